From an optimization exercise on the open Yosys and OpenROAD flow, aimed at small area; shortcuts taken in it are not production practice.
At most, simulation tests tie the RTL to the original design; equivalence was not proved.
Runs are listed by start time; runs that overlapped did not see each other's results, and the first one shown may already differ from the original design.
Not every run is shown, and edits may drop behaviour that the tests do not exercise.
Function not checked in runs 2, 9 and 10: the RTL went through the layout flow alone.
The clock cells of runs 7 to 16 come from the design's own scripts or RTL, not from TritonCTS.
No driver is modelled on the clock port, so clock power and skew are understated where the tree is cut down; a real chip needs a root buffer or a tree.

==> design.v <==
module t1b_ultrasonic(
    input clk_50M, reset, echo_rx,
    output reg trig,
    output op,
    output wire [15:0] distance_out
);
localparam CYCLE_LENGTH        = 600554; 
localparam TRIGGER_PULSE_WIDTH = 500;    
localparam INIT_DELAY_LENGTH   = 51;     
parameter S_INIT_DELAY = 2'd0; 
parameter S_RUN        = 2'd1; 
parameter S_IDLE       = 2'd0; 
parameter S_WAIT_ECHO  = 2'd1; 
parameter S_MEASURE    = 2'd2; 
reg [1:0] state;     
reg [1:0] sub_state;      
reg [19:0] cycle_counter;      
reg [6:0] delay_counter;      
reg [19:0] echo_counter;        
reg [15:0] distance;            
reg detection;                 
wire [31:0] distance_product = echo_counter * 34;
wire [15:0] calculated_distance = distance_product / 10000; 
always @(posedge clk_50M or negedge reset) begin
    if (!reset) begin                            
        state <= S_INIT_DELAY;
        sub_state <= S_IDLE;
        trig <= 1'b0;
        cycle_counter <= 0;
        delay_counter <= 0;
        echo_counter <= 0;
        distance <= 0;
        detection <= 0;
    end else begin
        case (state)                                                 
            S_INIT_DELAY: begin
                if (delay_counter == INIT_DELAY_LENGTH - 1) begin
                    state <= S_RUN;
                    cycle_counter <= 0;
                end else begin
                    delay_counter <= delay_counter + 1;
                end
            end
            S_RUN: begin
                if (cycle_counter == CYCLE_LENGTH - 1) begin
                    cycle_counter <= 0;
                end else begin
                    cycle_counter <= cycle_counter + 1;
                end
                trig <= (cycle_counter < TRIGGER_PULSE_WIDTH);       
                case (sub_state)                                     
                    S_IDLE: begin
                        if (cycle_counter == TRIGGER_PULSE_WIDTH) begin
                            sub_state <= S_WAIT_ECHO;                
                            if (!echo_rx) begin
                                distance <= 0;
                                detection <= 0;
                            end
                        end
                    end
                    S_WAIT_ECHO: begin                                
                        if (echo_rx) begin
                            sub_state <= S_MEASURE;
                            echo_counter <= 0;
                        end else if (cycle_counter == (TRIGGER_PULSE_WIDTH + 1)) begin
                            distance <= 0;
                            detection <= 0;
                        end else if (cycle_counter == CYCLE_LENGTH - 1) begin
                            distance <= 0;
                            detection <= 1'b0;
                            sub_state <= S_IDLE;
                        end
                    end
                    S_MEASURE: begin
                        if (cycle_counter == CYCLE_LENGTH - 1) begin
                            distance <= 0;
                            detection <= 1'b0;
                            echo_counter <= 0;
                            sub_state <= S_IDLE;
                        end else if (echo_rx) begin
                            echo_counter <= echo_counter + 1;            
                        end else begin
                            distance <= calculated_distance;             
                            detection <= (calculated_distance < 70);
                            sub_state <= S_IDLE;
                        end
                    end
                endcase
            end
        endcase
    end
end
assign op = detection;
assign distance_out = distance;
endmodule
==> run.sh <==
#!/bin/bash
# synth_recipe.tcl (not shown) runs the flow's synth.tcl, then flattens the netlist and writes it again
# the make line also repeats each setting of config.mk as NAME=value (left out here)
make -C /OpenROAD-flow-scripts/flow DESIGN_CONFIG=/design/flow/config.mk WORK_HOME=/design/flow/orfs CLKGATE_MAP_FILE= SYNTH_SCRIPT=/design/flow/synth_recipe.tcl finish
==> config.mk <==
export PLATFORM = sky130hd
export DESIGN_NAME = t1b_ultrasonic
export DESIGN_NICKNAME = t1b_ultrasonic
export VERILOG_FILES = /design/flow/design.v
export SDC_FILE = /design/flow/constraint.sdc
export NUM_CORES = 4
export LEC_CHECK = 0
export CAP_MARGIN = 20
export CORE_MARGIN = 2
export CORE_UTILIZATION = 40
export SLEW_MARGIN = 20
==> constraint.sdc <==
create_clock -name core_clock -period 20.0 [get_ports {clk_50M}]
set_input_delay 4.0000 -clock core_clock [delete_from_list [all_inputs] [get_ports {clk_50M}]]
set_output_delay 4.0000 -clock core_clock [all_outputs]
set_load 0.01 [all_outputs]
==> impl_metrics.py, run 1 <==
metrics = {
    "synth": {
        "netlist_area_um2": 12900,
        "yosys.area_share.simple": 0.311,
        "synth_warnings": 1,
        "synthAdderAreaFrac": 0.0432,
        "synth_mux_area_frac": 0.0304,
        "synth_compound_area_frac": 0.355,
        "synth_top_family_by_area": "compound AO/OA/AOI/OAI gates",
        "yosysTopAreaCellShare": 0.126,
        "synth.largest_area_cell": "dfrtp_1",
        "synth_seq_cells": 65,
        "ys_seq_area_frac": 0.126,
        "synthXorXnorAreaFrac": 0.0996,
        "synthArstFlopShare": 1.00,
        "synth_cell_types": 134,
        "synth-edff-count": 0,
        "synth_flop_cell": "dfrtp_1",
        "synth.top_cells.by_area": "dfrtp_1 13%, xnor2_1 6.9%, nand2_1 5.8%, o21ai_0 5.2%, nor2_1 4.4%",
        "syn_inst": 1781,
        "syn_area_per_cell_um2": 7.25,
    },
    "critical_path": {
        "critPathLaunchType": "flip-flop",
        "critical_path_class": "reg -> reg",
        "endpoint_kind": "flip-flop",
        "critical_path.max_stage_delay_ns": 0.78,
        "arrival_ns": 19.03,
        "crit_slowest_cell": "dfrtp_1",
        "worstPathRequired_ns": 20.24,
        "crit_fanout": 21,
    },
    "timing": {
        "max_freq_mhz": 53.2,
        "final_max_slew_viol_count": 0,
        "setup_viol": 0,
        "tightest_slew_ns": 1.04,
        "final.period_utilization": 0.939,
        "hold_viol": 0,
        "timing.slew.headroom": 0.307,
        "fin_crit_ns": 18.79,
        "fin_ws_ns": 1.21,
        "skew_ns": 0.0132,
        "rsz0062_at_grt": "false",
        "fin_tns_setup_ns": 0,
    },
    "placement": {
        "place_area_um2": 13300,
        "dp.cells": 2142,
        "gp_congestion": 0.972,
        "io_buffers": 17,
        "hpwlAfterDp_um": 34900,
        "dp_slack_ns": 1.01,
    },
    "floorplan": {
        "chipHeight_um": 184,
        "io_pins": 21,
        "fp.coreArea_um2": 31600,
        "fp-row-count": 65,
        "start_util": 0.408,
        "die_w_um": 184,
        "dieArea_um2": 33700,
    },
    "cells_and_area": {
        "most-common-layout-cells": "200 x nand2_1, 153 x nor2_1, 135 x o21ai_0, 100 x xnor2_1, 93 x a21oi_1",
        "fin_cells": 2158,
        "drive_gt1_frac": 0.0831,
        "area_growth_pct": 6.01,
        "design_area_um2": 13700,
        "final_nets": 1798,
        "diodes": 0,
        "final_common_cell": "nand2_1",
    },
    "routing": {
        "routed_via_density": 6.69,
        "wl_met3_um": 3020,
        "drt_iter0_drc": 1435,
        "ant_nets": 0,
        "drt-wirelength-per-cell_um": 20.5,
        "drt-met1-wl_um": 20500,
        "drc": 0,
        "dr.max_layer_used": "met5",
        "met2_length_um": 19700,
        "vias": 14400,
        "routed_wl_um": 44300,
        "firstDrtPassIters": 5,
    },
    "cts": {
        "cts_buffers": 9,
        "htree_levels": 3,
        "path_clk_slew_ns": 0.07,
        "cts_root_buf": "clkbuf_16",
        "cts_tree": "yes",
        "cts.sinks": 65,
        "cts_setup_buffers": 0,
        "clk_path_buf_depth": 2,
        "clkLatencyLatePin_ns": 0.36,
    },
    "job": {
        "max_cap_viol_count": 0,
    },
    "status": {
        "outcome": "no timing/DRC/antenna violations",
    },
    "global_routing": {
        "grt_pass1_vias": 13100,
        "grt-ovfl-total": 0,
        "track_usage": 0.258,
        "antenna_found_initial": 1,
        "grt_max_degree": 66,
        "grt_pass1_wl_um": 71000,
    },
    "hold_path": {
        "hp-class": "reg -> reg",
    },
}
[sequential cells by signal, summed over array words and instances (netlist names)]
name,flops
cycle_counter,20
echo_counter,20
distance,13
delay_counter,7
sub_state,2
detection,1
state,1
trig,1
[critical path: cells and delay by family (launching register included)]
| kind | cells | cell delay, ns |
|---|---|---|
| AO/OA/AOI/OAI | 32 | 11.32 |
| AND/OR/NAND/NOR | 13 | 4.53 |
| adder cells (fa/ha/maj) | 2 | 0.91 |
| flip-flops | 1 | 0.78 |
| XOR/XNOR | 2 | 0.54 |
| multiplexers | 1 | 0.54 |
[metrics by stage]
stage               hold slack (ns)   util
finish                        0.477  0.433
global route                  0.493  0.433
CTS                           0.480  0.431
detailed placement            0.460  0.422
global placement              0.453  0.422
floorplan                     0.437      -
[final cells by class]
| class | count | area [um^2] |
|---|---|---|
| fill | 3215 | 17900 |
| sequential | 65 | 1630 |
| tap | 402 | 503 |
| clock inverter | 7 | 85.1 |
| multi-input combinational | 1618 | 10900 |
| clock buffer | 9 | 225 |
| inverter | 29 | 109 |
| timing repair buffer | 28 | 248 |
[what timing repair did]
item                                    CTS  global route
hold buffers                              0             0
gates resized for setup                   0             6
hold endpoints to repair                  0             0
endpoints found under the setup margin    0             2
[logic make-up after synthesis]
logic type	count (synthesis)
simple gates	767
compound gates	624
xor+xnor	143
buf+inv	100
flops	65
fa+ha+maj	44
mux	37
other cells	1
[path summary, 6_finish.rpt]
check	startpoint	endpoint	slack, ns	depth (start not counted)
worst max-delay path	echo_counter[2]$_DFFE_PN0P_	distance[0]$_DFFE_PN0P_	1.21	50
min in group asynchronous	reset	distance[2]$_DFFE_PN0P_	3.84	2
worst max register to register	echo_counter[2]$_DFFE_PN0P_	distance[0]$_DFFE_PN0P_	1.21	50
worst min-delay path	delay_counter[6]$_DFFE_PN0P_	delay_counter[6]$_DFFE_PN0P_	0.48	1
max in group asynchronous	reset	echo_counter[17]$_DFFE_PN0P_	15.54	2
worst min register to register	delay_counter[6]$_DFFE_PN0P_	delay_counter[6]$_DFFE_PN0P_	0.48	1
[synthesized netlist by cell type (9+ instances only)]
library cell and count:
inv_1 28, xor2_1 38, mux2_2 11, a221oi_1 10
or2_2 15, nor4_1 21, a21o_1 31, clkbuf_1 39
a31o_2 9, o31ai_1 24, and3_1 49, dfrtp_1 65
nand2b_1 21, buf_2 18, nand2_1 200, or3_1 26
o21a_1 18, o2111ai_1 10, nor3_1 56, o211a_1 14
and4_1 11, or4_1 9, nand3_1 82, nor2_1 153
o211ai_1 33, a211oi_1 38, nand4_1 31, a21oi_1 95
o21ai_0 135, a31oi_1 24, o22ai_1 10, mux2i_1 24
and2_1 30, ha_1 43, xnor2_1 102, o21ai_1 17
[metal layers]
layer / track usage / vias up
met5: 0 / -
met3: 0.0258 / 96
met4: 0.0762 / 2
met2: 0.409 / 658
met1: 0.370 / 6878
li1: - / 6804
Power of run 1 is not shown: the default activity estimate is doubtful for this run.
==> inputs of run 2 (changes only) <==
==> design.v (replaced) <==
module t1b_ultrasonic(
    input clk_50M, reset, echo_rx,
    output reg trig,
    output op,
    output wire [15:0] distance_out
);
localparam [19:0] LF_A = 20'h92d73;
localparam [19:0] LF_B = 20'h9eaa7;
localparam [19:0] LF_C = 20'hc96b9;
localparam [19:0] LF_R = 20'hc7a1b;
localparam [8:0] U_P = 9'h100;
localparam [8:0] U_S = 9'h000;
localparam [8:0] U_E = 9'h017;
localparam [1:0] S_IDLE = 2'd0, S_WF = 2'd1, S_WAIT = 2'd2, S_MEAS = 2'd3;
reg [19:0] lf;
reg [1:0]  sub;
reg [10:0] dreg;
reg        det;
reg [8:0]  u;
reg [4:0]  p;
reg [10:0] q;
wire at_b = (lf == LF_B);
wire at_c = (lf == LF_C);
wire at_a = (lf == LF_A);
wire meas = (sub == S_MEAS);
wire ovf  = (u == U_E);
wire lnext = (p == 5'd7) | (p == 5'd16);
always @(posedge clk_50M or negedge reset) begin
    if (!reset) begin
        lf   <= LF_R;
        sub  <= S_IDLE;
        trig <= 1'b0;
        dreg <= 11'd0;
        det  <= 1'b0;
    end else begin
        lf <= {lf[18:0], ~(lf[19] ^ lf[16]) ^ at_c};
        if (at_a) trig <= 1'b1;
        else if (at_b) trig <= 1'b0;
        case (sub)
            S_IDLE: if (at_b) begin
                sub <= S_WF;
                if (!echo_rx) begin dreg <= 11'd0; det <= 1'b0; end
            end
            S_WF: if (echo_rx) sub <= S_MEAS;
                  else begin sub <= S_WAIT; dreg <= 11'd0; det <= 1'b0; end
            S_WAIT: if (echo_rx) sub <= S_MEAS;
                    else if (at_c) begin sub <= S_IDLE; dreg <= 11'd0; det <= 1'b0; end
            S_MEAS: if (at_c) begin sub <= S_IDLE; dreg <= 11'd0; det <= 1'b0; end
                    else if (!echo_rx) begin
                        sub <= S_IDLE; dreg <= q; det <= (q < 11'd70);
                    end
        endcase
    end
end
always @(posedge clk_50M) begin
    if (!meas) begin
        u <= U_P;
        p <= 5'd0;
        q <= 11'd0;
    end else if (ovf) begin
        u <= lnext ? U_P : U_S;
        p <= (p == 5'd16) ? 5'd0 : p + 5'd1;
        q <= q + 11'd1;
    end else begin
        u <= {u[7:0], ~(u[8] ^ u[4])};
    end
end
assign op = det;
assign distance_out = {5'd0, dreg};
endmodule
==> impl_metrics.py, run 2 <==
metrics = {
    "placement": {
        "io_buffers": 15,
        "gp_congestion": 0.736,
        "hpwlAfterDp_um": 3570,
        "place_area_um2": 2780,
    },
    "cells_and_area": {
        "final_common_cell": "dfxtp_1",
        "seq_area_um2": 1390,
        "most-common-layout-cells": "25 x dfxtp_1, 24 x dfrtp_1, 16 x o31ai_1, 15 x clkdlybuf4s50_1",
        "fillers": 609,
        "reg.largest.list": "lf (20), dreg (11), q (11)",
        "final_nets": 262,
        "area_growth_pct": 16.3,
        "largest-register": "lf",
        "largest_reg_flops": 20,
        "design_area_um2": 3010,
        "diodes": 0,
        "drive_gt1_frac": 0.134,
        "multi_input_area_um2": 1110,
    },
    "cts": {
        "clkLatencyLatePin_ns": 0.33,
        "cts.sinks": 60,
        "cts_tree": "yes",
        "path_clk_slew_ns": 0.06,
        "postCtsResizedCells": 0,
        "clk_path_buf_depth": 2,
        "htree_levels": 3,
        "cts_root_buf": "clkbuf_8",
        "cts_buffers": 9,
        "ctsHoldBuffers": 0,
        "cts_setup_buffers": 0,
    },
    "floorplan": {
        "chipHeight_um": 84.5,
        "die_w_um": 84.5,
        "fp-row-count": 29,
        "start_util": 0.410,
        "fp.coreArea_um2": 6310,
        "io_pins": 21,
        "dieArea_um2": 7140,
    },
    "routing": {
        "drt_iter0_drc": 98,
        "ant_nets": 0,
        "met2_length_um": 2570,
        "firstDrtPassIters": 4,
        "routed_wl_um": 5500,
        "dr.max_layer_used": "met4",
        "wl_met3_um": 192,
        "drt-met1-wl_um": 2660,
        "drc": 0,
        "vias": 1877,
        "routed_via_density": 5.55,
        "drt-wirelength-per-cell_um": 16.3,
    },
    "synth": {
        "syn_inst": 240,
        "yosysTopAreaCellShare": 0.232,
        "synth_cell_types": 45,
        "synth.top_cells.by_area": "dfrtp_1 23%, dfxtp_1 19%, dfstp_2 11%, mux2i_1 5.0%, o31ai_1 4.9%",
        "synth_seq_cells": 60,
        "synth_warnings": 1,
        "yosysMostFrequentCell": "dfxtp_1",
        "synth-edff-count": 0,
        "netlist_top_cells_count": "25 x dfxtp_1, 24 x dfrtp_1, 17 x o31ai_1",
        "synthArstFlopShare": 0.583,
        "syn_area_per_cell_um2": 10.8,
        "synth.largest_area_cell": "dfrtp_1",
        "ys_seq_area_frac": 0.536,
        "netlist_area_um2": 2590,
        "synth_flop_cell": "dfxtp_1",
    },
    "timing": {
        "final.period_utilization": 0.276,
        "setup_viol": 0,
        "skew_ns": 0.00738,
        "fin_crit_ns": 5.52,
        "tightest_slew_ns": 0.828,
        "max_freq_mhz": 181,
        "hold_viol": 0,
        "fin_tns_setup_ns": 0,
        "final_max_slew_viol_count": 0,
        "rsz0062_at_grt": "false",
        "timing.slew.headroom": 0.441,
    },
    "hold_path": {
        "hp-class": "reg -> reg",
    },
    "job": {
        "max_cap_viol_count": 0,
    },
    "critical_path": {
        "crit_fanout": 12,
        "critPathLaunchType": "input pin",
        "worstPathRequired_ns": 20.25,
        "endpoint_kind": "flip-flop",
        "arrival_ns": 5.77,
        "critical_path_class": "in -> reg",
    },
    "global_routing": {
        "track_usage": 0.164,
        "grt_pass1_wl_um": 9250,
        "grt_pass1_vias": 1823,
        "grt_max_degree": 36,
        "grt-ovfl-total": 0,
        "antenna_found_initial": 0,
    },
    "status": {
        "outcome": "no timing/DRC/antenna violations",
    },
}
## run 2: logic make-up after synthesis
family	Yosys count	synth area share
and+or+nand+nor	82	0.190
DFF	60	0.536
AOI/OAI and AO/OA	52	0.139
buffers and inverters	21	0.0410
muxes	13	0.0502
xor gates and xnor gates	8	0.0270
adders and majority gates	3	0.0145
other	1	0.00145
## run 2: layer usage
metal / vias to the layer above / GRT usage
met5: - / 0
met4: 0 / 0.0620
met3: 8 / 0.0472
met2: 36 / 0.235
met1: 914 / 0.236
li1: 919 / -
## run 2: critical path, stage by stage
cell and delay [ns]:
clkdlybuf4s50_1 0.52, or4_1 0.57, o31ai_2 0.19, buf_4 0.28, mux2i_1 0.21
## run 2: final timing paths
check | startpoint | to | slack [ns] | cells past startpoint
max in group asynchronous | reset | lf[11]$_DFF_PN1_ | 15.58 | 2
setup / recovery | echo_rx | dreg[2]$_DFFE_PN0P_ | 14.48 | 5
hold / removal | lf[0]$_DFF_PN1_ | lf[1]$_DFF_PN1_ | 0.37 | 0
setup reg to reg | u[4]$_SDFF_PP0_ | u[8]$_SDFF_PN1_ | 17.41 | 4
hold reg to reg | lf[0]$_DFF_PN1_ | lf[1]$_DFF_PN1_ | 0.37 | 0
min in group asynchronous | reset | sub[1]$_DFFE_PN0P_ | 4.08 | 2
## run 2: final cells by class
class / count / area share
Clock inverter: 3 / 0.0141
Timing Repair Buffer: 18 / 0.0585
Clock buffer: 13 / 0.0594
Sequential cell: 60 / 0.461
Inverter: 4 / 0.00498
Multi-Input combinational cell: 163 / 0.370
Tap cell: 77 / 0.0320
## run 2: stage by stage
stage | utilization | setup WS (ns) | hold slack, ns | cells
6_report | 0.477 | 14.48 | 0.366 | 338
5_1_grt | 0.477 | 14.40 | 0.370 | 338
4_1_cts | 0.476 | 14.50 | 0.366 | 337
3_5_place_dp | 0.441 | 14.15 | 0.357 | 321
3_3_place_gp | 0.441 | 14.19 | 0.353 | 321
2_1_floorplan | - | 14.51 | 0.348 | 244
Power of run 2 is not shown: the default activity estimate is doubtful for this run.
==> inputs of run 3 (changes only) <==
--- a/design.v
+++ b/design.v
@@ -17,14 +17,20 @@
 reg [10:0] dreg;
 reg        det;
 reg [8:0]  u;
-reg [4:0]  p;
 reg [10:0] q;
 wire at_b = (lf == LF_B);
 wire at_c = (lf == LF_C);
 wire at_a = (lf == LF_A);
 wire meas = (sub == S_MEAS);
+wire cnt  = meas & echo_rx & ~at_c;    
 wire ovf  = (u == U_E);
+reg [4:0] p;
 wire lnext = (p == 5'd7) | (p == 5'd16);
+wire ld  = meas & ~echo_rx & ~at_c;
+wire clr = ((sub == S_IDLE) & at_b & ~echo_rx) |
+           ((sub == S_WF) & ~echo_rx) |
+           ((sub == S_WAIT) & at_c & ~echo_rx) |
+           (meas & at_c);
 always @(posedge clk_50M or negedge reset) begin
     if (!reset) begin
         lf   <= LF_R;
@@ -37,23 +43,19 @@
         if (at_a) trig <= 1'b1;
         else if (at_b) trig <= 1'b0;
         case (sub)
-            S_IDLE: if (at_b) begin
-                sub <= S_WF;
-                if (!echo_rx) begin dreg <= 11'd0; det <= 1'b0; end
-            end
-            S_WF: if (echo_rx) sub <= S_MEAS;
-                  else begin sub <= S_WAIT; dreg <= 11'd0; det <= 1'b0; end
-            S_WAIT: if (echo_rx) sub <= S_MEAS;
-                    else if (at_c) begin sub <= S_IDLE; dreg <= 11'd0; det <= 1'b0; end
-            S_MEAS: if (at_c) begin sub <= S_IDLE; dreg <= 11'd0; det <= 1'b0; end
-                    else if (!echo_rx) begin
-                        sub <= S_IDLE; dreg <= q; det <= (q < 11'd70);
-                    end
+            S_IDLE: if (at_b) sub <= S_WF;
+            S_WF:   sub <= echo_rx ? S_MEAS : S_WAIT;
+            S_WAIT: if (echo_rx) sub <= S_MEAS; else if (at_c) sub <= S_IDLE;
+            S_MEAS: if (~cnt) sub <= S_IDLE;
         endcase
+        if (ld | clr) begin
+            dreg <= ld ? q : 11'd0;
+            det  <= ld & (q < 11'd70);
+        end
     end
 end
 always @(posedge clk_50M) begin
-    if (!meas) begin
+    if (!cnt) begin
         u <= U_P;
         p <= 5'd0;
         q <= 11'd0;
==> flow/run.sh (new file) <==
#!/bin/bash
set -euo pipefail
W=$(pwd)
export MY_ABC_SCRIPT=$W/flow/area.abc
export FLOW_SYNTH_TCL=$W/synth_recipe.tcl
bash standard.sh SYNTH_SCRIPT=$W/flow/my_synth.tcl ADDER_MAP_FILE= \
  "BUFFER_PORTS_ARGS=-buffer_cell sky130_fd_sc_hd__buf_1" \
  ${EXTRA_MAKE_ARGS:-} finish > flow_make.log 2>&1
==> flow/area.abc (new file) <==
strash; dc2; &get -n; &dch -f; &nf -R 1000; &put; topo
==> flow/my_synth.tcl (new file) <==
# The standard synthesis, with an area-oriented ABC script in place of
# ORFS's delay-oriented one.  Registers are mapped exactly as in the standard
# synthesis; only the combinational mapping differs.
proc abc {args} {
  set out {}
  set skip 0
  foreach a $args {
    if {$skip} { set skip 0; continue }
    if {$a eq "-script" || $a eq "-D" || $a eq "-constr"} { set skip 1; continue }
    lappend out $a
  }
  yosys abc -script $::env(MY_ABC_SCRIPT) {*}$out
}
source $::env(FLOW_SYNTH_TCL)
==> standard.sh (new file) <==
#!/bin/bash
# synth_recipe.tcl (not shown) runs the flow's synth.tcl, then flattens the netlist and writes it again
# the make line also repeats each setting of config.mk as NAME=value (left out here)
make -C /OpenROAD-flow-scripts/flow DESIGN_CONFIG=/design/flow/config.mk WORK_HOME=/design/flow/orfs CLKGATE_MAP_FILE= SYNTH_SCRIPT=/design/flow/synth_recipe.tcl "${@:-finish}"
removed: run.sh
==> impl_metrics.py, run 3 <==
metrics = {
    "cts": {
        "cts_buffers": 9,
        "clk_path_buf_depth": 2,
        "postCtsResizedCells": 0,
        "htree_levels": 3,
        "clkLatencyLatePin_ns": 0.33,
        "cts_setup_buffers": 0,
        "cts_tree": "yes",
        "ctsHoldBuffers": 0,
        "cts.sinks": 60,
        "path_clk_slew_ns": 0.06,
        "cts_root_buf": "clkbuf_8",
    },
    "cells_and_area": {
        "drive_gt1_frac": 0.136,
        "largest-register": "lf",
        "reg.largest.list": "lf (20), dreg (11), q (11)",
        "largest_reg_flops": 20,
        "diodes": 0,
        "final_nets": 211,
        "area_growth_pct": 17.5,
        "most-common-layout-cells": "25 x dfxtp_1, 24 x dfrtp_1, 16 x nand2_1, 15 x nor2_1, 14 x buf_1",
        "fillers": 506,
        "design_area_um2": 2510,
        "final_common_cell": "dfxtp_1",
    },
    "synth": {
        "syn_inst": 181,
        "synth_warnings": 1,
        "syn_area_per_cell_um2": 11.8,
        "synth_seq_cells": 60,
        "synth.top_cells.by_area": "dfrtp_1 28%, dfxtp_1 23%, dfstp_2 14%, a22o_1 4.5%, nor3_1 3.0%",
        "yosysTopAreaCellShare": 0.281,
        "netlist_top_cells_count": "25 x dfxtp_1, 24 x dfrtp_1, 16 x nand2_1",
        "synthArstFlopShare": 0.583,
        "ys_seq_area_frac": 0.650,
        "synth.largest_area_cell": "dfrtp_1",
        "synth_flop_cell": "dfxtp_1",
        "synth-edff-count": 0,
        "synth_cell_types": 36,
        "netlist_area_um2": 2140,
        "yosysMostFrequentCell": "dfxtp_1",
    },
    "global_routing": {
        "antenna_found_initial": 0,
        "grt_pass1_vias": 1388,
        "track_usage": 0.141,
        "grt_pass1_wl_um": 6380,
        "grt_max_degree": 36,
        "grt-ovfl-total": 0,
    },
    "timing": {
        "max_freq_mhz": 180,
        "fin_tns_setup_ns": 0,
        "fin_crit_ns": 5.55,
        "final_max_slew_viol_count": 0,
        "tightest_slew_ns": 0.812,
        "final.period_utilization": 0.278,
        "rsz0062_at_grt": "false",
        "hold_viol": 0,
        "setup_viol": 0,
        "holdWs_ns": 0.374,
        "timing.slew.headroom": 0.459,
        "skew_ns": 0.00801,
    },
    "floorplan": {
        "dieArea_um2": 5950,
        "fp-row-count": 26,
        "die_w_um": 77.1,
        "io_pins": 21,
        "fp.coreArea_um2": 5140,
        "start_util": 0.416,
        "chipHeight_um": 77.1,
    },
    "placement": {
        "hpwlAfterDp_um": 2330,
        "io_buffers": 15,
        "place_area_um2": 2280,
        "gp_congestion": 0.714,
    },
    "routing": {
        "routed_via_density": 4.93,
        "vias": 1394,
        "firstDrtPassIters": 4,
        "ant_nets": 0,
        "routed_wl_um": 3550,
        "drc": 0,
        "drt-wirelength-per-cell_um": 12.6,
        "drt_iter0_drc": 89,
    },
    "status": {
        "outcome": "no timing/DRC/antenna violations",
    },
    "critical_path": {
        "crit_fanout": 19,
        "reg2reg_depth": 13,
        "critical_path_class": "in -> reg",
        "critPathLaunchType": "input pin",
        "endpoint_kind": "flip-flop",
        "r2r_start": "u[4]$_SDFF_PP0_",
        "arrival_ns": 5.77,
        "worstPathRequired_ns": 20.22,
        "reg2reg_slack_ns": 17.10,
        "r2r_end": "q[10]$_SDFFE_PP0N_",
    },
    "hold_path": {
        "hold_end": "lf[4]$_DFF_PN1_",
        "whs_path_depth": 0,
        "worstHoldStart": "lf[3]$_DFF_PN1_",
        "hp-class": "reg -> reg",
    },
    "job": {
        "max_cap_viol_count": 0,
    },
}
-- run 3: cell count changes after synthesis, sizes merged, moves of 6 or more --
cell,change
nand2,+7
nand3,-9
mux2i,-13
or3,-6
clkbuf,-9
a22o,+11
nor3,+11
and3,-8
o211ai,-10
o31ai,-17
and2,+7
-- run 3: worst max-delay path by stage --
stage / startpoint / end / depth (start not counted)
6_report: echo_rx / dreg[0]$_DFFE_PN0P_ / 4
5_1_grt: echo_rx / dreg[3]$_DFFE_PN0P_ / 4
4_1_cts: echo_rx / dreg[0]$_DFFE_PN0P_ / 4
3_5_place_dp: echo_rx / dreg[0]$_DFFE_PN0P_ / 4
3_3_place_gp: echo_rx / dreg[6]$_DFFE_PN0P_ / 4
2_1_floorplan: echo_rx / dreg[0]$_DFFE_PN0P_ / 3
-- run 3: per-stage QoR --
step | std cells | setup slack [ns] | util
after floorplan | 185 | 14.73 | -
after global placement | 267 | 14.13 | 0.443
after detailed placement | 267 | 14.07 | 0.443
after CTS | 283 | 14.45 | 0.489
after global routing | 283 | 14.21 | 0.489
final | 283 | 14.45 | 0.489
-- run 3: per-layer routing --
metal,vias up,track usage,wire length (um)
met2,23,0.206,1590
met4,0,0.0661,35
met3,4,0.0682,149
li1,708,-,-
met5,-,0,0
met1,659,0.176,1780
-- run 3: cell type report --
| type | count | area, um^2 | share of cell area |
|---|---|---|---|
| flip-flops and latches | 60 | 1390 | 0.553 |
| well taps | 70 | 87.6 | 0.0349 |
| repair buffers | 17 | 72.6 | 0.0289 |
| clock buffers | 13 | 169 | 0.0672 |
| clock inverters | 3 | 67.6 | 0.0269 |
| inverters | 1 | 3.75 | 0.00149 |
| multi-input cells | 119 | 722 | 0.287 |
-- run 3: cell families after synthesis --
logic type,synth area share
AO/OA/AOI/OAI,0.105
other,0.00175
flip-flops,0.650
XOR/XNOR,0.0205
buffers and inverters,0.0193
AND/OR/NAND/NOR,0.203
-- run 3: critical path: stages --
cell,delay [ns]
buf_1,0.14
nand4_1,0.60
nand4_1,0.62
a22o_1,0.42
Power of run 3 is not shown: the default activity estimate is doubtful for this run.
==> inputs of run 4 (changes only) <==
==> flow/run.sh (replaced) <==
#!/bin/bash
set -euo pipefail
W=$(pwd)
export MY_ABC_SCRIPT=$W/flow/area.abc
export FLOW_SYNTH_TCL=$W/synth_recipe.tcl
bash standard.sh SYNTH_SCRIPT=$W/flow/my_synth.tcl ADDER_MAP_FILE= \
  "BUFFER_PORTS_ARGS=-buffer_cell sky130_fd_sc_hd__buf_1" \
  "CTS_ARGS=-sink_clustering_enable -sink_clustering_size 80 -sink_clustering_max_diameter 500 -buf_list sky130_fd_sc_hd__clkbuf_16 -root_buf sky130_fd_sc_hd__clkbuf_16 -dont_use_dummy_load -repair_clock_nets" finish > flow_make.log 2>&1
==> impl_metrics.py, run 4 <==
metrics = {
    "global_routing": {
        "antenna_found_initial": 0,
        "grt-ovfl-total": 0,
        "grt_max_degree": 36,
        "track_usage": 0.139,
        "grt_pass1_wl_um": 6240,
        "grt_pass1_vias": 1354,
    },
    "routing": {
        "routed_via_density": 4.99,
        "vias": 1377,
        "routed_wl_um": 3530,
        "firstDrtPassIters": 4,
        "drc": 0,
        "drt-wirelength-per-cell_um": 12.8,
        "drt_iter0_drc": 73,
        "ant_nets": 0,
    },
    "critical_path": {
        "crit_fanout": 19,
        "arrival_ns": 5.77,
        "reg2reg_depth": 13,
        "worstPathRequired_ns": 20.20,
        "reg2reg_slack_ns": 17.11,
        "critPathLaunchType": "input pin",
        "critical_path_class": "in -> reg",
        "r2r_end": "q[10]$_SDFFE_PP0N_",
        "endpoint_kind": "flip-flop",
        "r2r_start": "u[4]$_SDFF_PP0_",
    },
    "timing": {
        "fin_ws_ns": 14.43,
        "fin_tns_setup_ns": 0,
        "tightest_slew_ns": 0.803,
        "skew_ns": 0.0137,
        "fin_crit_ns": 5.57,
        "final.period_utilization": 0.278,
        "hold_viol": 0,
        "timing.slew.headroom": 0.465,
        "setup_viol": 0,
        "max_freq_mhz": 180,
        "final_max_slew_viol_count": 0,
        "rsz0062_at_grt": "false",
    },
    "synth": {
        "synth_seq_cells": 60,
        "ys_seq_area_frac": 0.650,
        "synth_flop_cell": "dfxtp_1",
        "synthArstFlopShare": 0.583,
        "netlist_area_um2": 2140,
        "yosysMostFrequentCell": "dfxtp_1",
        "synth_warnings": 1,
        "syn_area_per_cell_um2": 11.8,
        "yosysTopAreaCellShare": 0.281,
        "syn_inst": 181,
        "synth.largest_area_cell": "dfrtp_1",
        "synth_cell_types": 36,
        "netlist_top_cells_count": "25 x dfxtp_1, 24 x dfrtp_1, 16 x nand2_1",
        "synth-edff-count": 0,
        "synth.top_cells.by_area": "dfrtp_1 28%, dfxtp_1 23%, dfstp_2 14%, a22o_1 4.5%, nor3_1 3.0%",
    },
    "hold_path": {
        "whs_path_depth": 0,
        "hp-class": "reg -> reg",
        "worstHoldStart": "lf[3]$_DFF_PN1_",
        "hold_end": "lf[4]$_DFF_PN1_",
    },
    "cells_and_area": {
        "largest-register": "lf",
        "drive_gt1_frac": 0.112,
        "diodes": 0,
        "most-common-layout-cells": "25 x dfxtp_1, 24 x dfrtp_1, 16 x nand2_1, 15 x nor2_1, 14 x buf_1",
        "fillers": 499,
        "reg.largest.list": "lf (20), dreg (11), q (11)",
        "final_nets": 211,
        "largest_reg_flops": 20,
        "final_common_cell": "dfxtp_1",
        "multi_input_area_um2": 722,
        "post-route-util": 0.487,
        "area_growth_pct": 17.0,
        "seq_area_um2": 1390,
        "design_area_um2": 2500,
    },
    "placement": {
        "hpwlAfterDp_um": 2330,
        "dp_slack_ns": 14.07,
        "io_buffers": 15,
        "gp_congestion": 0.714,
        "place_area_um2": 2280,
    },
    "cts": {
        "path_clk_slew_ns": 0.05,
        "htree_levels": 3,
        "clkLatencyLatePin_ns": 0.32,
        "cts.sinks": 60,
        "cts_setup_buffers": 0,
        "cts_buffers": 9,
        "postCtsResizedCells": 0,
        "cts_tree": "yes",
        "cts_root_buf": "clkbuf_16",
        "clk_path_buf_depth": 2,
        "ctsHoldBuffers": 0,
    },
    "floorplan": {
        "io_pins": 21,
        "fp-row-count": 26,
        "die_w_um": 77.1,
        "chipHeight_um": 77.1,
        "start_util": 0.416,
        "fp.coreArea_um2": 5140,
        "dieArea_um2": 5950,
    },
    "job": {
        "max_cap_viol_count": 0,
    },
    "status": {
        "outcome": "no timing/DRC/antenna violations",
    },
}
## run 4: cell counts after synthesis
No cell type changed its count.
## run 4: critical path: stages
cell     delay [ns]
buf_1          0.13
nand4_1        0.60
nand4_1        0.62
a22o_1         0.41
## run 4: worst max-delay path by stage
stage / depth (start not counted) / endpoint / from / slack, ns
global route: 4 / dreg[6]$_DFFE_PN0P_ / echo_rx / 14.18
floorplan: 3 / dreg[0]$_DFFE_PN0P_ / echo_rx / 14.73
finish: 4 / dreg[0]$_DFFE_PN0P_ / echo_rx / 14.43
detailed placement: 4 / dreg[0]$_DFFE_PN0P_ / echo_rx / 14.07
global placement: 4 / dreg[6]$_DFFE_PN0P_ / echo_rx / 14.13
CTS: 4 / dreg[0]$_DFFE_PN0P_ / echo_rx / 14.42
## run 4: cells by family (layout without fill, tap and decap cells)
group	after synthesis	count (layout)	synth area share
flops	60	60	0.650
buf+inv	6	27	0.0193
simple gates	79	79	0.203
other cells	1	5	0.00175
compound gates	30	30	0.105
xor+xnor	5	5	0.0205
## run 4: layout make-up
cell class                      instances  area share
Tap cell                               70      0.0350
Clock buffer                            9      0.0900
Inverter                                1     0.00150
Timing Repair Buffer                   17      0.0290
Multi-Input combinational cell        119       0.289
Sequential cell                        60       0.556
## run 4: stage by stage
stage          hold slack, ns  std cells
6_report                0.366        276
5_1_grt                 0.372        276
3_5_place_dp            0.368        267
4_1_cts                 0.365        276
2_1_floorplan           0.358        185
3_3_place_gp            0.370        267
## run 4: routing by layer
layer  up-vias  share of wire  wire [um]  GRT usage
li1        702              -          -          -
met1       648           0.50       1760      0.171
met2        23           0.45       1580      0.202
met3         4          0.043        153     0.0647
met4         0         0.0096         34     0.0786
met5         -              0          0          0
Power of run 4 is not shown: the default activity estimate is doubtful for this run.
==> inputs of run 5 (changes only) <==
==> flow/run.sh (replaced) <==
#!/bin/bash
set -euo pipefail
W=$(pwd)
export MY_ABC_SCRIPT=$W/flow/area.abc
export FLOW_SYNTH_TCL=$W/synth_recipe.tcl
bash standard.sh SYNTH_SCRIPT=$W/flow/my_synth.tcl ADDER_MAP_FILE= \
  "BUFFER_PORTS_ARGS=-buffer_cell sky130_fd_sc_hd__buf_1" \
  "CTS_ARGS=-sink_clustering_enable -sink_clustering_size 30 -sink_clustering_max_diameter 200 -buf_list sky130_fd_sc_hd__clkbuf_4 -root_buf sky130_fd_sc_hd__clkbuf_4 -dont_use_dummy_load -repair_clock_nets" finish > flow_make.log 2>&1
==> impl_metrics.py, run 5 <==
metrics = {
    "status": {
        "outcome": "no timing/DRC/antenna violations",
    },
    "synth": {
        "ys_seq_area_frac": 0.650,
        "synth.largest_area_cell": "dfrtp_1",
        "synth_flop_cell": "dfxtp_1",
        "synth.top_cells.by_area": "dfrtp_1 28%, dfxtp_1 23%, dfstp_2 14%, a22o_1 4.5%, nor3_1 3.0%",
        "synth_seq_cells": 60,
        "synth_warnings": 1,
        "syn_inst": 181,
        "synth_cell_types": 36,
        "netlist_area_um2": 2140,
        "yosysTopAreaCellShare": 0.281,
        "synth-edff-count": 0,
        "syn_area_per_cell_um2": 11.8,
        "synthArstFlopShare": 0.583,
        "netlist_top_cells_count": "25 x dfxtp_1, 24 x dfrtp_1, 16 x nand2_1",
        "yosysMostFrequentCell": "dfxtp_1",
    },
    "cts": {
        "cts_buffers": 9,
        "cts_root_buf": "clkbuf_4",
        "postCtsResizedCells": 0,
        "ctsHoldBuffers": 0,
        "clkLatencyLatePin_ns": 0.39,
        "cts_setup_buffers": 0,
        "htree_levels": 3,
        "cts_tree": "yes",
        "clk_path_buf_depth": 2,
        "cts.sinks": 60,
        "path_clk_slew_ns": 0.09,
    },
    "timing": {
        "max_freq_mhz": 182,
        "tightest_slew_ns": 0.805,
        "hold_viol": 0,
        "fin_crit_ns": 5.48,
        "rsz0062_at_grt": "false",
        "timing.slew.headroom": 0.463,
        "setup_viol": 0,
        "fin_tns_setup_ns": 0,
        "final_max_slew_viol_count": 0,
        "skew_ns": 0.0312,
        "final.period_utilization": 0.274,
    },
    "critical_path": {
        "reg2reg_depth": 13,
        "worstPathRequired_ns": 20.28,
        "cpMostUsedCell": "nand4_1",
        "worstPathCellList": "buf_1 -> nand4_1 -> nand4_1 -> a22o_1",
        "critical_path.top_delay_family": "simple AND/OR/NAND/NOR gates",
        "r2r_end": "q[10]$_SDFFE_PP0N_",
        "critPathLaunchType": "input pin",
        "critPathLaunch": "echo_rx",
        "crit_slowest_cell": "nand4_1",
        "arrival_ns": 5.76,
        "critPathBufInv": 1,
        "endpoint_kind": "flip-flop",
        "reg2reg_slack_ns": 17.14,
        "crit_fanout": 19,
        "setup.worst_path.end": "dreg[0]$_DFFE_PN0P_",
        "r2r_start": "u[4]$_SDFF_PP0_",
        "cp.depth": 4,
        "critical_path_class": "in -> reg",
        "critical_path.max_stage_delay_ns": 0.61,
    },
    "cells_and_area": {
        "largest-register": "lf",
        "final_common_cell": "dfxtp_1",
        "most-common-layout-cells": "25 x dfxtp_1, 24 x dfrtp_1, 16 x nand2_1, 15 x nor2_1, 14 x buf_1",
        "fillers": 527,
        "area_growth_pct": 9.60,
        "largest_reg_flops": 20,
        "reg.largest.list": "lf (20), dreg (11), q (11)",
        "drive_gt1_frac": 0.112,
        "final_nets": 211,
        "diodes": 0,
    },
    "global_routing": {
        "antenna_found_initial": 0,
        "grt_pass1_vias": 1356,
        "track_usage": 0.139,
        "grt-ovfl-total": 0,
        "grt_pass1_wl_um": 6280,
        "grt_max_degree": 36,
    },
    "routing": {
        "vias": 1385,
        "drt_iter0_drc": 86,
        "firstDrtPassIters": 4,
        "routed_via_density": 5.02,
        "ant_nets": 0,
        "routed_wl_um": 3490,
        "drt-wirelength-per-cell_um": 12.6,
        "drc": 0,
    },
    "floorplan": {
        "fp.coreArea_um2": 5140,
        "fp-row-count": 26,
        "die_w_um": 77.1,
        "start_util": 0.416,
        "dieArea_um2": 5950,
        "chipHeight_um": 77.1,
        "io_pins": 21,
    },
    "placement": {
        "io_buffers": 15,
        "hpwlAfterDp_um": 2330,
        "gp_congestion": 0.714,
    },
    "hold_path": {
        "hp-class": "reg -> reg",
    },
    "job": {
        "max_cap_viol_count": 0,
    },
}
run 5: kinds of logic (layout without fill, tap and decap cells):
kind of cell,after synthesis,after routing,synth area share
and+or+nand+nor,79,79,0.203
other,1,5,0.00175
AOI/OAI and AO/OA,30,30,0.105
xor gates and xnor gates,5,5,0.0205
buffers and inverters,6,27,0.0193
DFF,60,60,0.650
run 5: worst min-delay path by stage:
| stage | start | end | slack, ns | depth (start not counted) |
|---|---|---|---|---|
| 6_report | lf[3]$_DFF_PN1_ | lf[4]$_DFF_PN1_ | 0.35 | 0 |
| 5_1_grt | lf[3]$_DFF_PN1_ | lf[4]$_DFF_PN1_ | 0.36 | 0 |
| 4_1_cts | lf[3]$_DFF_PN1_ | lf[4]$_DFF_PN1_ | 0.36 | 0 |
| 3_5_place_dp | lf[12]$_DFF_PN1_ | lf[13]$_DFF_PN1_ | 0.37 | 0 |
| 3_3_place_gp | lf[0]$_DFF_PN1_ | lf[1]$_DFF_PN1_ | 0.37 | 0 |
| 2_1_floorplan | lf[12]$_DFF_PN1_ | lf[13]$_DFF_PN1_ | 0.36 | 0 |
run 5: area by class of cell:
type | instances | area (um^2) | area share
clock buffer | 9 | 67.6 | 0.0288
timing repair buffer | 17 | 72.6 | 0.0310
multi-input combinational | 119 | 722 | 0.308
sequential | 60 | 1390 | 0.593
inverter | 1 | 3.75 | 0.00160
tap | 70 | 87.6 | 0.0374
run 5: worst reg2reg max path, cell delays in order, from the launching register on:
cell and delay, ns:
dfxtp_1 0.36, nand4_1 0.11, or4_1 0.40, nor3_1 0.15
buf_4 0.19, nand2_1 0.10, nor2_1 0.18, and2_0 0.26
and3_1 0.24, and2_0 0.25, and3_1 0.23, nand2_1 0.08
xor2_1 0.14, nor2_1 0.05
run 5: through the flow:
stage          utilization  instance area [um^2]  hold WS (ns)  setup WS, ns  cells
6_report             0.456                  2340         0.354         14.52    276
5_1_grt              0.456                  2340         0.360         14.29    276
4_1_cts              0.456                  2340         0.355         14.52    276
3_5_place_dp         0.443                  2280         0.368         14.07    267
3_3_place_gp         0.443                  2280         0.370         14.13    267
2_1_floorplan            -                  2150         0.358         14.73    185
run 5: per-layer routing:
layer	wire, um	up-vias	GRT usage	share of wire
met5	0	-	0	0
met4	37	0	0.0518	0.011
met3	181	5	0.0788	0.052
met2	1550	20	0.202	0.45
met1	1720	654	0.172	0.49
li1	-	706	-	-
Power of run 5 is not shown: the default activity estimate is doubtful for this run.
==> inputs of run 6 (changes only) <==
--- a/design.v
+++ b/design.v
@@ -4,10 +4,13 @@
     output op,
     output wire [15:0] distance_out
 );
-localparam [19:0] LF_A = 20'h92d73;
-localparam [19:0] LF_B = 20'h9eaa7;
-localparam [19:0] LF_C = 20'hc96b9;
-localparam [19:0] LF_R = 20'hc7a1b;
+localparam [19:0] LF_A = 20'h9d693;
+localparam [19:0] LF_B = 20'h6cd59;
+localparam [19:0] LF_C = 20'hceb49;
+localparam [19:0] LF_R = 20'h01d39;
+localparam [19:0] M_A = 20'hfefde;
+localparam [19:0] M_B = 20'hedbff;
+localparam [19:0] M_C = 20'h7f7ef;
 localparam [8:0] U_P = 9'h100;
 localparam [8:0] U_S = 9'h000;
 localparam [8:0] U_E = 9'h017;
@@ -17,14 +20,14 @@
 reg [10:0] dreg;
 reg        det;
 reg [8:0]  u;
+reg [4:0]  p;
 reg [10:0] q;
-wire at_b = (lf == LF_B);
-wire at_c = (lf == LF_C);
-wire at_a = (lf == LF_A);
+wire at_a = ((lf & M_A) == (LF_A & M_A));
+wire at_b = ((lf & M_B) == (LF_B & M_B));
+wire at_c = ((lf & M_C) == (LF_C & M_C));
 wire meas = (sub == S_MEAS);
 wire cnt  = meas & echo_rx & ~at_c;    
 wire ovf  = (u == U_E);
-reg [4:0] p;
 wire lnext = (p == 5'd7) | (p == 5'd16);
 wire ld  = meas & ~echo_rx & ~at_c;
 wire clr = ((sub == S_IDLE) & at_b & ~echo_rx) |
@@ -39,14 +42,14 @@
         dreg <= 11'd0;
         det  <= 1'b0;
     end else begin
-        lf <= {lf[18:0], ~(lf[19] ^ lf[16]) ^ at_c};
+        lf <= {lf[18:0], ~(lf[19] ^ lf[2]) ^ at_c};
         if (at_a) trig <= 1'b1;
         else if (at_b) trig <= 1'b0;
         case (sub)
             S_IDLE: if (at_b) sub <= S_WF;
             S_WF:   sub <= echo_rx ? S_MEAS : S_WAIT;
             S_WAIT: if (echo_rx) sub <= S_MEAS; else if (at_c) sub <= S_IDLE;
-            S_MEAS: if (~cnt) sub <= S_IDLE;
+            default: if (~cnt) sub <= S_IDLE;
         endcase
         if (ld | clr) begin
             dreg <= ld ? q : 11'd0;
==> flow/run.sh (replaced) <==
#!/bin/bash
# The standard layout (standard.sh), with:
#  - an area-oriented ABC mapping in synthesis (flow/my_synth.tcl, flow/area.abc);
#    registers are mapped exactly as in the standard synthesis
#  - the smallest buffer on every port
#  - small clock buffers and no dummy clock loads in CTS
#  - no timing-driven buffering in global placement, and one tie cell for
#    the constant outputs
set -euo pipefail
W=$(pwd)
export MY_ABC_SCRIPT=$W/flow/area.abc
export FLOW_SYNTH_TCL=$W/synth_recipe.tcl
bash standard.sh SYNTH_SCRIPT=$W/flow/my_synth.tcl ADDER_MAP_FILE= SYNTH_INSBUF=0 \
  "BUFFER_PORTS_ARGS=-buffer_cell sky130_fd_sc_hd__buf_1" \
  GPL_TIMING_DRIVEN=0 SKIP_REPAIR_TIE_FANOUT=1 \
  "CTS_ARGS=-sink_clustering_enable -sink_clustering_size 30 -sink_clustering_max_diameter 200 -buf_list sky130_fd_sc_hd__clkbuf_4 -root_buf sky130_fd_sc_hd__clkbuf_4 -dont_use_dummy_load -repair_clock_nets" \
  finish > flow_make.log 2>&1
==> flow/area.abc (replaced) <==
strash; &get -n; &deepsyn -T 10; &dch -f; &nf -R 1000; &put; topo
==> impl_metrics.py, run 6 <==
metrics = {
    "status": {
        "outcome": "no timing/DRC/antenna violations",
    },
    "cts": {
        "cts.sinks": 60,
        "cts_root_buf": "clkbuf_4",
        "cts_tree": "yes",
        "cts_buffers": 9,
        "ctsHoldBuffers": 0,
        "path_clk_slew_ns": 0.08,
        "htree_levels": 3,
        "clkLatencyLatePin_ns": 0.38,
        "postCtsResizedCells": 0,
        "cts_setup_buffers": 0,
        "clk_path_buf_depth": 2,
    },
    "hold_path": {
        "hold_end": "lf[4]$_DFF_PN1_",
        "whs_path_depth": 0,
        "hp-class": "reg -> reg",
        "worstHoldStart": "lf[3]$_DFF_PN1_",
    },
    "timing": {
        "max_freq_mhz": 186,
        "fin_tns_setup_ns": 0,
        "tightest_slew_ns": 0.830,
        "holdWs_ns": 0.371,
        "rsz0062_at_grt": "false",
        "fin_crit_ns": 5.38,
        "setup_viol": 0,
        "final.period_utilization": 0.269,
        "final_max_slew_viol_count": 0,
        "skew_ns": 0.0173,
        "timing.slew.headroom": 0.444,
        "hold_viol": 0,
    },
    "synth": {
        "synthAdderAreaFrac": 0,
        "yosys.area_share.simple": 0.197,
        "synth_flop_cell": "dfrtp_1",
        "yosysTopAreaCellShare": 0.325,
        "synthXorXnorAreaFrac": 0.0126,
        "ys_seq_area_frac": 0.667,
        "synth_compound_area_frac": 0.117,
        "netlist_area_um2": 2080,
        "synth_top_family_by_area": "simple AND/OR/NAND/NOR gates",
        "synth_warnings": 1,
        "yosysMostFrequentCell": "dfrtp_1",
        "synthArstFlopShare": 0.583,
        "netlist_top_cells_count": "27 x dfrtp_1, 25 x dfxtp_1, 22 x nor2_1",
        "synth-edff-count": 0,
        "synth_cell_types": 31,
        "synth.largest_area_cell": "dfrtp_1",
        "syn_inst": 176,
        "synth.top_cells.by_area": "dfrtp_1 32%, dfxtp_1 24%, dfstp_2 10%, a22o_1 5.1%, nor2_1 4.0%",
        "syn_area_per_cell_um2": 11.8,
        "synth_mux_area_frac": 0,
        "synth_seq_cells": 60,
    },
    "floorplan": {
        "fp-row-count": 26,
        "io_pins": 21,
        "fp.coreArea_um2": 5070,
        "start_util": 0.410,
        "chipHeight_um": 76.1,
        "die_w_um": 76.1,
        "dieArea_um2": 5790,
    },
    "global_routing": {
        "track_usage": 0.155,
        "grt_pass1_wl_um": 6860,
        "grt-ovfl-total": 0,
        "grt_pass1_vias": 1473,
        "antenna_found_initial": 0,
        "grt_max_degree": 36,
    },
    "cells_and_area": {
        "most-common-layout-cells": "27 x dfrtp_1, 25 x dfxtp_1, 22 x nor2_1, 14 x nor3_1, 14 x buf_1",
        "design_area_um2": 2300,
        "largest_reg_flops": 20,
        "final_nets": 205,
        "fin_cells": 270,
        "fillers": 497,
        "largest-register": "lf",
        "reg.largest.list": "lf (20), dreg (11), q (11)",
        "diodes": 0,
        "final_common_cell": "dfrtp_1",
        "seq_area_um2": 1390,
        "area_growth_pct": 10.5,
        "drive_gt1_frac": 0.0950,
        "multi_input_area_um2": 687,
    },
    "critical_path": {
        "critical_path.max_stage_delay_ns": 0.69,
        "worstPathCellList": "buf_1 -> nand4b_1 -> a41o_1 -> a211o_1",
        "worstPathRequired_ns": 20.27,
        "arrival_ns": 5.65,
        "critPathLaunchType": "input pin",
        "endpoint_kind": "flip-flop",
        "critical_path.top_delay_family": "compound AO/OA/AOI/OAI gates",
        "cp.depth": 4,
        "reg2reg_slack_ns": 17.07,
        "r2r_end": "u[5]$_SDFF_PP0_",
        "r2r_start": "lf[3]$_DFF_PN1_",
        "crit_fanout": 20,
        "crit_slowest_cell": "nand4b_1",
        "critPathBufInv": 1,
        "reg2reg_depth": 6,
        "critical_path_class": "in -> reg",
    },
    "placement": {
        "gp_congestion": 0.793,
        "hpwlAfterDp_um": 2690,
        "place_area_um2": 2230,
        "dp.cells": 261,
        "io_buffers": 15,
    },
    "routing": {
        "ant_nets": 0,
        "routed_wl_um": 3910,
        "routed_via_density": 5.30,
        "drt_iter0_drc": 77,
        "firstDrtPassIters": 5,
        "drc": 0,
        "drt-wirelength-per-cell_um": 14.5,
        "vias": 1431,
    },
    "job": {
        "max_cap_viol_count": 0,
    },
}
-- run 6: cell count changes in the layout (fill, tap and decap cells not counted), moves of 3 or more --
cell and change:
nor3b_1 -3, and2_0 -4, nand4_1 -5, dfstp_2 -3, conb_1 -4, nand3_1 +3
nor2_1 +7, dfrtp_1 +3, nand2_1 -5, and4_1 +3
-- run 6: cell families after synthesis --
logic type	count (synthesis)
and+or+nand+nor	76
AOI/OAI and AO/OA	33
xor gates and xnor gates	3
buffers and inverters	3
other	1
DFF	60
-- run 6: worst max-delay path by stage --
| stage | startpoint | to |
|---|---|---|
| 6_report | echo_rx | u[8]$_SDFF_PP1_ |
| 3_3_place_gp | echo_rx | u[8]$_SDFF_PP1_ |
| 2_1_floorplan | echo_rx | u[8]$_SDFF_PP1_ |
| 3_5_place_dp | echo_rx | u[8]$_SDFF_PP1_ |
| 4_1_cts | echo_rx | u[8]$_SDFF_PP1_ |
| 5_1_grt | echo_rx | u[8]$_SDFF_PP1_ |
-- run 6: final cells by class --
cell class	count	share of cell area
Sequential cell	60	0.603
Tap cell	70	0.0381
Timing Repair Buffer	15	0.0251
Clock buffer	9	0.0294
Inverter	3	0.00490
Multi-Input combinational cell	113	0.299
-- run 6: metrics by stage --
step | utilization | setup slack, ns
CTS | 0.453 | 14.63
floorplan | - | 14.78
detailed placement | 0.439 | 14.21
finish | 0.453 | 14.62
global placement | 0.438 | 14.34
global route | 0.453 | 14.53
-- run 6: worst reg2reg max path, stage by stage, from the launching register on --
cell      delay (ns)
dfstp_2         0.54
nor4bb_1        0.26
nor4bb_1        0.36
nor4bb_1        0.54
nand4b_1        0.67
nor2_1          0.22
and2_0          0.22
-- run 6: routing by layer --
layer / routed length, um / GRT usage / part of all wire / up-vias
met1: 1810 / 0.192 / 0.46 / 703
met5: 0 / 0 / 0 / -
met4: 79 / 0.0764 / 0.020 / 0
li1: - / - / - / 694
met3: 170 / 0.0604 / 0.043 / 7
met2: 1850 / 0.238 / 0.47 / 27
Power of run 6 is not shown: the default activity estimate is doubtful for this run.
==> inputs of run 7 (changes only) <==
--- a/flow/run.sh
+++ b/flow/run.sh
@@ -3,7 +3,8 @@
 #  - an area-oriented ABC mapping in synthesis (flow/my_synth.tcl, flow/area.abc);
 #    registers are mapped exactly as in the standard synthesis
 #  - the smallest buffer on every port
-#  - small clock buffers and no dummy clock loads in CTS
+#  - a flat clock tree: after CTS, flow/post_cts.tcl replaces CTS's tree with
+#    two clock buffers, each driving half of the flip-flops
 #  - no timing-driven buffering in global placement, and one tie cell for
 #    the constant outputs
 set -euo pipefail
@@ -13,5 +14,6 @@
 bash standard.sh SYNTH_SCRIPT=$W/flow/my_synth.tcl ADDER_MAP_FILE= SYNTH_INSBUF=0 \
   "BUFFER_PORTS_ARGS=-buffer_cell sky130_fd_sc_hd__buf_1" \
   GPL_TIMING_DRIVEN=0 SKIP_REPAIR_TIE_FANOUT=1 \
+  POST_CTS_TCL=$W/flow/post_cts.tcl \
   "CTS_ARGS=-sink_clustering_enable -sink_clustering_size 30 -sink_clustering_max_diameter 200 -buf_list sky130_fd_sc_hd__clkbuf_4 -root_buf sky130_fd_sc_hd__clkbuf_4 -dont_use_dummy_load -repair_clock_nets" \
   finish > flow_make.log 2>&1
==> flow/post_cts.tcl (new file) <==
# split a list of {iterm x y} into k groups of (nearly) equal size by recursive
# bisection, alternating the axis
proc my_split {g k axis} {
  if {$k <= 1} { return [list $g] }
  set k1 [expr {$k / 2}]
  set s [lsort -integer -index $axis $g]
  set h [expr {([llength $s] * $k1 + $k / 2) / $k}]
  set na [expr {3 - $axis}]
  return [concat [my_split [lrange $s 0 [expr {$h-1}]] $k1 $na] [my_split [lrange $s $h end] [expr {$k - $k1}] $na]]
}

# Replace the clock tree that CTS built with a flat one: the clock port drives
# NLEAF clock buffers, each driving an equal share of the flip-flops, split by
# recursive bisection of their placed locations.
proc my_clock_tree {nleaf leafcell} {
  set block [ord::get_db_block]
  set db [ord::get_db]
  set clknet [$block findNet clk_50M]
  # remove the buffers and nets CTS made
  foreach inst [$block getInsts] {
    set n [$inst getName]
    if {[string match "clkbuf_*" $n] || [string match "clkload*" $n]} {
      puts "removing $n [[$inst getMaster] getName]"
      foreach it [$inst getITerms] { $it disconnect }
      odb::dbInst_destroy $inst
    }
  }
  foreach net [$block getNets] {
    if {[string match "clknet_*" [$net getName]]} {
      foreach it [$net getITerms] { $it disconnect }
      odb::dbNet_destroy $net
    }
  }
  set sinks {}
  foreach inst [$block getInsts] {
    if {[string match "*__df*" [[$inst getMaster] getName]]} {
      set it [$inst findITerm CLK]
      $it disconnect
      set b [$inst getBBox]
      lappend sinks [list $it [expr {([$b xMin]+[$b xMax])/2}] [expr {([$b yMin]+[$b yMax])/2}]]
    }
  }
  set groups [my_split $sinks $nleaf 1]
  set master [$db findMaster $leafcell]
  set k 0
  foreach g $groups {
    set sx 0; set sy 0
    foreach s $g { set sx [expr {$sx + [lindex $s 1]}]; set sy [expr {$sy + [lindex $s 2]}] }
    set cx [expr {$sx / [llength $g]}]; set cy [expr {$sy / [llength $g]}]
    set inst [odb::dbInst_create $block $master "clkbuf_leaf_$k"]
    set net [odb::dbNet_create $block "clknet_leaf_$k"]
    $net setSigType CLOCK
    $inst setLocation $cx $cy
    $inst setPlacementStatus PLACED
    [$inst findITerm A] connect $clknet
    [$inst findITerm X] connect $net
    foreach s $g { [lindex $s 0] connect $net }
    puts "clock leaf $k: [llength $g] flip-flops at ($cx, $cy)"
    incr k
  }
}

my_clock_tree 2 sky130_fd_sc_hd__clkbuf_16
detailed_placement
check_placement -verbose
estimate_parasitics -placement
report_clock_skew
==> impl_metrics.py, run 7 <==
metrics = {
    "synth": {
        "synthXorXnorAreaFrac": 0.0126,
        "yosysMostFrequentCell": "dfrtp_1",
        "synth-edff-count": 0,
        "synthAdderAreaFrac": 0,
        "synth_warnings": 1,
        "synth_flop_cell": "dfrtp_1",
        "synthArstFlopShare": 0.583,
        "yosys.area_share.simple": 0.197,
        "syn_inst": 176,
        "synth_top_family_by_area": "simple AND/OR/NAND/NOR gates",
        "synth.top_cells.by_area": "dfrtp_1 32%, dfxtp_1 24%, dfstp_2 10%, a22o_1 5.1%, nor2_1 4.0%",
        "netlist_area_um2": 2080,
        "synth_cell_types": 31,
        "synth.largest_area_cell": "dfrtp_1",
        "synth_seq_cells": 60,
        "synth_mux_area_frac": 0,
        "ys_seq_area_frac": 0.667,
        "yosysTopAreaCellShare": 0.325,
        "synth_compound_area_frac": 0.117,
        "netlist_top_cells_count": "27 x dfrtp_1, 25 x dfxtp_1, 22 x nor2_1",
        "syn_area_per_cell_um2": 11.8,
    },
    "routing": {
        "routed_via_density": 5.35,
        "ant_nets": 0,
        "drt-wirelength-per-cell_um": 14.5,
        "drt_iter0_drc": 80,
        "firstDrtPassIters": 5,
        "vias": 1407,
        "routed_wl_um": 3810,
        "drc": 0,
    },
    "floorplan": {
        "start_util": 0.410,
        "fp.coreArea_um2": 5070,
        "io_pins": 21,
        "dieArea_um2": 5790,
        "chipHeight_um": 76.1,
        "die_w_um": 76.1,
        "fp-row-count": 26,
    },
    "cells_and_area": {
        "diodes": 0,
        "most-common-layout-cells": "27 x dfrtp_1, 25 x dfxtp_1, 22 x nor2_1, 14 x nor3_1, 14 x buf_1",
        "largest_reg_flops": 20,
        "final_nets": 198,
        "largest-register": "lf",
        "drive_gt1_frac": 0.0622,
        "post-route-util": 0.449,
        "reg.largest.list": "lf (20), dreg (11), q (11)",
        "final_common_cell": "dfrtp_1",
        "area_growth_pct": 9.63,
    },
    "critical_path": {
        "r2r_end": "u[5]$_SDFF_PP0_",
        "reg2reg_slack_ns": 17.06,
        "endpoint_kind": "flip-flop",
        "setup.worst_path.end": "u[8]$_SDFF_PP1_",
        "crit_fanout": 20,
        "reg2reg_depth": 6,
        "worstPathRequired_ns": 20.07,
        "r2r_start": "lf[3]$_DFF_PN1_",
        "critPathLaunch": "echo_rx",
        "arrival_ns": 5.64,
        "critical_path_class": "in -> reg",
        "critPathLaunchType": "input pin",
    },
    "global_routing": {
        "grt_pass1_vias": 1403,
        "grt_max_degree": 36,
        "antenna_found_initial": 0,
        "grt_pass1_wl_um": 6670,
        "grt-ovfl-total": 0,
        "track_usage": 0.141,
    },
    "timing": {
        "tightest_slew_ns": 0.832,
        "final.period_utilization": 0.279,
        "timing.slew.headroom": 0.442,
        "fin_tns_setup_ns": 0,
        "setup_viol": 0,
        "skew_ns": 0.00683,
        "fin_ws_ns": 14.42,
        "final_max_slew_viol_count": 0,
        "rsz0062_at_grt": "false",
        "hold_viol": 0,
        "fin_crit_ns": 5.58,
        "max_freq_mhz": 179,
    },
    "cts": {
        "cts.sinks": 60,
        "clkLatencyLatePin_ns": 0.17,
        "path_clk_slew_ns": 0.11,
    },
    "placement": {
        "dp_slack_ns": 14.21,
        "gp_congestion": 0.793,
        "io_buffers": 15,
        "hpwlAfterDp_um": 2690,
    },
    "hold_path": {
        "hp-class": "reg -> reg",
    },
    "status": {
        "outcome": "no timing/DRC/antenna violations",
    },
    "job": {
        "max_cap_viol_count": 0,
    },
}
[run 7: cell counts after synthesis]
Identical to the previous run, type by type.
[run 7: worst min-delay path by stage]
stage	start	endpoint	slack, ns	cells after the start
finish	lf[3]$_DFF_PN1_	lf[4]$_DFF_PN1_	0.38	0
global route	lf[3]$_DFF_PN1_	lf[4]$_DFF_PN1_	0.39	0
detailed placement	lf[3]$_DFF_PN1_	lf[4]$_DFF_PN1_	0.37	0
global placement	lf[3]$_DFF_PN1_	lf[4]$_DFF_PN1_	0.36	0
floorplan	lf[3]$_DFF_PN1_	lf[4]$_DFF_PN1_	0.36	0
[run 7: through the flow]
stage          area, um^2  std cells  hold WS (ns)
3_5_place_dp         2230        261         0.366
5_1_grt              2280        263         0.389
2_1_floorplan        2080        176         0.356
6_report             2280        263         0.380
3_3_place_gp         2220        261         0.363
[run 7: metal layers]
layer,vias to the layer above,GRT usage,part of all wire
li1,677,-,-
met2,22,0.229,0.47
met5,-,0,0
met1,702,0.197,0.48
met4,0,0.0345,0.014
met3,6,0.0284,0.036
[run 7: cells by family after synthesis]
| logic type | count (synthesis) |
|---|---|
| and+or+nand+nor | 76 |
| DFF | 60 |
| AOI/OAI and AO/OA | 33 |
| xor gates and xnor gates | 3 |
| buffers and inverters | 3 |
| other | 1 |
[run 7: cell type report]
class,count,area [um^2]
buffer,2,50.0
multi-input combinational,113,687
inverter,3,11.3
fill,493,2800
tap,70,87.6
timing repair buffer,15,57.6
sequential,60,1390
[run 7: critical path, stage by stage]
cell,delay [ns]
buf_1,0.16
nand4b_1,0.69
a41o_1,0.52
a211o_1,0.27
Power of run 7 is not shown: the default activity estimate is doubtful for this run.
==> inputs of run 8 (changes only) <==
--- a/flow/run.sh
+++ b/flow/run.sh
@@ -4,7 +4,7 @@
 #    registers are mapped exactly as in the standard synthesis
 #  - the smallest buffer on every port
 #  - a flat clock tree: after CTS, flow/post_cts.tcl replaces CTS's tree with
-#    two clock buffers, each driving half of the flip-flops
+#    three clock buffers, each driving a third of the flip-flops
 #  - no timing-driven buffering in global placement, and one tie cell for
 #    the constant outputs
 set -euo pipefail
--- a/flow/post_cts.tcl
+++ b/flow/post_cts.tcl
@@ -60,7 +60,7 @@
   }
 }
 
-my_clock_tree 2 sky130_fd_sc_hd__clkbuf_16
+my_clock_tree 3 sky130_fd_sc_hd__clkbuf_8
 detailed_placement
 check_placement -verbose
 estimate_parasitics -placement
==> impl_metrics.py, run 8 <==
metrics = {
    "cells_and_area": {
        "diodes": 0,
        "final_common_cell": "dfrtp_1",
        "area_growth_pct": 9.21,
        "seq_area_um2": 1390,
        "post-route-util": 0.447,
        "largest_reg_flops": 20,
        "most-common-layout-cells": "27 x dfrtp_1, 25 x dfxtp_1, 22 x nor2_1, 14 x nor3_1, 14 x buf_1",
        "largest-register": "lf",
        "final_nets": 199,
        "fillers": 497,
        "reg.largest.list": "lf (20), dreg (11), q (11)",
        "multi_input_area_um2": 687,
        "fin_cells": 264,
        "drive_gt1_frac": 0.0670,
    },
    "synth": {
        "ys_seq_area_frac": 0.667,
        "synth.top_cells.by_area": "dfrtp_1 32%, dfxtp_1 24%, dfstp_2 10%, a22o_1 5.1%, nor2_1 4.0%",
        "synth-edff-count": 0,
        "syn_area_per_cell_um2": 11.8,
        "syn_inst": 176,
        "synth_flop_cell": "dfrtp_1",
        "synth_warnings": 1,
        "netlist_top_cells_count": "27 x dfrtp_1, 25 x dfxtp_1, 22 x nor2_1",
        "synth_cell_types": 31,
        "synth.largest_area_cell": "dfrtp_1",
        "synthArstFlopShare": 0.583,
        "yosysMostFrequentCell": "dfrtp_1",
        "netlist_area_um2": 2080,
        "yosysTopAreaCellShare": 0.325,
        "synth_seq_cells": 60,
    },
    "critical_path": {
        "r2r_end": "u[5]$_SDFF_PP0_",
        "arrival_ns": 5.64,
        "critPathBufInv": 1,
        "worstPathCellList": "buf_1 -> nand4b_1 -> a41o_1 -> a211o_1",
        "r2r_start": "lf[3]$_DFF_PN1_",
        "crit_slowest_cell": "nand4b_1",
        "endpoint_kind": "flip-flop",
        "reg2reg_slack_ns": 17.06,
        "critical_path.top_delay_family": "compound AO/OA/AOI/OAI gates",
        "crit_fanout": 20,
        "critical_path.max_stage_delay_ns": 0.68,
        "reg2reg_depth": 6,
        "worstPathRequired_ns": 20.07,
        "critPathLaunchType": "input pin",
        "critical_path_class": "in -> reg",
    },
    "placement": {
        "gp_congestion": 0.793,
        "dp.cells": 261,
        "hpwlAfterDp_um": 2690,
        "io_buffers": 15,
    },
    "timing": {
        "hold_viol": 0,
        "final.period_utilization": 0.279,
        "max_freq_mhz": 179,
        "final_max_slew_viol_count": 0,
        "timing.slew.headroom": 0.446,
        "tightest_slew_ns": 0.827,
        "setup_viol": 0,
        "fin_tns_setup_ns": 0,
        "rsz0062_at_grt": "false",
        "fin_crit_ns": 5.57,
        "skew_ns": 0.00576,
    },
    "floorplan": {
        "fp-row-count": 26,
        "start_util": 0.410,
        "fp.coreArea_um2": 5070,
        "dieArea_um2": 5790,
        "chipHeight_um": 76.1,
        "die_w_um": 76.1,
        "io_pins": 21,
    },
    "global_routing": {
        "grt_max_degree": 36,
        "grt_pass1_wl_um": 6730,
        "grt_pass1_vias": 1402,
        "track_usage": 0.145,
        "antenna_found_initial": 0,
        "grt-ovfl-total": 0,
    },
    "hold_path": {
        "whs_path_depth": 0,
        "hold_end": "lf[4]$_DFF_PN1_",
        "worstHoldStart": "lf[3]$_DFF_PN1_",
        "hp-class": "reg -> reg",
    },
    "routing": {
        "firstDrtPassIters": 4,
        "vias": 1405,
        "drt_iter0_drc": 78,
        "drt-wirelength-per-cell_um": 14.4,
        "drc": 0,
        "routed_wl_um": 3800,
        "ant_nets": 0,
        "routed_via_density": 5.32,
    },
    "status": {
        "outcome": "no timing/DRC/antenna violations",
    },
    "cts": {
        "path_clk_slew_ns": 0.11,
        "clkLatencyLatePin_ns": 0.17,
        "cts.sinks": 60,
    },
    "job": {
        "max_cap_viol_count": 0,
    },
}
==> run 8: cell counts after synthesis <==
No cell type changed its count.
==> run 8: how the worst max path moves through the flow <==
| stage | from | cells past startpoint | slack, ns | end |
|---|---|---|---|---|
| after global routing | echo_rx | 4 | 14.30 | u[8]$_SDFF_PP1_ |
| final | echo_rx | 4 | 14.43 | u[8]$_SDFF_PP1_ |
| after global placement | echo_rx | 4 | 14.34 | u[8]$_SDFF_PP1_ |
| after floorplan | echo_rx | 3 | 14.78 | u[8]$_SDFF_PP1_ |
| after detailed placement | echo_rx | 4 | 14.21 | u[8]$_SDFF_PP1_ |
==> run 8: cell type report <==
type | instances | area share
flip-flops and latches | 60 | 0.610
multi-input cells | 113 | 0.302
well taps | 70 | 0.0386
repair buffers | 15 | 0.0253
plain buffers | 3 | 0.0182
inverters | 3 | 0.00496
==> run 8: worst reg2reg max path: stages (launching register included) <==
cell and delay (ns):
dfstp_2 0.55, nor4bb_1 0.26, nor4bb_1 0.37, nor4bb_1 0.56, nand4b_1 0.67, nor2_1 0.22
and2_0 0.22
==> run 8: logic make-up (layout without fill, tap and decap cells) <==
| group | Yosys count | count (layout) | share of synthesized area |
|---|---|---|---|
| XOR/XNOR | 3 | 3 | 0.0126 |
| buffers and inverters | 3 | 21 | 0.00541 |
| AO/OA/AOI/OAI | 33 | 33 | 0.117 |
| AND/OR/NAND/NOR | 76 | 76 | 0.197 |
| other | 1 | 1 | 0.00180 |
| flip-flops | 60 | 60 | 0.667 |
==> run 8: per-stage QoR <==
stage	area (um^2)	worst slack, ns	hold slack, ns
after global placement	2220	14.34	0.363
after detailed placement	2230	14.21	0.366
after floorplan	2080	14.78	0.356
final	2270	14.43	0.381
after global routing	2270	14.30	0.391
==> run 8: routing by layer <==
metal,vias up,share of wire,track usage,wire (um)
li1,677,-,-,-
met1,700,0.47,0.198,1780
met2,24,0.48,0.229,1840
met3,4,0.034,0.0249,129
met4,0,0.015,0.0618,56
met5,-,0,0,0
Power of run 8 is not shown: the default activity estimate is doubtful for this run.
==> inputs of run 9 (changes only) <==
--- a/design.v
+++ b/design.v
@@ -58,7 +58,7 @@
     end
 end
 always @(posedge clk_50M) begin
-    if (!cnt) begin
+    if (!meas) begin
         u <= U_P;
         p <= 5'd0;
         q <= 11'd0;
==> flow/area.abc (replaced) <==
strash; &get -n; &deepsyn -T 10; &dch -f; &nf -R 1000; &put; &get -n; &dch -f; &nf -R 1000; &put; topo
==> impl_metrics.py, run 9 <==
metrics = {
    "critical_path": {
        "critical_path_class": "in -> reg",
        "arrival_ns": 5.20,
        "crit_fanout": 12,
        "critPathLaunchType": "input pin",
        "worstPathRequired_ns": 20.11,
        "endpoint_kind": "flip-flop",
    },
    "synth": {
        "yosysMostFrequentCell": "dfrtp_1",
        "netlist_top_cells_count": "27 x dfrtp_1, 25 x dfxtp_1, 14 x a21oi_1, 14 x nor2_1, 13 x nor3_1",
        "synth_warnings": 1,
        "yosysTopAreaCellShare": 0.331,
        "synthArstFlopShare": 0.583,
        "synth.top_cells.by_area": "dfrtp_1 33%, dfxtp_1 24%, dfstp_2 10%, a22o_1 4.7%, a21oi_1 3.4%",
        "synth-edff-count": 0,
        "synth.largest_area_cell": "dfrtp_1",
        "synth_flop_cell": "dfrtp_1",
        "netlist_area_um2": 2040,
        "syn_area_per_cell_um2": 12.0,
        "ys_seq_area_frac": 0.679,
        "syn_inst": 170,
        "synth_cell_types": 26,
        "synth_seq_cells": 60,
    },
    "timing": {
        "final_max_slew_viol_count": 0,
        "fin_crit_ns": 5.09,
        "fin_ws_ns": 14.91,
        "skew_ns": 0.00666,
        "fin_tns_setup_ns": 0,
        "setup_viol": 0,
        "timing.slew.headroom": 0.464,
        "hold_viol": 0,
        "tightest_slew_ns": 0.801,
        "final.period_utilization": 0.255,
        "max_freq_mhz": 196,
        "rsz0062_at_grt": "false",
    },
    "cells_and_area": {
        "most-common-layout-cells": "27 x dfrtp_1, 25 x dfxtp_1, 14 x nor2_1, 14 x a21oi_1, 14 x buf_1",
        "reg.largest.list": "lf (20), dreg (11), q (11)",
        "largest_reg_flops": 20,
        "fillers": 485,
        "final_nets": 193,
        "drive_gt1_frac": 0.0745,
        "final_common_cell": "dfrtp_1",
        "area_growth_pct": 9.68,
        "largest-register": "lf",
        "fin_cells": 258,
        "diodes": 0,
    },
    "floorplan": {
        "io_pins": 21,
        "start_util": 0.408,
        "fp-row-count": 26,
        "die_w_um": 75.5,
        "dieArea_um2": 5700,
        "fp.coreArea_um2": 5010,
        "chipHeight_um": 75.5,
    },
    "routing": {
        "ant_nets": 0,
        "drt_iter0_drc": 65,
        "wl_met3_um": 126,
        "vias": 1366,
        "met2_length_um": 1830,
        "drc": 0,
        "drt-met1-wl_um": 1660,
        "routed_wl_um": 3640,
        "dr.max_layer_used": "met4",
        "firstDrtPassIters": 4,
        "drt-wirelength-per-cell_um": 14.1,
        "routed_via_density": 5.29,
    },
    "global_routing": {
        "grt_max_degree": 36,
        "grt-ovfl-total": 0,
        "grt_pass1_wl_um": 6020,
        "grt_pass1_vias": 1336,
        "track_usage": 0.140,
        "antenna_found_initial": 0,
    },
    "placement": {
        "hpwlAfterDp_um": 2530,
        "gp_congestion": 0.781,
        "dp_slack_ns": 14.69,
        "io_buffers": 15,
        "dp.cells": 255,
    },
    "job": {
        "max_cap_viol_count": 0,
    },
    "cts": {
        "clkLatencyLatePin_ns": 0.17,
        "cts.sinks": 60,
        "path_clk_slew_ns": 0.11,
    },
    "status": {
        "outcome": "no timing/DRC/antenna violations",
    },
    "hold_path": {
        "hp-class": "reg -> reg",
    },
}
run 9: final timing paths:
path,startpoint,endpoint,slack [ns],cells past startpoint
setup / recovery,echo_rx,dreg[10]$_DFFE_PN0P_,14.91,4
hold / removal,lf[3]$_DFF_PN1_,lf[4]$_DFF_PN1_,0.38,0
setup reg to reg,u[4]$_SDFF_PP0_,q[10]$_SDFFE_PP0N_,17.19,10
hold reg to reg,lf[3]$_DFF_PN1_,lf[4]$_DFF_PN1_,0.38,0
max in group asynchronous,reset,lf[7]$_DFF_PN0_,15.64,1
min in group asynchronous,reset,trig$_DFFE_PN0P_,3.89,1
run 9: area by class of cell:
class / instances / area (um^2) / area share
plain buffers: 3 / 41.3 / 0.0184
multi-input cells: 109 / 664 / 0.296
flip-flops and latches: 60 / 1390 / 0.619
well taps: 70 / 87.6 / 0.0391
inverters: 1 / 3.75 / 0.00168
repair buffers: 15 / 57.6 / 0.0257
run 9: per-layer routing:
metal | track usage | vias to the layer above
met2 | 0.235 | 20
met5 | 0 | -
li1 | - | 653
met3 | 0.0437 | 3
met4 | 0.0370 | 0
met1 | 0.177 | 690
run 9: critical path, stage by stage:
cell     delay [ns]
buf_1          0.19
a21oi_1        0.12
nor2_1         0.62
a22o_1         0.26
run 9: stage by stage:
stage / utilization / hold slack (ns) / instance area, um^2
6_report: 0.447 / 0.383 / 2240
2_1_floorplan: - / 0.358 / 2040
3_3_place_gp: 0.437 / 0.365 / 2190
3_5_place_dp: 0.438 / 0.367 / 2190
5_1_grt: 0.447 / 0.389 / 2240
run 9: cells by family (layout without fill, tap and decap cells):
family	after synthesis	count (layout)	share of synthesized area
DFF	60	60	0.679
xor gates and xnor gates	3	3	0.0129
AOI/OAI and AO/OA	36	36	0.123
and+or+nand+nor	69	69	0.182
buffers and inverters	1	19	0.00184
other	1	1	0.00184
Power of run 9 is not shown: the default activity estimate is doubtful for this run.
==> inputs of run 10 (changes only) <==
--- a/design.v
+++ b/design.v
@@ -22,9 +22,10 @@
 reg [8:0]  u;
 reg [4:0]  p;
 reg [10:0] q;
-wire at_a = ((lf & M_A) == (LF_A & M_A));
 wire at_b = ((lf & M_B) == (LF_B & M_B));
 wire at_c = ((lf & M_C) == (LF_C & M_C));
+reg at_c_d;
+always @(posedge clk_50M) at_c_d <= at_c;
 wire meas = (sub == S_MEAS);
 wire cnt  = meas & echo_rx & ~at_c;    
 wire ovf  = (u == U_E);
@@ -43,8 +44,7 @@
         det  <= 1'b0;
     end else begin
         lf <= {lf[18:0], ~(lf[19] ^ lf[2]) ^ at_c};
-        if (at_a) trig <= 1'b1;
-        else if (at_b) trig <= 1'b0;
+        trig <= (at_c_d & (lf[1] == 1'b1)) | (trig & ~at_b);
         case (sub)
             S_IDLE: if (at_b) sub <= S_WF;
             S_WF:   sub <= echo_rx ? S_MEAS : S_WAIT;
==> impl_metrics.py, run 10 <==
metrics = {
    "synth": {
        "synth.largest_area_cell": "dfrtp_1",
        "synth_cell_types": 30,
        "synth_flop_cell": "dfrtp_1",
        "synth_seq_cells": 61,
        "syn_area_per_cell_um2": 12.4,
        "synth-edff-count": 0,
        "netlist_area_um2": 2030,
        "synth.top_cells.by_area": "dfrtp_1 33%, dfxtp_1 26%, dfstp_2 10%, a22o_1 4.7%, nor2_1 2.8%",
        "syn_inst": 164,
        "synthArstFlopShare": 0.574,
        "ys_seq_area_frac": 0.693,
        "yosysTopAreaCellShare": 0.333,
        "yosysMostFrequentCell": "dfrtp_1",
        "synth_warnings": 1,
        "netlist_top_cells_count": "27 x dfrtp_1, 26 x dfxtp_1, 15 x nor2_1",
    },
    "critical_path": {
        "critPathLaunchType": "input pin",
        "reg2reg_slack_ns": 17.37,
        "arrival_ns": 5.07,
        "endpoint_kind": "flip-flop",
        "critical_path_class": "in -> reg",
        "crit_fanout": 12,
        "worstPathRequired_ns": 20.12,
    },
    "cells_and_area": {
        "largest_reg_flops": 20,
        "largest-register": "lf",
        "reg.largest.list": "lf (20), dreg (11), q (11)",
        "multi_input_area_um2": 614,
        "fillers": 464,
        "most-common-layout-cells": "27 x dfrtp_1, 26 x dfxtp_1, 15 x nor2_1, 14 x buf_1, 11 x a22o_1",
        "final_common_cell": "dfrtp_1",
        "design_area_um2": 2220,
        "diodes": 0,
        "area_growth_pct": 9.24,
        "drive_gt1_frac": 0.0714,
        "seq_area_um2": 1410,
        "final_nets": 187,
    },
    "timing": {
        "skew_ns": 0.0110,
        "timing.slew.headroom": 0.380,
        "max_freq_mhz": 202,
        "rsz0062_at_grt": "false",
        "fin_tns_setup_ns": 0,
        "fin_crit_ns": 4.95,
        "holdWs_ns": 0.371,
        "final_max_slew_viol_count": 0,
        "tightest_slew_ns": 0.923,
        "setup_viol": 0,
        "hold_viol": 0,
        "final.period_utilization": 0.248,
    },
    "cts": {
        "clkLatencyLatePin_ns": 0.17,
        "cts.sinks": 61,
        "path_clk_slew_ns": 0.12,
    },
    "placement": {
        "io_buffers": 15,
        "place_area_um2": 2180,
        "hpwlAfterDp_um": 2430,
        "gp_congestion": 0.758,
    },
    "global_routing": {
        "grt_pass1_wl_um": 5820,
        "grt_pass1_vias": 1258,
        "antenna_found_initial": 0,
        "grt-ovfl-total": 0,
        "grt_max_degree": 36,
        "track_usage": 0.135,
    },
    "routing": {
        "vias": 1282,
        "ant_nets": 0,
        "drt-wirelength-per-cell_um": 13.9,
        "routed_via_density": 5.15,
        "routed_wl_um": 3460,
        "drt_iter0_drc": 48,
        "drc": 0,
        "firstDrtPassIters": 4,
    },
    "floorplan": {
        "start_util": 0.422,
        "fp-row-count": 25,
        "dieArea_um2": 5660,
        "io_pins": 21,
        "chipHeight_um": 75.3,
        "die_w_um": 75.3,
        "fp.coreArea_um2": 4820,
    },
    "hold_path": {
        "hp-class": "reg -> reg",
    },
    "status": {
        "outcome": "no timing/DRC/antenna violations",
    },
    "job": {
        "max_cap_viol_count": 0,
    },
}
[run 10: cell count changes in the layout (fill, tap and decap cells not counted), sizes merged, moves of 2 or more]
| cell | change |
|---|---|
| a21o | -3 |
| nand2b | +2 |
| nand2 | -4 |
| nand4 | -2 |
| a211oi | +2 |
| a21oi | -4 |
| o21ai | +2 |
| nor4bb | -2 |
| nor3 | -2 |
| clkinv | +3 |
| nor2b | -3 |
[run 10: area by class of cell]
| class | count | share of cell area |
|---|---|---|
| inverters | 4 | 0.00677 |
| multi-input cells | 99 | 0.277 |
| well taps | 67 | 0.0378 |
| plain buffers | 3 | 0.0186 |
| repair buffers | 15 | 0.0259 |
| flip-flops and latches | 61 | 0.634 |
[run 10: stage by stage]
stage               setup slack (ns)  utilization  cells
floorplan                      14.97            -    164
finish                         15.05        0.461    249
global placement               14.49        0.451    246
detailed placement             14.84        0.452    246
global route                   14.96        0.461    249
[run 10: final timing paths]
path | from | cells past startpoint | endpoint
max | echo_rx | 3 | det$_DFFE_PN0P_
min | lf[4]$_DFF_PN1_ | 0 | lf[5]$_DFF_PN1_
max reg2reg | u[5]$_SDFF_PP0_ | 6 | u[8]$_SDFF_PP1_
min reg2reg | lf[4]$_DFF_PN1_ | 0 | lf[5]$_DFF_PN1_
max in group asynchronous | reset | 1 | sub[0]$_DFFE_PN0P_
min in group asynchronous | reset | 1 | lf[15]$_DFF_PN0_
[run 10: cell families after synthesis]
| family | synth area share |
|---|---|
| AOI/OAI and AO/OA | 0.122 |
| xor gates and xnor gates | 0.0173 |
| buffers and inverters | 0.00739 |
| DFF | 0.693 |
| muxes | 0.00554 |
| other | 0.00185 |
| and+or+nand+nor | 0.153 |
[run 10: worst max-delay path, cell delays in order]
cell and delay (ns):
buf_1 0.13, nor3_2 0.68, a32o_1 0.26
[run 10: per-layer routing]
| layer | GRT usage | up-vias | routed length (um) |
|---|---|---|---|
| li1 | - | 630 | - |
| met4 | 0.0370 | 0 | 43 |
| met2 | 0.231 | 12 | 1700 |
| met3 | 0.0281 | 4 | 102 |
| met1 | 0.174 | 636 | 1620 |
| met5 | 0 | - | 0 |
Power of run 10 is not shown: the default activity estimate is doubtful for this run.
==> inputs of run 11 (changes only) <==
--- a/design.v
+++ b/design.v
@@ -14,6 +14,7 @@
 localparam [8:0] U_P = 9'h100;
 localparam [8:0] U_S = 9'h000;
 localparam [8:0] U_E = 9'h017;
+localparam [8:0] M_U = 9'h0bd;    
 localparam [1:0] S_IDLE = 2'd0, S_WF = 2'd1, S_WAIT = 2'd2, S_MEAS = 2'd3;
 reg [19:0] lf;
 reg [1:0]  sub;
@@ -28,8 +29,8 @@
 always @(posedge clk_50M) at_c_d <= at_c;
 wire meas = (sub == S_MEAS);
 wire cnt  = meas & echo_rx & ~at_c;    
-wire ovf  = (u == U_E);
-wire lnext = (p == 5'd7) | (p == 5'd16);
+wire ovf  = ((u & M_U) == (U_E & M_U));
+wire lnext = p[4] | (p[3:0] == 4'd7);
 wire ld  = meas & ~echo_rx & ~at_c;
 wire clr = ((sub == S_IDLE) & at_b & ~echo_rx) |
            ((sub == S_WF) & ~echo_rx) |
@@ -64,7 +65,7 @@
         q <= 11'd0;
     end else if (ovf) begin
         u <= lnext ? U_P : U_S;
-        p <= (p == 5'd16) ? 5'd0 : p + 5'd1;
+        p <= p[4] ? 5'd0 : p + 5'd1;
         q <= q + 11'd1;
     end else begin
         u <= {u[7:0], ~(u[8] ^ u[4])};
==> impl_metrics.py, run 11 <==
metrics = {
    "critical_path": {
        "r2r_end": "q[10]$_SDFFE_PP0N_",
        "critical_path_class": "in -> reg",
        "setup.worst_path.end": "dreg[9]$_DFFE_PN0P_",
        "reg2reg_slack_ns": 17.02,
        "reg2reg_depth": 10,
        "critPathLaunch": "echo_rx",
        "crit_fanout": 12,
        "worstPathRequired_ns": 20.11,
        "endpoint_kind": "flip-flop",
        "arrival_ns": 5.15,
        "r2r_start": "u[4]$_SDFF_PP0_",
        "critPathLaunchType": "input pin",
    },
    "synth": {
        "netlist_top_cells_count": "27 x dfrtp_1, 26 x dfxtp_1, 13 x a21oi_1, 13 x nor2_1, 12 x a22o_1",
        "synth_seq_cells": 61,
        "ys_seq_area_frac": 0.703,
        "synth_flop_cell": "dfrtp_1",
        "synth_cell_types": 26,
        "yosysTopAreaCellShare": 0.338,
        "syn_inst": 161,
        "yosysMostFrequentCell": "dfrtp_1",
        "synth.largest_area_cell": "dfrtp_1",
        "synth.top_cells.by_area": "dfrtp_1 34%, dfxtp_1 26%, dfstp_2 11%, a22o_1 5.2%, a21oi_1 3.3%",
        "syn_area_per_cell_um2": 12.4,
        "synth_warnings": 1,
        "synth-edff-count": 0,
        "synthArstFlopShare": 0.574,
        "netlist_area_um2": 2000,
    },
    "timing": {
        "rsz0062_at_grt": "false",
        "tightest_slew_ns": 1.01,
        "setup_viol": 0,
        "fin_crit_ns": 5.04,
        "final.period_utilization": 0.252,
        "fin_tns_setup_ns": 0,
        "timing.slew.headroom": 0.324,
        "hold_viol": 0,
        "skew_ns": 0.00923,
        "final_max_slew_viol_count": 0,
        "max_freq_mhz": 198,
    },
    "cells_and_area": {
        "diodes": 0,
        "reg.largest.list": "lf (20), dreg (11), q (11)",
        "largest-register": "lf",
        "area_growth_pct": 9.38,
        "final_common_cell": "dfrtp_1",
        "final_nets": 184,
        "largest_reg_flops": 20,
        "drive_gt1_frac": 0.0726,
        "most-common-layout-cells": "27 x dfrtp_1, 26 x dfxtp_1, 14 x buf_1, 13 x nor2_1, 13 x a21oi_1",
    },
    "hold_path": {
        "hp-class": "reg -> reg",
    },
    "floorplan": {
        "dieArea_um2": 5590,
        "start_util": 0.418,
        "die_w_um": 74.7,
        "chipHeight_um": 74.7,
        "io_pins": 21,
        "fp.coreArea_um2": 4790,
        "fp-row-count": 25,
    },
    "cts": {
        "clkLatencyLatePin_ns": 0.17,
        "path_clk_slew_ns": 0.11,
        "cts.sinks": 61,
    },
    "job": {
        "max_cap_viol_count": 0,
    },
    "routing": {
        "routed_wl_um": 3310,
        "firstDrtPassIters": 4,
        "vias": 1250,
        "ant_nets": 0,
        "drt-wirelength-per-cell_um": 13.4,
        "routed_via_density": 5.08,
        "drt_iter0_drc": 102,
        "drc": 0,
    },
    "global_routing": {
        "grt_max_degree": 36,
        "grt-ovfl-total": 0,
        "grt_pass1_wl_um": 5560,
        "track_usage": 0.133,
        "antenna_found_initial": 0,
        "grt_pass1_vias": 1208,
    },
    "placement": {
        "io_buffers": 15,
        "hpwlAfterDp_um": 2310,
        "gp_congestion": 0.715,
    },
    "status": {
        "outcome": "no timing/DRC/antenna violations",
    },
}
run 11: worst min-delay path by stage:
stage	cells after the start	end	slack, ns	startpoint
after global placement	0	lf[8]$_DFF_PN1_	0.36	lf[7]$_DFF_PN0_
after floorplan	0	lf[8]$_DFF_PN1_	0.35	lf[7]$_DFF_PN0_
after global routing	0	lf[11]$_DFF_PN1_	0.38	lf[10]$_DFF_PN1_
final	0	lf[11]$_DFF_PN1_	0.37	lf[10]$_DFF_PN1_
after detailed placement	0	lf[11]$_DFF_PN1_	0.36	lf[10]$_DFF_PN1_
run 11: critical path, stage by stage:
cell and delay [ns]:
buf_1 0.16, clkinv_1 0.14, o211ai_1 0.23, o21a_1 0.42, a22o_1 0.20
run 11: cells by family after synthesis:
kind of cell              share of synthesized area
AOI/OAI and AO/OA                             0.128
xor gates and xnor gates                     0.0219
buffers and inverters                       0.00750
DFF                                           0.703
muxes                                       0.00500
other                                       0.00187
and+or+nand+nor                               0.133
run 11: final cells by class:
class	instances	area, um^2
tap	67	83.8
sequential	61	1410
multi-input combinational	96	586
fill	463	2600
timing repair buffer	15	57.6
buffer	3	41.3
inverter	4	15.0
run 11: layer usage:
| metal | wire length [um] | global-route usage | vias up |
|---|---|---|---|
| met5 | 0 | 0 | - |
| met4 | 65 | 0.0536 | 0 |
| met3 | 103 | 0.0281 | 6 |
| met2 | 1550 | 0.218 | 19 |
| met1 | 1590 | 0.174 | 613 |
| li1 | - | - | 612 |
run 11: stage by stage:
step            util  cells  setup WS (ns)  cell area (um^2)  hold slack [ns]
2_1_floorplan      -    161          14.97              2000            0.346
3_3_place_gp   0.448    243          14.43              2140            0.357
3_5_place_dp   0.449    243          14.74              2150            0.359
5_1_grt        0.458    246          14.84              2190            0.377
6_report       0.458    246          14.96              2190            0.373
Power of run 11 is not shown: the default activity estimate is doubtful for this run.
==> inputs of run 12 (changes only) <==
--- a/flow/run.sh
+++ b/flow/run.sh
@@ -4,7 +4,8 @@
 #    registers are mapped exactly as in the standard synthesis
 #  - the smallest buffer on every port
 #  - a flat clock tree: after CTS, flow/post_cts.tcl replaces CTS's tree with
-#    three clock buffers, each driving a third of the flip-flops
+#    three clkbuf_8 (or, if their slew would be too close to the limit, two
+#    clkbuf_16), each driving an equal share of the flip-flops
 #  - no timing-driven buffering in global placement, and one tie cell for
 #    the constant outputs
 set -euo pipefail
--- a/flow/post_cts.tcl
+++ b/flow/post_cts.tcl
@@ -60,8 +60,33 @@
   }
 }
 
-my_clock_tree 3 sky130_fd_sc_hd__clkbuf_8
-detailed_placement
+# largest estimated slew at a flip-flop clock pin
+proc my_max_clk_slew {} {
+  estimate_parasitics -placement
+  set mx 0.0
+  foreach inst [[ord::get_db_block] getInsts] {
+    if {[string match "*__df*" [[$inst getMaster] getName]]} {
+      set s [get_property [get_pins [$inst getName]/CLK] slew_max]
+      if {$s > $mx} { set mx $s }
+    }
+  }
+  return $mx
+}
+
+proc my_clock_tree_fit {} {
+  my_clock_tree 3 sky130_fd_sc_hd__clkbuf_8
+  detailed_placement
+  set s [my_max_clk_slew]
+  puts "clock tree: 3 x clkbuf_8, estimated max clock-pin slew $s"
+  if {$s > 0.115} {
+    my_clock_tree 2 sky130_fd_sc_hd__clkbuf_16
+    detailed_placement
+    set s [my_max_clk_slew]
+    puts "clock tree: 2 x clkbuf_16, estimated max clock-pin slew $s"
+  }
+}
+
+my_clock_tree_fit
 check_placement -verbose
 estimate_parasitics -placement
 report_clock_skew
==> impl_metrics.py, run 12 <==
metrics = {
    "status": {
        "outcome": "no timing/DRC/antenna violations",
    },
    "job": {
        "max_cap_viol_count": 0,
    },
    "critical_path": {
        "critical_path.max_stage_delay_ns": 0.42,
        "crit_fanout": 12,
        "r2r_end": "q[10]$_SDFFE_PP0N_",
        "reg2reg_depth": 10,
        "worstPathCellList": "buf_1 -> clkinv_1 -> o211ai_1 -> o21a_1 -> a22o_1",
        "crit_slowest_cell": "o21a_1",
        "critPathLaunchType": "input pin",
        "critical_path_class": "in -> reg",
        "reg2reg_slack_ns": 17.02,
        "r2r_start": "u[4]$_SDFF_PP0_",
        "arrival_ns": 5.15,
        "endpoint_kind": "flip-flop",
        "worstPathRequired_ns": 20.11,
    },
    "cells_and_area": {
        "final_common_cell": "dfrtp_1",
        "area_growth_pct": 9.81,
        "largest-register": "lf",
        "fillers": 461,
        "final_nets": 183,
        "diodes": 0,
        "multi_input_area_um2": 586,
        "most-common-layout-cells": "27 x dfrtp_1, 26 x dfxtp_1, 14 x buf_1, 13 x nor2_1, 13 x a21oi_1",
        "reg.largest.list": "lf (20), dreg (11), q (11)",
        "post-route-util": 0.459,
        "largest_reg_flops": 20,
        "drive_gt1_frac": 0.0674,
        "seq_area_um2": 1410,
    },
    "routing": {
        "drt-wirelength-per-cell_um": 13.1,
        "firstDrtPassIters": 4,
        "drc": 0,
        "drt_iter0_drc": 86,
        "vias": 1228,
        "routed_via_density": 5.01,
        "ant_nets": 0,
        "routed_wl_um": 3200,
    },
    "global_routing": {
        "antenna_found_initial": 0,
        "grt_pass1_wl_um": 5550,
        "track_usage": 0.130,
        "grt-ovfl-total": 0,
        "grt_pass1_vias": 1191,
        "grt_max_degree": 36,
    },
    "timing": {
        "rsz0062_at_grt": "false",
        "fin_crit_ns": 5.04,
        "tightest_slew_ns": 1.01,
        "timing.slew.headroom": 0.319,
        "fin_tns_setup_ns": 0,
        "final.period_utilization": 0.252,
        "max_freq_mhz": 198,
        "skew_ns": 0.00341,
        "hold_viol": 0,
        "final_max_slew_viol_count": 0,
        "setup_viol": 0,
    },
    "synth": {
        "syn_inst": 161,
        "yosysMostFrequentCell": "dfrtp_1",
        "synthArstFlopShare": 0.574,
        "synth_flop_cell": "dfrtp_1",
        "yosysTopAreaCellShare": 0.338,
        "netlist_top_cells_count": "27 x dfrtp_1, 26 x dfxtp_1, 13 x a21oi_1, 13 x nor2_1, 12 x a22o_1",
        "synth_seq_cells": 61,
        "synth_warnings": 1,
        "syn_area_per_cell_um2": 12.4,
        "ys_seq_area_frac": 0.703,
        "synth_cell_types": 26,
        "netlist_area_um2": 2000,
        "synth.largest_area_cell": "dfrtp_1",
        "synth.top_cells.by_area": "dfrtp_1 34%, dfxtp_1 26%, dfstp_2 11%, a22o_1 5.2%, a21oi_1 3.3%",
        "synth-edff-count": 0,
    },
    "hold_path": {
        "whs_path_depth": 0,
        "hp-class": "reg -> reg",
        "hold_end": "lf[11]$_DFF_PN1_",
        "worstHoldStart": "lf[10]$_DFF_PN1_",
    },
    "cts": {
        "clkLatencyLatePin_ns": 0.16,
        "cts.sinks": 61,
        "path_clk_slew_ns": 0.10,
    },
    "floorplan": {
        "io_pins": 21,
        "dieArea_um2": 5590,
        "fp.coreArea_um2": 4790,
        "start_util": 0.418,
        "die_w_um": 74.7,
        "chipHeight_um": 74.7,
        "fp-row-count": 25,
    },
    "placement": {
        "gp_congestion": 0.715,
        "hpwlAfterDp_um": 2310,
        "io_buffers": 15,
    },
}
## run 12: area by class of cell
cell class              count  share of cell area
repair buffers             15              0.0262
plain buffers               2              0.0228
multi-input cells          96               0.266
well taps                  67              0.0381
flip-flops and latches     61               0.640
inverters                   4             0.00683
## run 12: worst max-delay path: cells and delay by family
family / cells / cell delay, ns
compound gates: 3 / 0.85
buf+inv: 2 / 0.30
## run 12: cell families (layout without fill, tap and decap cells)
| kind of cell | count (synthesis) | count (layout) | synth area share |
|---|---|---|---|
| buf+inv | 4 | 21 | 0.00750 |
| other cells | 1 | 1 | 0.00187 |
| simple gates | 50 | 50 | 0.133 |
| xor+xnor | 5 | 5 | 0.0219 |
| mux | 1 | 1 | 0.00500 |
| compound gates | 39 | 39 | 0.128 |
| flops | 61 | 61 | 0.703 |
## run 12: layer usage
metal  share of wire  track usage  routed length [um]  up-vias
li1                -            -                   -      610
met1            0.48        0.177                1530      595
met2            0.48        0.216                1540       20
met3           0.035       0.0321                 112        3
met4          0.0081       0.0238                  26        0
met5               0            0                   0        -
## run 12: worst max path at each step
| stage | startpoint | to | slack [ns] |
|---|---|---|---|
| final | echo_rx | dreg[0]$_DFFE_PN0P_ | 14.96 |
| after global routing | echo_rx | dreg[6]$_DFFE_PN0P_ | 14.83 |
| after detailed placement | echo_rx | dreg[9]$_DFFE_PN0P_ | 14.74 |
| after global placement | reset | lf[14]$_DFF_PN0_ | 14.43 |
| after floorplan | echo_rx | det$_DFFE_PN0P_ | 14.97 |
## run 12: stage by stage
stage,instance area [um^2],instances,setup slack [ns],hold slack (ns)
after global placement,2140,243,14.43,0.357
final,2200,245,14.96,0.372
after floorplan,2000,161,14.97,0.346
after detailed placement,2150,243,14.74,0.359
after global routing,2200,245,14.83,0.376
Power of run 12 is not shown: the default activity estimate is doubtful for this run.
==> inputs of run 13 (changes only) <==
--- a/flow/run.sh
+++ b/flow/run.sh
@@ -6,6 +6,7 @@
 #  - a flat clock tree: after CTS, flow/post_cts.tcl replaces CTS's tree with
 #    three clkbuf_8 (or, if their slew would be too close to the limit, two
 #    clkbuf_16), each driving an equal share of the flip-flops
+#  - a denser placement (shorter clock wires)
 #  - no timing-driven buffering in global placement, and one tie cell for
 #    the constant outputs
 set -euo pipefail
@@ -14,7 +15,7 @@
 export FLOW_SYNTH_TCL=$W/synth_recipe.tcl
 bash standard.sh SYNTH_SCRIPT=$W/flow/my_synth.tcl ADDER_MAP_FILE= SYNTH_INSBUF=0 \
   "BUFFER_PORTS_ARGS=-buffer_cell sky130_fd_sc_hd__buf_1" \
-  GPL_TIMING_DRIVEN=0 SKIP_REPAIR_TIE_FANOUT=1 \
+  GPL_TIMING_DRIVEN=0 SKIP_REPAIR_TIE_FANOUT=1 CORE_UTILIZATION=65 PLACE_DENSITY=0.8 \
   POST_CTS_TCL=$W/flow/post_cts.tcl \
   "CTS_ARGS=-sink_clustering_enable -sink_clustering_size 30 -sink_clustering_max_diameter 200 -buf_list sky130_fd_sc_hd__clkbuf_4 -root_buf sky130_fd_sc_hd__clkbuf_4 -dont_use_dummy_load -repair_clock_nets" \
   finish > flow_make.log 2>&1
==> impl_metrics.py, run 13 <==
metrics = {
    "synth": {
        "ys_seq_area_frac": 0.703,
        "synthXorXnorAreaFrac": 0.0219,
        "synth_mux_area_frac": 0.00500,
        "synth.largest_area_cell": "dfrtp_1",
        "yosysMostFrequentCell": "dfrtp_1",
        "synth_seq_cells": 61,
        "synth-edff-count": 0,
        "yosysTopAreaCellShare": 0.338,
        "yosys.area_share.simple": 0.133,
        "netlist_area_um2": 2000,
        "synthAdderAreaFrac": 0,
        "synthArstFlopShare": 0.574,
        "synth_cell_types": 26,
        "synth_warnings": 1,
        "netlist_top_cells_count": "27 x dfrtp_1, 26 x dfxtp_1, 13 x a21oi_1, 13 x nor2_1, 12 x a22o_1",
        "synth_flop_cell": "dfrtp_1",
        "synth.top_cells.by_area": "dfrtp_1 34%, dfxtp_1 26%, dfstp_2 11%, a22o_1 5.2%, a21oi_1 3.3%",
        "synth_top_family_by_area": "simple AND/OR/NAND/NOR gates",
        "syn_inst": 161,
        "synth_compound_area_frac": 0.128,
        "syn_area_per_cell_um2": 12.4,
    },
    "cells_and_area": {
        "drive_gt1_frac": 0.0730,
        "diodes": 0,
        "largest-register": "lf",
        "multi_input_area_um2": 591,
        "reg.largest.list": "lf (20), dreg (11), q (11)",
        "seq_area_um2": 1410,
        "fillers": 214,
        "final_nets": 183,
        "area_growth_pct": 7.94,
        "final_common_cell": "dfrtp_1",
        "fin_cells": 211,
        "most-common-layout-cells": "27 x dfrtp_1, 26 x dfxtp_1, 14 x buf_1, 13 x nor2_1, 13 x a21oi_1",
        "largest_reg_flops": 20,
    },
    "routing": {
        "vias": 1269,
        "routed_via_density": 6.01,
        "routed_wl_um": 3420,
        "firstDrtPassIters": 4,
        "ant_nets": 0,
        "drc": 0,
        "drt-wirelength-per-cell_um": 16.2,
        "drt_iter0_drc": 63,
    },
    "global_routing": {
        "grt_max_degree": 36,
        "antenna_found_initial": 0,
        "grt_pass1_wl_um": 5600,
        "track_usage": 0.211,
        "grt-ovfl-total": 0,
        "grt_pass1_vias": 1206,
    },
    "placement": {
        "dp.cells": 209,
        "io_buffers": 15,
        "hpwlAfterDp_um": 2310,
        "dp_slack_ns": 14.75,
        "gp_congestion": 0.767,
    },
    "floorplan": {
        "fp.coreArea_um2": 2980,
        "dieArea_um2": 3540,
        "chipHeight_um": 59.5,
        "io_pins": 21,
        "start_util": 0.672,
        "fp-row-count": 20,
        "die_w_um": 59.5,
    },
    "critical_path": {
        "worstPathRequired_ns": 20.11,
        "arrival_ns": 5.21,
        "critical_path_class": "in -> reg",
        "crit_slowest_cell": "o21a_1",
        "endpoint_kind": "flip-flop",
        "worstPathCellList": "buf_1 -> clkinv_1 -> o211ai_1 -> o21a_1 -> a22o_1",
        "reg2reg_slack_ns": 17.22,
        "crit_fanout": 12,
        "critPathLaunchType": "input pin",
        "critical_path.max_stage_delay_ns": 0.45,
    },
    "job": {
        "max_cap_viol_count": 0,
    },
    "timing": {
        "fin_ws_ns": 14.90,
        "rsz0062_at_grt": "false",
        "max_freq_mhz": 196,
        "skew_ns": 0.00775,
        "setup_viol": 0,
        "fin_crit_ns": 5.10,
        "tightest_slew_ns": 0.755,
        "hold_viol": 0,
        "final_max_slew_viol_count": 0,
        "final.period_utilization": 0.255,
        "fin_tns_setup_ns": 0,
        "timing.slew.headroom": 0.494,
    },
    "status": {
        "outcome": "no timing/DRC/antenna violations",
    },
    "cts": {
        "path_clk_slew_ns": 0.10,
        "clkLatencyLatePin_ns": 0.17,
        "cts.sinks": 61,
    },
    "hold_path": {
        "hp-class": "reg -> reg",
    },
}
## run 13: cell counts after synthesis
Identical to the previous run, type by type.
## run 13: worst paths after layout
check                                  from                   to  depth (start not counted)
max                                 echo_rx  dreg[9]$_DFFE_PN0P_                          5
min                        lf[11]$_DFF_PN1_     lf[12]$_DFF_PN1_                          0
max reg2reg                 u[5]$_SDFF_PP0_   q[10]$_SDFFE_PP0N_                         10
min reg2reg                lf[11]$_DFF_PN1_     lf[12]$_DFF_PN1_                          0
max in group asynchronous             reset     lf[18]$_DFF_PN0_                          1
min in group asynchronous             reset  dreg[3]$_DFFE_PN0P_                          1
## run 13: metal layers
| layer | GRT usage | share of wire |
|---|---|---|
| met5 | 0 | 0 |
| met2 | 0.339 | 0.50 |
| met4 | 0.0444 | 0 |
| met1 | 0.305 | 0.47 |
| met3 | 0.0415 | 0.034 |
## run 13: kinds of logic after synthesis
kind of cell | after synthesis
xor gates and xnor gates | 5
and+or+nand+nor | 50
buffers and inverters | 4
muxes | 1
AOI/OAI and AO/OA | 39
other | 1
DFF | 61
## run 13: worst max-delay path: cells and delay by family
family | cells | cell delay [ns]
AO/OA/AOI/OAI | 3 | 0.88
buffers and inverters | 2 | 0.32
## run 13: stage by stage
stage,hold slack [ns],utilization,instance area [um^2]
finish,0.373,0.726,2160
global placement,0.356,0.705,2100
global route,0.380,0.726,2160
detailed placement,0.358,0.707,2110
floorplan,0.346,-,2000
## run 13: layout make-up
class / count / share of cell area
sequential: 61 / 0.651
multi-input combinational: 96 / 0.273
timing repair buffer: 15 / 0.0266
buffer: 2 / 0.0232
tap: 33 / 0.0191
inverter: 4 / 0.00695
Power of run 13 is not shown: the default activity estimate is doubtful for this run.
==> inputs of run 14 (changes only) <==
--- a/flow/post_cts.tcl
+++ b/flow/post_cts.tcl
@@ -78,7 +78,7 @@
   detailed_placement
   set s [my_max_clk_slew]
   puts "clock tree: 3 x clkbuf_8, estimated max clock-pin slew $s"
-  if {$s > 0.115} {
+  if {$s > 0.118} {
     my_clock_tree 2 sky130_fd_sc_hd__clkbuf_16
     detailed_placement
     set s [my_max_clk_slew]
==> impl_metrics.py, run 14 <==
metrics = {
    "status": {
        "outcome": "no timing/DRC/antenna violations",
    },
    "cells_and_area": {
        "area_growth_pct": 7.50,
        "diodes": 0,
        "drive_gt1_frac": 0.0782,
        "reg.largest.list": "lf (20), dreg (11), q (11)",
        "largest-register": "lf",
        "final_common_cell": "dfrtp_1",
        "largest_reg_flops": 20,
        "most-common-layout-cells": "27 x dfrtp_1, 26 x dfxtp_1, 14 x buf_1, 13 x nor2_1, 13 x a21oi_1",
        "final_nets": 184,
        "fillers": 215,
    },
    "synth": {
        "synth.top_cells.by_area": "dfrtp_1 34%, dfxtp_1 26%, dfstp_2 11%, a22o_1 5.2%, a21oi_1 3.3%",
        "syn_area_per_cell_um2": 12.4,
        "synthArstFlopShare": 0.574,
        "syn_inst": 161,
        "synth_seq_cells": 61,
        "yosysMostFrequentCell": "dfrtp_1",
        "synth.largest_area_cell": "dfrtp_1",
        "synth_cell_types": 26,
        "synth_flop_cell": "dfrtp_1",
        "netlist_top_cells_count": "27 x dfrtp_1, 26 x dfxtp_1, 13 x a21oi_1, 13 x nor2_1, 12 x a22o_1",
        "ys_seq_area_frac": 0.703,
        "netlist_area_um2": 2000,
        "yosysTopAreaCellShare": 0.338,
        "synth-edff-count": 0,
        "synth_warnings": 1,
    },
    "global_routing": {
        "track_usage": 0.217,
        "grt_pass1_wl_um": 5640,
        "antenna_found_initial": 0,
        "grt-ovfl-total": 0,
        "grt_pass1_vias": 1204,
        "grt_max_degree": 36,
    },
    "timing": {
        "setup_viol": 0,
        "timing.slew.headroom": 0.491,
        "fin_tns_setup_ns": 0,
        "final_max_slew_viol_count": 0,
        "rsz0062_at_grt": "false",
        "hold_viol": 0,
        "max_freq_mhz": 196,
        "final.period_utilization": 0.255,
        "fin_crit_ns": 5.10,
        "skew_ns": 0.00949,
        "tightest_slew_ns": 0.759,
    },
    "floorplan": {
        "io_pins": 21,
        "dieArea_um2": 3540,
        "fp-row-count": 20,
        "die_w_um": 59.5,
        "chipHeight_um": 59.5,
        "fp.coreArea_um2": 2980,
        "start_util": 0.672,
    },
    "routing": {
        "drt-wirelength-per-cell_um": 16.1,
        "ant_nets": 0,
        "drt_iter0_drc": 51,
        "firstDrtPassIters": 4,
        "drc": 0,
        "vias": 1269,
        "routed_via_density": 5.99,
        "routed_wl_um": 3410,
    },
    "critical_path": {
        "critical_path_class": "in -> reg",
        "critical_path.max_stage_delay_ns": 0.45,
        "crit_slowest_cell": "o21a_1",
        "reg2reg_depth": 10,
        "reg2reg_slack_ns": 17.27,
        "critPathBufInv": 2,
        "crit_fanout": 12,
        "critPathLaunchType": "input pin",
        "arrival_ns": 5.21,
        "endpoint_kind": "flip-flop",
        "critical_path.top_delay_family": "compound AO/OA/AOI/OAI gates",
        "worstPathRequired_ns": 20.11,
        "worstPathCellList": "buf_1 -> clkinv_1 -> o211ai_1 -> o21a_1 -> a22o_1",
        "cp.depth": 5,
    },
    "cts": {
        "clkLatencyLatePin_ns": 0.17,
        "cts.sinks": 61,
        "path_clk_slew_ns": 0.11,
    },
    "placement": {
        "hpwlAfterDp_um": 2310,
        "io_buffers": 15,
        "gp_congestion": 0.767,
    },
    "job": {
        "max_cap_viol_count": 0,
    },
    "hold_path": {
        "whs_path_depth": 0,
        "hp-class": "reg -> reg",
    },
}
run 14: cell counts after synthesis:
No cell type changed its count.
run 14: through the flow:
stage          worst slack, ns  hold WS (ns)   util  instances  instance area [um^2]
2_1_floorplan            14.97         0.346      -        161                  2000
3_3_place_gp             14.48         0.356  0.705        209                  2100
3_5_place_dp             14.75         0.358  0.707        209                  2110
5_1_grt                  14.81         0.372  0.723        212                  2150
6_report                 14.90         0.366  0.723        212                  2150
run 14: cell type report:
class	instances	area [um^2]	area share
inverter	4	15.0	0.00698
multi-input combinational	96	591	0.274
sequential	61	1410	0.653
timing repair buffer	15	57.6	0.0267
buffer	3	41.3	0.0192
tap	33	41.3	0.0192
run 14: metal layers:
metal / track usage / vias up / part of all wire / routed length, um
met1: 0.318 / 639 / 0.48 / 1640
met2: 0.325 / 17 / 0.48 / 1620
met4: 0.0889 / 0 / 0.014 / 46
met3: 0.0349 / 5 / 0.028 / 96
li1: - / 608 / - / -
met5: 0 / - / 0 / 0
run 14: kinds of logic (layout without fill, tap and decap cells):
family,after synthesis,count (layout),share of synthesized area
DFF,61,61,0.703
other,1,1,0.00187
AOI/OAI and AO/OA,39,39,0.128
xor gates and xnor gates,5,5,0.0219
and+or+nand+nor,50,50,0.133
muxes,1,1,0.00500
buffers and inverters,4,22,0.00750
run 14: worst paths after layout:
| check | start | end |
|---|---|---|
| setup / recovery | echo_rx | dreg[5]$_DFFE_PN0P_ |
| hold / removal | lf[11]$_DFF_PN1_ | lf[12]$_DFF_PN1_ |
| max in group asynchronous | reset | dreg[10]$_DFFE_PN0P_ |
| min in group asynchronous | reset | dreg[3]$_DFFE_PN0P_ |
| setup reg to reg | u[4]$_SDFF_PP0_ | q[10]$_SDFFE_PP0N_ |
| hold reg to reg | lf[11]$_DFF_PN1_ | lf[12]$_DFF_PN1_ |
Power of run 14 is not shown: the default activity estimate is doubtful for this run.
==> inputs of run 15 (changes only) <==
--- a/flow/run.sh
+++ b/flow/run.sh
@@ -1,6 +1,7 @@
 #!/bin/bash
 # The standard layout (standard.sh), with:
-#  - an area-oriented ABC mapping in synthesis (flow/my_synth.tcl, flow/area.abc);
+#  - an area-oriented ABC mapping in synthesis (flow/my_synth.tcl, flow/area.abc),
+#    best of six &deepsyn seeds;
 #    registers are mapped exactly as in the standard synthesis
 #  - the smallest buffer on every port
 #  - a flat clock tree: after CTS, flow/post_cts.tcl replaces CTS's tree with
==> flow/area.abc (replaced) <==
strash; &get -n; &deepsyn -T 10 -S SEED; &dch -f; &nf -R 1000; &put; &get -n; &dch -f; &nf -R 1000; &put; topo
==> flow/my_synth.tcl (replaced) <==
# The standard synthesis, with an area-oriented ABC mapping in place of
# ORFS's delay-oriented one.  Registers are mapped exactly as in the standard
# synthesis; only the combinational mapping differs.  ABC's &deepsyn is run
# with several random seeds and the smallest mapping is kept.
proc abc {args} {
  set out {}
  set lib {}
  set skip 0
  set prev {}
  foreach a $args {
    if {$skip} { set skip 0; set prev $a; continue }
    if {$a eq "-script" || $a eq "-D" || $a eq "-constr"} { set skip 1; continue }
    if {$prev eq "-liberty"} { set lib $a }
    lappend out $a
    set prev $a
  }
  set tmpl [read [open $::env(MY_ABC_SCRIPT)]]
  set dir [file dirname $::env(MY_ABC_SCRIPT)]
  yosys design -save my_pre_abc
  set best 1e30
  foreach seed {0 1 2 3 4 5} {
    yosys design -load my_pre_abc
    set f $::env(RESULTS_DIR)/my_abc_seed$seed.abc
    set fh [open $f w]
    puts $fh [string map [list SEED $seed] $tmpl]
    close $fh
    yosys abc -script $f {*}$out
    yosys tee -q -o $::env(RESULTS_DIR)/my_abc_seed$seed.stat stat -liberty $lib
    set txt [read [open $::env(RESULTS_DIR)/my_abc_seed$seed.stat]]
    regexp {Chip area for module [^:]*:\s*([0-9.]+)} $txt -> area
    puts "ABC seed $seed: area $area"
    if {$area < $best} { set best $area; yosys design -save my_best_abc }
  }
  yosys design -load my_best_abc
  puts "ABC: kept area $best"
}
source $::env(FLOW_SYNTH_TCL)
==> impl_metrics.py, run 15 <==
metrics = {
    "status": {
        "outcome": "no timing/DRC/antenna violations",
    },
    "timing": {
        "final.period_utilization": 0.248,
        "skew_ns": 0.00665,
        "holdWs_ns": 0.375,
        "rsz0062_at_grt": "false",
        "tightest_slew_ns": 0.862,
        "fin_tns_setup_ns": 0,
        "hold_viol": 0,
        "timing.slew.headroom": 0.420,
        "final_max_slew_viol_count": 0,
        "max_freq_mhz": 201,
        "fin_ws_ns": 15.04,
        "setup_viol": 0,
        "fin_crit_ns": 4.96,
    },
    "cells_and_area": {
        "fin_cells": 211,
        "diodes": 0,
        "reg.largest.list": "lf (20), dreg (11), q (11)",
        "largest_reg_flops": 20,
        "drive_gt1_frac": 0.0730,
        "largest-register": "lf",
        "final_nets": 183,
        "final_common_cell": "dfrtp_1",
        "area_growth_pct": 7.28,
        "most-common-layout-cells": "27 x dfrtp_1, 26 x dfxtp_1, 14 x nor2_1, 14 x buf_1",
    },
    "critical_path": {
        "critPathBufInv": 1,
        "worstPathCellList": "buf_1 -> a21boi_0 -> nor2_1 -> nand2_1 -> a22o_1",
        "worstPathRequired_ns": 20.06,
        "critical_path.max_stage_delay_ns": 0.33,
        "crit_slowest_cell": "a22o_1",
        "critPathLaunchType": "input pin",
        "crit_fanout": 12,
        "critical_path_class": "in -> reg",
        "arrival_ns": 5.02,
        "critical_path.top_delay_family": "compound AO/OA/AOI/OAI gates",
        "endpoint_kind": "flip-flop",
    },
    "floorplan": {
        "start_util": 0.669,
        "die_w_um": 59.4,
        "fp-row-count": 20,
        "io_pins": 21,
        "fp.coreArea_um2": 2980,
        "dieArea_um2": 3530,
        "chipHeight_um": 59.4,
    },
    "routing": {
        "ant_nets": 0,
        "drc": 0,
        "routed_wl_um": 3310,
        "drt_iter0_drc": 60,
        "routed_via_density": 6.11,
        "drt-wirelength-per-cell_um": 15.7,
        "vias": 1289,
        "firstDrtPassIters": 4,
    },
    "synth": {
        "syn_area_per_cell_um2": 12.5,
        "ys_seq_area_frac": 0.706,
        "synth_cell_types": 26,
        "netlist_top_cells_count": "27 x dfrtp_1, 26 x dfxtp_1, 14 x nor2_1",
        "netlist_area_um2": 1990,
        "synth.largest_area_cell": "dfrtp_1",
        "synth.top_cells.by_area": "dfrtp_1 34%, dfxtp_1 26%, dfstp_2 11%, a22o_1 5.3%, a21oi_1 3.0%",
        "synth_warnings": 1,
        "synthArstFlopShare": 0.574,
        "yosysMostFrequentCell": "dfrtp_1",
        "synth_seq_cells": 61,
        "synth_flop_cell": "dfrtp_1",
        "synth-edff-count": 0,
        "yosysTopAreaCellShare": 0.339,
        "syn_inst": 160,
    },
    "placement": {
        "dp.cells": 208,
        "hpwlAfterDp_um": 2390,
        "gp_congestion": 0.806,
        "io_buffers": 15,
        "dp_slack_ns": 14.55,
    },
    "cts": {
        "clkLatencyLatePin_ns": 0.17,
        "cts.sinks": 61,
        "path_clk_slew_ns": 0.11,
    },
    "global_routing": {
        "grt_max_degree": 36,
        "grt-ovfl-total": 0,
        "antenna_found_initial": 0,
        "grt_pass1_wl_um": 5590,
        "track_usage": 0.210,
        "grt_pass1_vias": 1271,
    },
    "hold_path": {
        "hp-class": "reg -> reg",
    },
    "job": {
        "max_cap_viol_count": 0,
    },
}
[run 15: path summary, 6_finish.rpt]
path	startpoint	end	slack [ns]	cells after the start
worst max-delay path	echo_rx	dreg[2]$_DFFE_PN0P_	15.04	5
worst min-delay path	lf[10]$_DFF_PN1_	lf[11]$_DFF_PN1_	0.38	0
worst max register to register	lf[0]$_DFF_PN1_	dreg[2]$_DFFE_PN0P_	16.99	7
worst min register to register	lf[10]$_DFF_PN1_	lf[11]$_DFF_PN1_	0.38	0
max in group asynchronous	reset	dreg[2]$_DFFE_PN0P_	15.65	1
min in group asynchronous	reset	lf[13]$_DFF_PN0_	3.88	1
[run 15: area by class of cell]
type | count | area (um^2)
Inverter | 2 | 7.51
Tap cell | 33 | 41.3
Timing Repair Buffer | 15 | 57.6
Sequential cell | 61 | 1410
Fill cell | 223 | 840
Buffer | 3 | 41.3
Multi-Input combinational cell | 97 | 584
[run 15: kinds of logic after synthesis]
group | after synthesis | synth area share
compound gates | 36 | 0.121
xor+xnor | 5 | 0.0220
buf+inv | 2 | 0.00377
flops | 61 | 0.706
other cells | 1 | 0.00188
simple gates | 55 | 0.146
[run 15: metrics by stage]
| step | util | area, um^2 |
|---|---|---|
| final | 0.718 | 2140 |
| after global routing | 0.718 | 2140 |
| after detailed placement | 0.703 | 2090 |
| after global placement | 0.702 | 2090 |
| after floorplan | - | 1990 |
[run 15: metal layers]
layer	wire (um)	track usage	part of all wire
met5	0	0	0
met3	122	0.0393	0.037
met4	38	0.0877	0.011
met2	1600	0.345	0.48
met1	1550	0.273	0.47
Power of run 15 is not shown: the default activity estimate is doubtful for this run.
==> inputs of run 16 (changes only) <==
--- a/design.v
+++ b/design.v
@@ -20,9 +20,11 @@
 reg [1:0]  sub;
 reg [10:0] dreg;
 reg        det;
-reg [8:0]  u;
-reg [4:0]  p;
-reg [10:0] q;
+localparam [8:0] U_I = 9'h155;
+reg [8:0]  u_q;
+wire [8:0] u = u_q ^ U_I;
+reg [4:0]    p;
+reg [10:0]   q;
 wire at_b = ((lf & M_B) == (LF_B & M_B));
 wire at_c = ((lf & M_C) == (LF_C & M_C));
 reg at_c_d;
@@ -60,15 +62,15 @@
 end
 always @(posedge clk_50M) begin
     if (!meas) begin
-        u <= U_P;
+        u_q <= U_P ^ U_I;
         p <= 5'd0;
         q <= 11'd0;
     end else if (ovf) begin
-        u <= lnext ? U_P : U_S;
-        p <= p[4] ? 5'd0 : p + 5'd1;
-        q <= q + 11'd1;
+        u_q <= (lnext ? U_P : U_S) ^ U_I;
+        p <= (p[4] ? 5'd0 : p + 5'd1);
+        q <= (q + 11'd1);
     end else begin
-        u <= {u[7:0], ~(u[8] ^ u[4])};
+        u_q <= {u[7:0], ~(u[8] ^ u[4])} ^ U_I;
     end
 end
 assign op = det;
--- a/flow/run.sh
+++ b/flow/run.sh
@@ -7,7 +7,8 @@
 #  - a flat clock tree: after CTS, flow/post_cts.tcl replaces CTS's tree with
 #    three clkbuf_8 (or, if their slew would be too close to the limit, two
 #    clkbuf_16), each driving an equal share of the flip-flops
-#  - a denser placement (shorter clock wires)
+#  - a denser placement (shorter clock wires), in a core still large enough
+#    for two met5 power straps of each net
 #  - no timing-driven buffering in global placement, and one tie cell for
 #    the constant outputs
 set -euo pipefail
@@ -16,7 +17,7 @@
 export FLOW_SYNTH_TCL=$W/synth_recipe.tcl
 bash standard.sh SYNTH_SCRIPT=$W/flow/my_synth.tcl ADDER_MAP_FILE= SYNTH_INSBUF=0 \
   "BUFFER_PORTS_ARGS=-buffer_cell sky130_fd_sc_hd__buf_1" \
-  GPL_TIMING_DRIVEN=0 SKIP_REPAIR_TIE_FANOUT=1 CORE_UTILIZATION=65 PLACE_DENSITY=0.8 \
+  GPL_TIMING_DRIVEN=0 SKIP_REPAIR_TIE_FANOUT=1 CORE_UTILIZATION=60 PLACE_DENSITY=0.8 \
   POST_CTS_TCL=$W/flow/post_cts.tcl \
   "CTS_ARGS=-sink_clustering_enable -sink_clustering_size 30 -sink_clustering_max_diameter 200 -buf_list sky130_fd_sc_hd__clkbuf_4 -root_buf sky130_fd_sc_hd__clkbuf_4 -dont_use_dummy_load -repair_clock_nets" \
   finish > flow_make.log 2>&1
==> impl_metrics.py, run 16 <==
metrics = {
    "status": {
        "outcome": "no timing/DRC/antenna violations",
    },
    "synth": {
        "yosysTopAreaCellShare": 0.343,
        "syn_inst": 159,
        "synth_warnings": 1,
        "synth-edff-count": 0,
        "ys_seq_area_frac": 0.714,
        "syn_area_per_cell_um2": 12.4,
        "synth.largest_area_cell": "dfrtp_1",
        "synth_flop_cell": "dfrtp_1",
        "synthArstFlopShare": 0.574,
        "synth.top_cells.by_area": "dfrtp_1 34%, dfxtp_1 26%, dfstp_2 11%, a22o_1 5.3%, a21oi_1 3.8%",
        "yosysMostFrequentCell": "dfrtp_1",
        "synth_seq_cells": 61,
        "netlist_area_um2": 1970,
        "netlist_top_cells_count": "27 x dfrtp_1, 26 x dfxtp_1, 18 x nor2_1",
        "synth_cell_types": 24,
    },
    "global_routing": {
        "track_usage": 0.196,
        "grt-ovfl-total": 0,
        "grt_pass1_wl_um": 5350,
        "grt_pass1_vias": 1258,
        "grt_max_degree": 36,
        "antenna_found_initial": 0,
    },
    "cells_and_area": {
        "most-common-layout-cells": "27 x dfrtp_1, 26 x dfxtp_1, 18 x nor2_1, 15 x a21oi_1, 14 x buf_1",
        "drive_gt1_frac": 0.0734,
        "diodes": 0,
        "largest_reg_flops": 20,
        "final_common_cell": "dfrtp_1",
        "reg.largest.list": "lf (20), dreg (11), q (11)",
        "area_growth_pct": 8.07,
        "largest-register": "lf",
        "final_nets": 182,
        "post-route-util": 0.691,
    },
    "floorplan": {
        "fp.coreArea_um2": 3080,
        "die_w_um": 61.3,
        "io_pins": 21,
        "fp-row-count": 20,
        "dieArea_um2": 3760,
        "start_util": 0.640,
        "chipHeight_um": 61.3,
    },
    "job": {
        "max_cap_viol_count": 0,
    },
    "critical_path": {
        "endpoint_kind": "flip-flop",
        "critPathLaunch": "echo_rx",
        "worstPathRequired_ns": 20.06,
        "crit_fanout": 12,
        "arrival_ns": 5.11,
        "r2r_start": "u_q[2]$_SDFF_PP1_",
        "critPathLaunchType": "input pin",
        "critical_path_class": "in -> reg",
    },
    "routing": {
        "ant_nets": 0,
        "drt-wirelength-per-cell_um": 14.7,
        "routed_via_density": 5.69,
        "firstDrtPassIters": 4,
        "vias": 1257,
        "drc": 0,
        "drt_iter0_drc": 87,
        "routed_wl_um": 3260,
    },
    "timing": {
        "fin_ws_ns": 14.96,
        "holdWs_ns": 0.371,
        "skew_ns": 0.00660,
        "fin_tns_setup_ns": 0,
        "rsz0062_at_grt": "false",
        "hold_viol": 0,
        "setup_viol": 0,
        "fin_crit_ns": 5.04,
        "timing.slew.headroom": 0.479,
        "final.period_utilization": 0.252,
        "tightest_slew_ns": 0.778,
        "max_freq_mhz": 198,
        "final_max_slew_viol_count": 0,
    },
    "hold_path": {
        "worstHoldStart": "lf[10]$_DFF_PN1_",
        "hp-class": "reg -> reg",
    },
    "placement": {
        "dp_slack_ns": 14.78,
        "io_buffers": 15,
        "hpwlAfterDp_um": 2280,
        "gp_congestion": 0.772,
    },
    "cts": {
        "cts.sinks": 61,
        "path_clk_slew_ns": 0.11,
        "clkLatencyLatePin_ns": 0.17,
    },
}
==> run 16: area by class of cell <==
type                       instances  area [um^2]
tap                               44         55.1
timing repair buffer              15         57.6
fill                             234          950
sequential                        61         1410
buffer                             3         41.3
multi-input combinational         98          568
==> run 16: metrics by stage <==
stage / cells / cell area [um^2]
after floorplan: 159 / 1970
after global placement: 218 / 2080
after detailed placement: 218 / 2090
after global routing: 221 / 2130
final: 221 / 2130
==> run 16: critical path, stage by stage <==
cell	delay [ns]
buf_1	0.12
o21ai_0	0.18
nor2_1	0.06
a21oi_1	0.16
nand2_1	0.29
a32o_1	0.31
==> run 16: logic make-up (layout without fill, tap and decap cells) <==
| family | Yosys count | after routing | synth area share |
|---|---|---|---|
| AO/OA/AOI/OAI | 39 | 39 | 0.131 |
| AND/OR/NAND/NOR | 54 | 54 | 0.135 |
| flip-flops | 61 | 61 | 0.714 |
| XOR/XNOR | 4 | 4 | 0.0178 |
| buffers and inverters | 0 | 18 | 0 |
| other | 1 | 1 | 0.00190 |
==> run 16: final timing paths <==
path                                       to  slack [ns]  depth (start not counted)
min in group asynchronous      trig$_DFF_PN0_        3.87                          1
max in group asynchronous    lf[13]$_DFF_PN0_       15.67                          1
setup reg to reg           q[10]$_SDFFE_PP0N_       16.75                         10
setup / recovery              det$_DFFE_PN0P_       14.96                          6
hold / removal               lf[11]$_DFF_PN1_        0.37                          0
hold reg to reg              lf[11]$_DFF_PN1_        0.37                          0
==> run 16: metal layers <==
layer,GRT usage,share of wire,vias to the layer above
met5,0,0,-
met4,0.0932,0.0058,0
met3,0.0336,0.035,2
met2,0.334,0.50,24
met1,0.243,0.46,623
li1,-,-,608
Power of run 16 is not shown: the default activity estimate is doubtful for this run.

[what the ideal ports hide]
No port has a modelled driver above. Below, the same layouts with a new extraction and two added sets of constraints.
Step 1 sets driving cells, clkbuf_16 on the clock port and buf_2 on the other inputs (assumed; they add their load-dependent delay and slew).
Step 2 adds t to the input delays and takes it off the output delays; t is the mean of the earliest and latest rising clock arrival at the registers after step 1. Input paths then give back, and output paths get back, about the clock's delay inside the block.
Three values: ideal ports, drivers, drivers and shift; two values: the first two.
run | t (ns) | slack for setup (ns) | latest minus earliest clock arrival (ns) | worst register clock-pin slew, ns
run 1 | 0.385 | 1.210 / 1.210 / 1.210 | 0.014 / 0.014 | 0.07 / 0.07
run 2 | 0.358 | 14.483 / 14.479 / 14.121 | 0.009 / 0.009 | 0.07 / 0.07
run 3 | 0.351 | 14.446 / 14.449 / 14.098 | 0.008 / 0.008 | 0.07 / 0.07
run 4 | 0.342 | 14.430 / 14.438 / 14.096 | 0.014 / 0.014 | 0.05 / 0.05
run 5 | 0.401 | 14.518 / 14.519 / 14.117 | 0.031 / 0.031 | 0.10 / 0.10
run 6 | 0.399 | 14.625 / 14.608 / 14.209 | 0.017 / 0.017 | 0.09 / 0.09
run 7 | 0.211 | 14.424 / 14.432 / 14.221 | 0.007 / 0.006 | 0.11 / 0.11
run 8 | 0.210 | 14.428 / 14.436 / 14.226 | 0.006 / 0.006 | 0.11 / 0.11
run 9 | 0.210 | 14.907 / 14.910 / 14.700 | 0.007 / 0.007 | 0.11 / 0.11
run 10 | 0.209 | 15.047 / 15.062 / 14.853 | 0.011 / 0.011 | 0.12 / 0.12
run 11 | 0.216 | 14.962 / 14.986 / 14.770 | 0.009 / 0.010 | 0.12 / 0.12
run 12 | 0.207 | 14.959 / 14.980 / 14.773 | 0.003 / 0.003 | 0.10 / 0.10
run 13 | 0.207 | 14.895 / 14.915 / 14.708 | 0.008 / 0.008 | 0.11 / 0.11
run 14 | 0.208 | 14.899 / 14.920 / 14.712 | 0.009 / 0.010 | 0.11 / 0.11
run 15 | 0.206 | 15.036 / 15.057 / 14.852 | 0.007 / 0.007 | 0.11 / 0.11
run 16 | 0.206 | 14.956 / 14.965 / 14.759 | 0.006 / 0.007 | 0.12 / 0.12
After both steps every run listed still meets setup and hold. The setup slack of run 6, which loses most, moves by -0.017 ns with the drivers and by -0.416 ns with both steps.
